What follows belongs to an exercise in optimizing a design on an open flow for small area, a short achievable clock period and few clock cycles per item; a production flow would make more cautious choices. Where RTL was checked, it was by simulation tests only, not by an equivalence proof against the original. Runs are listed by start time; runs that overlapped did not see each other's results, and the first one shown may already differ from the original design. The series may have gaps, and a smaller design here may also do less where the tests do not look. The RTL of runs 1 to 3 was laid out without a check of its function. Power is estimated from default activity; no workload was simulated.

**design/flow/run.sh**
```bash
#!/bin/bash
# synth_recipe.tcl (not shown) runs the flow's synth.tcl, then flattens the netlist and writes it again
# the make line also repeats each setting of config.mk as NAME=value (left out here)
make -C /OpenROAD-flow-scripts/flow DESIGN_CONFIG=/design/flow/config.mk WORK_HOME=/design/flow/orfs CLKGATE_MAP_FILE= SYNTH_SCRIPT=/design/flow/synth_recipe.tcl finish
```
**design/flow/config.mk**
```make
export PLATFORM = sky130hd
export DESIGN_NAME = lfgm_top
export DESIGN_NICKNAME = lfgm_top
export VERILOG_FILES = /design/flow/design.v
export SDC_FILE = /design/flow/constraint.sdc
export NUM_CORES = 4
export LEC_CHECK = 0
export CAP_MARGIN = 20
export CORE_MARGIN = 2
export CORE_UTILIZATION = 25
export PLACE_DENSITY = 0.35
export SLEW_MARGIN = 20
```
**design/flow/constraint.sdc**
```tcl
create_clock -name core_clock -period 10.0 [get_ports {clk}]
set_input_delay 2.0000 -clock core_clock [delete_from_list [all_inputs] [get_ports {clk}]]
set_output_delay 2.0000 -clock core_clock [all_outputs]
set_load 0.01 [all_outputs]
```
**design/flow/design.v**
```verilog
module lfgm_jdg (
  input wire    [2:0]         up,
  input wire    [2:0]         mid,
  input wire    [2:0]         dn,
  output wire                 nxt_gen_cell
);
  logic         [3:0]         alive_cnt;
  assign alive_cnt    = up[0] + up[1] + up[2] + mid[0] + mid[2] + dn[0] + dn[1] + dn[2];
  assign nxt_gen_cell = (alive_cnt == 4'd3) || (mid[1] && (alive_cnt == 4'd2));
endmodule
module lfgm_gen_ln #(
  parameter                   GP_COLS                       = 40
)(
  input wire    [GP_COLS-1:0] up,
  input wire    [GP_COLS-1:0] mid,
  input wire    [GP_COLS-1:0] dn,
  output wire   [GP_COLS-1:0] nxt
);
  logic         [GP_COLS+1:0] w_up, w_mid, w_dn;
  assign w_up  = {1'b0, up,  1'b0};
  assign w_mid = {1'b0, mid, 1'b0};
  assign w_dn  = {1'b0, dn,  1'b0};
  genvar i;
  generate
    for(i = 0; i < GP_COLS; i = i + 1) begin: jdg_block
      lfgm_jdg lfgm_jdg_inst (
        .up           ( w_up [i+2:i] ),
        .mid          ( w_mid[i+2:i] ),
        .dn           ( w_dn [i+2:i] ),
        .nxt_gen_cell ( nxt[i] )
      );
    end
  endgenerate
endmodule
module lfgm_ctrl (
  input wire                  clk,
  input wire                  rst_n,
  input wire                  start_trg,
  output wire                 step,                                                        
  output wire                 phase,                                                       
  output wire                 busy
);
  logic                       busy_q;
  always_ff @( posedge clk, negedge rst_n ) begin
    if(~rst_n)
                              busy_q                        <= 1'b0;
    else
                              busy_q                        <= ~busy_q & start_trg;
  end
  assign                      step                          = busy_q | start_trg;
  assign                      phase                         = busy_q;
  assign                      busy                          = busy_q;
endmodule
module lfgm_cram #(
  parameter                   GP_COLS                       = 40,
  parameter                   GP_ROWS                       = 30
)(
  input wire                  clock,
  input wire                  rst_n,
  input wire                  step,
  input wire    [GP_COLS*GP_ROWS/2-1:0] new_rows,                                       
  output wire   [GP_COLS*GP_ROWS-1:0] slots,                                            
  input wire                  ld_we,
  input wire    [4:0]         ld_row,
  input wire    [GP_COLS-1:0] ld_data,
  input wire    [4:0]         rd_row,
  output reg    [GP_COLS-1:0] rd_data
);
  localparam                  LP_HALF                       = GP_ROWS / 2;
  logic         [GP_COLS-1:0] mem [0:GP_ROWS-1];
  genvar i;
  generate
    for(i = 0; i < GP_ROWS; i = i + 1) begin: word
      always_ff @( posedge clock, negedge rst_n ) begin
        if(~rst_n)
                              mem[i]                        <= '0;
        else if(ld_we && (ld_row == i + 1))
                              mem[i]                        <= ld_data;
        else if(step)
                              mem[i]                        <= (i < LP_HALF) ? mem[(i + LP_HALF) % GP_ROWS] : new_rows[((i + LP_HALF) % LP_HALF)*GP_COLS +: GP_COLS];
        else
                              mem[i]                        <= mem[i];
      end
      assign                  slots[i*GP_COLS +: GP_COLS]   = mem[i];
    end
  endgenerate
  always_ff @( posedge clock ) begin
    if((rd_row >= 5'd1) && (rd_row <= GP_ROWS))
                              rd_data                       <= mem[rd_row - 5'd1];
    else
                              rd_data                       <= '0;
  end
endmodule
module lfgm_top (
  input wire                  clk,
  input wire                  rst_n,
  input wire                  start,                                                       
  output wire                 busy,
  input wire                  ld_we,
  input wire    [4:0]         ld_row,
  input wire    [39:0]        ld_data,
  input wire    [4:0]         rd_row,
  output wire   [39:0]        rd_data
);
  localparam                  LP_COLS                       = 40;
  localparam                  LP_ROWS                       = 30;
  localparam                  LP_HALF                       = LP_ROWS / 2;
  logic                       step;
  logic                       phase;
  logic         [LP_COLS*LP_ROWS-1:0] slots;
  logic         [LP_COLS*LP_HALF-1:0] new_rows;
  logic         [LP_COLS-1:0] bnd;                                                         
  lfgm_ctrl lfgm_ctrl_inst (
    .clk        ( clk ),
    .rst_n      ( rst_n ),
    .start_trg  ( start ),
    .step       ( step ),
    .phase      ( phase ),
    .busy       ( busy )
  );
  lfgm_cram #(.GP_COLS(LP_COLS), .GP_ROWS(LP_ROWS))
    cell_ram (
    .clock      ( clk ),
    .rst_n      ( rst_n ),
    .step       ( step ),
    .new_rows   ( new_rows ),
    .slots      ( slots ),
    .ld_we      ( ld_we ),
    .ld_row     ( ld_row ),
    .ld_data    ( ld_data ),
    .rd_row     ( rd_row ),
    .rd_data    ( rd_data )
  );
  always_ff @( posedge clk ) begin
    bnd <= slots[(LP_HALF-1)*LP_COLS +: LP_COLS];
  end
  genvar j;
  generate
    for(j = 0; j < LP_HALF; j = j + 1) begin: row
      logic [LP_COLS-1:0] up, dn;
      if(j == 0)
        assign up = phase ? bnd : '0;
      else
        assign up = slots[(j-1)*LP_COLS +: LP_COLS];
      if(j == LP_HALF-1)
        assign dn = phase ? '0 : slots[LP_HALF*LP_COLS +: LP_COLS];
      else
        assign dn = slots[(j+1)*LP_COLS +: LP_COLS];
      lfgm_gen_ln #(.GP_COLS(LP_COLS))
        lfgm_gen_ln_inst (
        .up   ( up ),
        .mid  ( slots[j*LP_COLS +: LP_COLS] ),
        .dn   ( dn ),
        .nxt  ( new_rows[j*LP_COLS +: LP_COLS] )
      );
    end
  endgenerate
endmodule
```
==> results of run 1 <==
## tightest hold or removal path, stage by stage, from the launching register on
cell	delay [ns]
dfrtp_1	0.41
nand2_1	0.07
a31oi_1	0.07
## logic make-up after synthesis
logic type,after synthesis,synth area share [%]
compound gates,3373,12.6
xor+xnor,71,0.381
fa+ha+maj,4060,41.8
buf+inv,5166,12.1
flops,1281,19.4
mux,366,2.26
simple gates,4126,11.4
## path summary, 6_finish.rpt
| path | from | end | cells past startpoint |
|---|---|---|---|
| worst max register to register | lfgm_ctrl_inst.busy_q | cell_ram.mem[29][35] | 13 |
| worst min register to register | cell_ram.mem[27][3] | cell_ram.mem[12][3] | 2 |
| worst max-delay path | lfgm_ctrl_inst.busy_q | busy | 3 |
| min in group asynchronous | rst_n | cell_ram.mem[22][33] | 1 |
| worst min-delay path | cell_ram.mem[27][3] | cell_ram.mem[12][3] | 2 |
| max in group asynchronous | rst_n | lfgm_ctrl_inst.busy_q | 3 |
## layer usage
metal	vias up	share of wire (%)	GRT usage (%)
met5	-	0.0072	0
met3	770	4.8	2.63
met1	67300	47	31.3
li1	59400	-	-
met2	3414	45	35.7
met4	8	3.3	6.14
## placed cells by master (no fill, tap or decap), types with 200 or more instances in the layout
cell type,count
inv_1,4414
fa_1,2304
ha_1,1756
nor2_1,1730
a21oi_1,1581
nand2_1,1201
dfrtp_1,1200
nor4_1,581
a31oi_1,467
mux2i_1,364
a2111oi_0,349
o21ai_0,332
a22oi_1,311
nor2b_1,233
clkbuf_16,205
buf_4,200
## layout make-up
class	count	area (um^2)	area share (%)
Timing Repair Buffer	319	2920	1.61
Clock buffer	305	6050	3.34
Clock inverter	68	908	0.502
Tap cell	8642	10800	5.98
Antenna cell	29	72.6	0.0401
Multi-Input combinational cell	12000	112000	61.9
Sequential cell	1281	31700	17.5
Inverter	4414	16600	9.16
## flip-flops by register name, summed over array words and instances (netlist names)
| signal | count |
|---|---|
| lfgm_ctrl_inst.busy_q | 1 |
| cell_ram.rd_data | 40 |
| bnd | 40 |
| cell_ram.mem | 1200 |
## power by group
| part | switching (W) | internal (W) | leakage, nW |
|---|---|---|---|
| clock | 0.00329 | 0.00460 | 3.44 |
| sequential | 0.00577 | 0.00718 | 16.4 |
| combinational | 0.0277 | 0.0208 | 68.3 |
## metrics by stage
step	setup WS [ns]	area (um^2)	utilization, %
2_1_floorplan	6.11	163000	-
3_3_place_gp	4.21	174000	26.8
3_5_place_dp	4.14	174000	26.8
4_1_cts	4.47	181000	27.8
5_1_grt	4.51	181000	27.8
6_report	4.66	181000	27.9
==> results by group, run 1 <==
Worst setup path
  • Setup crit end kind: output pin
  • R2r setup slk: 5.13 ns
  • Crit path DAT: 3.34 ns
  • CP required: 8.00 ns
  • CP top delay family: buffers and inverters
  • Critical Path Slowest Stage Cell: dfrtp_4
  • Buf+Inv Stages, Crit Path: 3
  • CP dominant cell by count: buf_4
  • CP startpoint kind: register
  • CP max FO: 25
  • Worst Setup Path Type: reg2out
  • CP max stage delay: 0.82 ns
  • Crit path cell chain: buf_4 -> buf_4 -> clkdlybuf4s50_1

Clock network
  • CTS Buf Count: 201
  • Clock Sinks: 1281
  • H-tree depth: 4
  • CTS tree: done
  • # hold bufs at CTS: 0
  • Post-cts sizing count: 0
  • Maximum buffer depth of the clock tree: 4
  • Post-CTS Setup Inserts: 0
  • Worst skew pair latency: 0.98 ns
  • Clock root buffer: clkbuf_16
  • CTS clk-pin slew, worst paths: 0.07 ns

Timing
  • Max Slew Vio Count: 0
  • Clock skew: 0.0649 ns
  • Final setup TNS: 0 ns
  • Max_slew headroom: 13.0%
  • FMAX: 187 MHz
  • Hold Fails Final Rpt: 0
  • RSZ-0062 raised after global routing: no
  • Hold_ws: 0.554 ns
  • Worst slew pin tran: 1.31 ns
  • Tmin final: 5.34 ns
  • Fin crit share: 53.4%
  • Endpoints failing setup: 0

Placement
  • Gpl congestion: 0.850
  • I/O Buffers: 94
  • Placed Cells: 26700
  • DP Wirelength: 548000 um

Hold path
  • Hold Crit Class: reg2reg

Power and ir drop
  • Pwr/cell area: 383 nW/um^2
  • Maximum vdd ir drop: 159 uV
  • P_leak: 88.1 nW
  • Tot Pwr: 0.0694 W

Global routing
  • First-pass GRT wire length: 1050000 um
  • Largest net degree at the start of global routing: 143
  • GRT Overall Usage: 22.2%
  • Grt total ovfl: 0
  • Antenna violations before repair: 56
  • Number of global-route vias before repair: 132000

Yosys
  • Post-synthesis average cell area: 8.84 um^2
  • Most frequent cells after synthesis: inv_1, fa_1, ha_1, nor2_1, a21oi_1
  • Sequential share of the synthesized area: 19.4%
  • Most common cell in the synthesized netlist: inv_1
  • Synth Warn #: 4
  • Post-synthesis instance total: 18400
  • Cell Area, Synth: 163000 um^2
  • Synth top area cells: fa_1, dfrtp_1, ha_1, inv_1, a21oi_1
  • Flip-flop and latch count after synthesis: 1281
  • Post-synth EDFFs: 0
  • Post-synth top area share: 28.3%
  • Leading area contributor after synthesis: fa_1
  • Netlist cell types: 70
  • Top FF cell, synth: dfrtp_1
  • Asr flop ratio synth: 93.8%

Floorplan
  • # rows: 296
  • Die X: 811 um
  • Top Ports: 95
  • Starting Density: 25.1%
  • Core area: 650000 um^2
  • Die area: 659000 um^2
  • Die height: 811 um

Routing
  • Count of antenna-violating nets left after detailed routing: 0
  • DR pass1 iterations: 6
  • Via/cell ratio: 4.84
  • Wire per inst: 27.2 um
  • Total Routed Length: 735000 um
  • Number of DRC markers in iteration 0: 10500
  • Vias: 131000
  • Drt drc: 0

Finish
  • Layout area overhead: 11.0%
  • Post-Layout Cell Count: 27100
  • Layout cells sized above 1: 3.80%
  • NumNets Final: 22300
  • Fill cells: 69400

Status
  • Status: finished clean

Run
  • Max capacitance violation total: 0
==> inputs of run 2 (changes only) <==
--- a/design/flow/design.v
+++ b/design/flow/design.v
@@ -1,10 +1,12 @@
 module lfgm_jdg (
-  input wire    [2:0]         up,
-  input wire    [2:0]         mid,
-  input wire    [2:0]         dn,
+  input wire    [2:0]         lo,
+  input wire    [2:0]         hi,
+  input wire                  mid,
   output wire                 nxt_gen_cell
 );
-  logic         [3:0]         alive_cnt;
-  assign alive_cnt    = up[0] + up[1] + up[2] + mid[0] + mid[2] + dn[0] + dn[1] + dn[2];
-  assign nxt_gen_cell = (alive_cnt == 4'd3) || (mid[1] && (alive_cnt == 4'd2));
+  logic         [1:0]         lo_sum;
+  logic         [1:0]         hi_sum;
+  assign lo_sum       = lo[0] + lo[1] + lo[2];
+  assign hi_sum       = hi[0] + hi[1] + hi[2];
+  assign nxt_gen_cell = ~hi_sum[1] & (hi_sum[0] ^ lo_sum[1]) & (lo_sum[0] | mid);
 endmodule
@@ -22,9 +24,15 @@
   assign w_dn  = {1'b0, dn,  1'b0};
+  logic         [1:0]         v [0:GP_COLS+1];
+  logic         [1:0]         h [0:GP_COLS+1];
   genvar i;
   generate
+    for(i = 0; i < GP_COLS + 2; i = i + 1) begin: col
+      assign v[i] = w_up[i] + w_mid[i] + w_dn[i];
+      assign h[i] = w_up[i] + w_dn[i];
+    end
     for(i = 0; i < GP_COLS; i = i + 1) begin: jdg_block
       lfgm_jdg lfgm_jdg_inst (
-        .up           ( w_up [i+2:i] ),
-        .mid          ( w_mid[i+2:i] ),
-        .dn           ( w_dn [i+2:i] ),
+        .lo           ( {v[i][0], h[i+1][0], v[i+2][0]} ),
+        .hi           ( {v[i][1], h[i+1][1], v[i+2][1]} ),
+        .mid          ( mid[i] ),
         .nxt_gen_cell ( nxt[i] )
@@ -40,5 +48,7 @@
   output wire                 phase,                                                       
+  output reg                  parity,                                                      
   output wire                 busy
 );
-  logic                       busy_q;
+  logic                       busy_q;                                                      
+  logic                       busy_nq;                                                     
   always_ff @( posedge clk, negedge rst_n ) begin
@@ -49,4 +59,16 @@
   end
-  assign                      step                          = busy_q | start_trg;
-  assign                      phase                         = busy_q;
+  always_ff @( posedge clk, negedge rst_n ) begin
+    if(~rst_n)
+                              busy_nq                       <= 1'b1;
+    else
+                              busy_nq                       <= ~(busy_nq & start_trg);
+  end
+  always_ff @( posedge clk, negedge rst_n ) begin
+    if(~rst_n)
+                              parity                        <= 1'b0;
+    else
+                              parity                        <= ~parity;
+  end
+  assign                      step                          = ~busy_nq | start_trg;
+  assign                      phase                         = ~busy_nq;
   assign                      busy                          = busy_q;
@@ -60,2 +82,3 @@
   input wire                  step,
+  input wire                  parity,
   input wire    [GP_COLS*GP_ROWS/2-1:0] new_rows,                                       
@@ -70,16 +93,43 @@
   logic         [GP_COLS-1:0] mem [0:GP_ROWS-1];
+  logic         [GP_COLS-1:0] rd_mux [0:GP_ROWS];
+  logic         [GP_ROWS:1]   ld_dec;
+  logic         [GP_ROWS:1]   rd_dec;
   genvar i;
   generate
+    for(i = 1; i <= GP_ROWS; i = i + 1) begin: dec
+      assign                  ld_dec[i]                     = ld_we && (ld_row == i);
+      assign                  rd_dec[i]                     = (rd_row == i);
+    end
+  endgenerate
+  assign                      rd_mux[0]                     = '0;
+  generate
     for(i = 0; i < GP_ROWS; i = i + 1) begin: word
-      always_ff @( posedge clock, negedge rst_n ) begin
-        if(~rst_n)
+      localparam              LP_ROW_P0                     = i + 1;                       
+      localparam              LP_ROW_P1                     = (i + LP_HALF) % GP_ROWS + 1;  
+      logic                   ld_sel;
+      logic                   rd_sel;
+      assign                  ld_sel                        = parity ? ld_dec[LP_ROW_P0] : ld_dec[LP_ROW_P1];
+      assign                  rd_sel                        = parity ? rd_dec[LP_ROW_P1] : rd_dec[LP_ROW_P0];
+      if(i < LP_HALF) begin: upper
+        always_ff @( posedge clock, negedge rst_n ) begin
+          if(~rst_n)
                               mem[i]                        <= '0;
-        else if(ld_we && (ld_row == i + 1))
+          else if(ld_sel)
                               mem[i]                        <= ld_data;
-        else if(step)
-                              mem[i]                        <= (i < LP_HALF) ? mem[(i + LP_HALF) % GP_ROWS] : new_rows[((i + LP_HALF) % LP_HALF)*GP_COLS +: GP_COLS];
-        else
-                              mem[i]                        <= mem[i];
+          else
+                              mem[i]                        <= mem[i + LP_HALF];
+        end
+      end
+      else begin: lower
+        always_ff @( posedge clock, negedge rst_n ) begin
+          if(~rst_n)
+                              mem[i]                        <= '0;
+          else
+                              mem[i]                        <= ({GP_COLS{ld_sel}}           & ld_data) |
+                                                               ({GP_COLS{step}}             & new_rows[(i - LP_HALF)*GP_COLS +: GP_COLS]) |
+                                                               ({GP_COLS{~(ld_sel | step)}} & mem[i - LP_HALF]);
+        end
       end
       assign                  slots[i*GP_COLS +: GP_COLS]   = mem[i];
+      assign                  rd_mux[i+1]                   = rd_mux[i] | ({GP_COLS{rd_sel}} & mem[i]);
     end
@@ -87,6 +137,3 @@
   always_ff @( posedge clock ) begin
-    if((rd_row >= 5'd1) && (rd_row <= GP_ROWS))
-                              rd_data                       <= mem[rd_row - 5'd1];
-    else
-                              rd_data                       <= '0;
+                              rd_data                       <= rd_mux[GP_ROWS];
   end
@@ -109,2 +156,3 @@
   logic                       phase;
+  logic                       parity;
   logic         [LP_COLS*LP_ROWS-1:0] slots;
@@ -118,2 +166,3 @@
     .phase      ( phase ),
+    .parity     ( parity ),
     .busy       ( busy )
@@ -125,2 +174,3 @@
     .step       ( step ),
+    .parity     ( parity ),
     .new_rows   ( new_rows ),
@@ -134,3 +184,3 @@
   always_ff @( posedge clk ) begin
-    bnd <= slots[(LP_HALF-1)*LP_COLS +: LP_COLS];
+    bnd <= parity ? slots[0 +: LP_COLS] : slots[(LP_HALF-1)*LP_COLS +: LP_COLS];
   end
@@ -141,3 +191,3 @@
       if(j == 0)
-        assign up = phase ? bnd : '0;
+        assign up = ~parity ? '0 : (phase ? bnd : slots[(LP_ROWS-1)*LP_COLS +: LP_COLS]);
       else
@@ -145,3 +195,3 @@
       if(j == LP_HALF-1)
-        assign dn = phase ? '0 : slots[LP_HALF*LP_COLS +: LP_COLS];
+        assign dn = parity ? '0 : (phase ? bnd : slots[LP_HALF*LP_COLS +: LP_COLS]);
       else
--- a/design/flow/config.mk
+++ b/design/flow/config.mk
@@ -7,6 +7,8 @@
 export LEC_CHECK = 0
+export ABC_CLOCK_PERIOD_IN_PS = 3500
 export CAP_MARGIN = 20
 export CORE_MARGIN = 2
-export CORE_UTILIZATION = 25
-export PLACE_DENSITY = 0.35
+export CORE_UTILIZATION = 55
+export PLACE_DENSITY = 0.65
+export SETUP_SLACK_MARGIN = 5
 export SLEW_MARGIN = 20
==> results by group, run 2 <==
Yosys
  • Synth Warn #: 8
  • Post-synthesis average cell area: 11.1 um^2
  • Cell Area, Synth: 121000 um^2
  • Sequential share of the synthesized area: 26.2%
  • Flip-flop and latch count after synthesis: 1283
  • Top FF cell, synth: dfrtp_1
  • Asr flop ratio synth: 93.8%
  • Post-synthesis instance total: 11000
  • Most frequent cells after synthesis: fa_1, inv_1, dfrtp_1, a21oi_1, ha_1
  • Most common cell in the synthesized netlist: fa_1
  • Synth top area cells: fa_1, dfrtp_1, ha_1, mux2_2, inv_1
  • Post-synth top area share: 28.8%
  • Post-synth EDFFs: 0
  • Leading area contributor after synthesis: fa_1
  • Netlist cell types: 94

Timing
  • Tmin final: 5.16 ns
  • Post-route setup slack: 4.84 ns
  • Fin crit share: 51.6%
  • Max_slew headroom: 8.80%
  • Clock skew: 0.0372 ns
  • Max Slew Vio Count: 0
  • Hold Fails Final Rpt: 0
  • FMAX: 194 MHz
  • RSZ-0062 raised after global routing: no
  • Final setup TNS: 0 ns
  • Endpoints failing setup: 0
  • Worst slew pin tran: 1.35 ns

Power and ir drop
  • Switching power share of the total: 50.9%
  • Clock Power Share: 11.4%
  • Seq pwr share: 21.1%
  • Internal: 0.0271 W
  • Pwr/cell area: 423 nW/um^2
  • P_leak: 62.3 nW
  • Gate power share: 67.4%
  • Maximum vdd ir drop: 236 uV
  • Sw Pwr: 0.0282 W

Clock network
  • CTS clk-pin slew, worst paths: 0.06 ns
  • # hold bufs at CTS: 0
  • Clock Sinks: 1283
  • CTS tree: done
  • Maximum buffer depth of the clock tree: 3
  • Clock root buffer: clkbuf_16
  • H-tree depth: 4
  • CTS Buf Count: 165
  • Worst skew pair latency: 0.87 ns

Worst setup path
  • Crit path DAT: 5.95 ns
  • Worst Setup Path Type: in2reg
  • Crit path cell chain: buf_4 -> buf_4 -> and3b_1 -> a21boi_4 -> buf_4 -> a22oi_1 -> and4_1 -> nand4_1
  • CP max stage delay: 1.00 ns
  • CP top delay family: buffers and inverters
  • Setup crit end kind: register
  • CP dominant cell by count: buf_4
  • Buf+Inv Stages, Crit Path: 3
  • CP startpoint kind: input port
  • Critical Path Slowest Stage Cell: a21boi_4
  • CP max FO: 33
  • CP required: 10.79 ns

Global routing
  • Number of global-route vias before repair: 97300
  • Largest net degree at the start of global routing: 213
  • First-pass GRT wire length: 745000 um
  • Grt total ovfl: 0
  • Antenna violations before repair: 45
  • GRT Overall Usage: 47.5%

Finish
  • Commonest non-fill, non-tap cell in the layout: fa_1
  • Highest-count cells in the layout ignoring fill and taps: fa_1, inv_1, dfrtp_1
  • NumNets Final: 13200
  • Largest Register: cell_ram.mem
  • Layout cells sized above 1: 11.5%
  • Layout area overhead: 8.02%
  • Max FFs per register: 1200
  • Fill cells: 18100
  • Top flop regs: cell_ram.mem x1200, bnd x40, cell_ram.rd_data x40

Floorplan
  • Die area: 224000 um^2
  • Top Ports: 95
  • Starting Density: 55.2%
  • Die height: 473 um
  • Core area: 219000 um^2
  • # rows: 172
  • Die X: 473 um

Routing
  • DR pass1 iterations: 11
  • Via/cell ratio: 6.98
  • Total Routed Length: 527000 um
  • Number of DRC markers in iteration 0: 13900
  • Drt drc: 0
  • Wire per inst: 38.1 um
  • Count of antenna-violating nets left after detailed routing: 0
  • Vias: 96500

Status
  • Status: finished clean

Placement
  • Pre-CTS setup slack: 4.01 ns
  • Gpl congestion: 1.06
  • I/O Buffers: 94
  • DP Wirelength: 391000 um

Hold path
  • Hold Crit Class: reg2reg

Run
  • Max capacitance violation total: 0
[run 2: cell count changes after synthesis, moves of 382 or more]
cell	before	now
a21oi_1	1582	844
a31oi_1	467	0
fa_1	2304	1740
ha_1	1756	660
inv_1	4414	1398
mux2_2	1	631
nand2_1	1219	321
nor2_1	1752	320
nor4_1	581	29
o41ai_1	0	382
[run 2: worst reg2reg max path, stage by stage, from the launching register on]
cell	delay [ns]
dfrtp_4	0.96
clkinv_2	0.79
buf_4	0.65
a21oi_1	0.37
fa_1	0.46
inv_1	0.30
fa_1	0.45
nor2b_1	0.14
o41ai_1	0.34
[run 2: area by class of cell]
class / instances / area (um^2) / area share (%)
antenna: 28 / 70.1 / 0.0536
clock buffer: 256 / 4900 / 3.75
clock inverter: 54 / 624 / 0.477
inverter: 1398 / 5250 / 4.01
multi-input combinational: 7649 / 82000 / 62.7
sequential: 1283 / 31700 / 24.3
tap: 2871 / 3590 / 2.75
timing repair buffer: 298 / 2630 / 2.01
[run 2: what timing repair did]
action,4_1_cts,5_1_grt
setup endpoints to repair,9,26
gates resized for setup,1,2
buffers inserted,0,9
cloned,0,0
pin swaps,0,1
[run 2: metrics by stage]
stage	utilization, %	instances	hold slack [ns]	total power (W)	area [um^2]
after floorplan	-	11000	0.457	0.0365	121000
after global placement	57.0	13500	0.420	0.0458	125000
final	59.6	13800	0.460	0.0553	131000
after global routing	59.6	13800	0.484	0.0602	131000
after CTS	59.5	13800	0.461	0.0547	131000
after detailed placement	57.0	13500	0.447	0.0480	125000
[run 2: cell families after synthesis]
family,share of synthesized area (%)
and+or+nand+nor,7.93
buffers and inverters,6.61
adders and majority gates,35.6
muxes,7.40
DFF,26.2
xor gates and xnor gates,4.34
AOI/OAI and AO/OA,11.9
[run 2: worst paths after layout]
path                                        from                     to  slack [ns]  cells past startpoint
setup reg to reg           lfgm_ctrl_inst.parity    cell_ram.mem[15][8]        5.40                      8
hold reg to reg            lfgm_ctrl_inst.busy_q  lfgm_ctrl_inst.busy_q        0.46                      1
hold / removal             lfgm_ctrl_inst.busy_q  lfgm_ctrl_inst.busy_q        0.46                      1
max in group asynchronous                  rst_n   cell_ram.mem[20][35]        6.56                      3
min in group asynchronous                  rst_n   cell_ram.mem[27][25]        1.10                      1
setup / recovery                       rd_row[1]   cell_ram.rd_data[10]        4.84                      8
[run 2: power groups by stage]
| stage | clock [W] | combinational [W] | sequential (W) |
|---|---|---|---|
| floorplan | 0 | 0.0271 | 0.00941 |
| global placement | 0 | 0.0343 | 0.0115 |
| detailed placement | 0 | 0.0365 | 0.0115 |
| CTS | 0.00633 | 0.0369 | 0.0114 |
| global route | 0.00653 | 0.0420 | 0.0118 |
| finish | 0.00633 | 0.0373 | 0.0117 |
[run 2: metal layers]
layer  GRT usage (%)  up-vias  part of all wire, %
li1                -    37300                    -
met3            17.1     1986                   14
met1            61.6    49800                   36
met5               0        -                0.067
met4            32.2       50                  8.5
met2            66.6     7407                   42
==> inputs of run 3 (changes only) <==
==> design/flow/flow/run.sh (new file) <==
#!/bin/bash
set -euo pipefail
SETUP_MARGIN=${SETUP_MARGIN:-6.4}
bash standard.sh SETUP_SLACK_MARGIN=$SETUP_MARGIN finish > standard_flow.log 2>&1
==> design/flow/standard.sh (new file) <==
#!/bin/bash
# synth_recipe.tcl (not shown) runs the flow's synth.tcl, then flattens the netlist and writes it again
# the make line also repeats each setting of config.mk as NAME=value (left out here)
make -C /OpenROAD-flow-scripts/flow DESIGN_CONFIG=/design/flow/config.mk WORK_HOME=/design/flow/orfs CLKGATE_MAP_FILE= SYNTH_SCRIPT=/design/flow/synth_recipe.tcl "${@:-finish}"
--- a/design/flow/config.mk
+++ b/design/flow/config.mk
@@ -7,3 +7,2 @@
 export LEC_CHECK = 0
-export ABC_CLOCK_PERIOD_IN_PS = 3500
 export CAP_MARGIN = 20
@@ -12,3 +11,2 @@
 export PLACE_DENSITY = 0.65
-export SETUP_SLACK_MARGIN = 5
 export SLEW_MARGIN = 20
removed: design/flow/run.sh
==> results by group, run 3 <==
Routing
  • Drt drc: 0
  • Via/cell ratio: 7.07
  • Total Routed Length: 544000 um
  • Number of DRC markers in iteration 0: 14400
  • Count of antenna-violating nets left after detailed routing: 0
  • DR pass1 iterations: 6
  • Wire per inst: 39.1 um
  • Vias: 98500

Clock network
  • CTS tree: done
  • CTS clk-pin slew, worst paths: 0.06 ns
  • Clock root buffer: clkbuf_16
  • CTS Buf Count: 163
  • # hold bufs at CTS: 0
  • Maximum buffer depth of the clock tree: 3
  • H-tree depth: 4
  • Clock Sinks: 1283
  • Worst skew pair latency: 0.88 ns

Placement
  • Placed Cells: 13500
  • Pre-CTS setup slack: 3.71 ns
  • I/O Buffers: 94
  • DP Wirelength: 380000 um
  • Gpl congestion: 1.03
  • DP Area: 125000 um^2

Yosys
  • Post-synthesis instance total: 11000
  • Synth Warn #: 8
  • Most common cell in the synthesized netlist: fa_1
  • Flip-flop and latch count after synthesis: 1283
  • Sequential share of the synthesized area: 26.2%
  • Synth top area cells: fa_1, dfrtp_1, ha_1, mux2_2, inv_1
  • Leading area contributor after synthesis: fa_1
  • Top FF cell, synth: dfrtp_1
  • Area share of and/or/nand/nor cells after synthesis: 7.93%
  • Post-synth top area share: 28.8%
  • Post-synthesis average cell area: 11.1 um^2
  • Most frequent cells after synthesis: fa_1, inv_1, dfrtp_1, a21oi_1, ha_1
  • Cell Area, Synth: 121000 um^2
  • Mux cell area share after synthesis: 7.40%
  • Synth Area in Compound Gates: 11.9%
  • Largest family of logic cells by synthesized area: adder cells
  • Post-synth EDFFs: 0
  • Synth Area in Adders: 35.6%
  • Asr flop ratio synth: 93.8%
  • Netlist cell types: 94
  • Post-synthesis xor/xnor area fraction: 4.34%

Global routing
  • GR Layer Usage met3: 17.0%
  • GR Layer Usage met1: 62.3%
  • Top Usage Layer GRT: met2
  • Largest net degree at the start of global routing: 166
  • Antenna violations before repair: 51
  • Grt met2 use: 67.4%
  • First-pass GRT wire length: 762000 um
  • Grt total ovfl: 0
  • GRT Overall Usage: 48.8%
  • Number of global-route vias before repair: 98900

Hold path
  • Hold Crit Class: reg2reg
  • Hold Path Origin: lfgm_ctrl_inst.busy_q
  • Worst hold stages: 1
  • Hold endpoint: lfgm_ctrl_inst.busy_q

Floorplan
  • Die area: 224000 um^2
  • Starting Density: 55.2%
  • Top Ports: 95
  • Die X: 473 um
  • Die height: 473 um
  • # rows: 172
  • Core area: 219000 um^2

Timing
  • FMAX: 268 MHz
  • Endpoints failing setup: 0
  • Tmin final: 3.73 ns
  • Worst slew pin tran: 1.30 ns
  • Hold Fails Final Rpt: 0
  • Post-route setup slack: 6.27 ns
  • Fin crit share: 37.3%
  • RSZ-0062 raised after global routing: no
  • Max_slew headroom: 13.4%
  • Max Slew Vio Count: 0
  • Clock skew: 0.0302 ns
  • Final setup TNS: 0 ns

Finish
  • NumNets Final: 13300
  • Top flop regs: cell_ram.mem x1200, bnd x40, cell_ram.rd_data x40
  • Layout area overhead: 9.68%
  • Fill cells: 17800
  • Fin util: 60.5%
  • Highest-count cells in the layout ignoring fill and taps: fa_1, inv_1, dfrtp_1
  • Final Cell Area: 133000 um^2
  • Max FFs per register: 1200
  • Layout cells sized above 1: 12.8%
  • Post-Layout Cell Count: 13900
  • Commonest non-fill, non-tap cell in the layout: fa_1
  • Largest Register: cell_ram.mem

Worst setup path
  • CP startpoint kind: input port
  • R2r setup slk: 6.38 ns
  • Reg2Reg Depth: 9
  • Crit path DAT: 4.47 ns
  • CP max stage delay: 0.94 ns
  • Critical Path Slowest Stage Cell: mux2i_1
  • Crit path cell chain: clkbuf_16 -> mux2i_1 -> a2111oi_0 -> a2111o_1 -> nor4_1 -> nand4_1
  • CP top delay family: multiplexers
  • CP required: 10.75 ns
  • CP max FO: 39
  • Reg2reg end: cell_ram.rd_data[38]
  • Worst Setup Path Type: in2reg
  • Buf+Inv Stages, Crit Path: 1
  • Setup crit end kind: register
  • RR Startpoint: lfgm_ctrl_inst.parity

Power and ir drop
  • P_leak: 63.4 nW
  • Maximum vdd ir drop: 219 uV
  • Pwr/cell area: 417 nW/um^2

Status
  • Status: finished clean

Run
  • Max capacitance violation total: 0
run 3: cell count changes in the layout (fill, tap and decap cells not counted), sizes merged:
| cell | before | now |
|---|---|---|
| clkdlybuf4s50 | 75 | 28 |
| clkdlybuf4s15 | 0 | 4 |
| nand3 | 97 | 98 |
| clkinvlp | 3 | 1 |
| clkbuf | 257 | 274 |
| and3b | 9 | 10 |
| bufbuf | 0 | 13 |
| diode | 28 | 39 |
| buf | 222 | 292 |
| bufinv | 11 | 6 |
| clkinv | 34 | 25 |
| dlygate4sd2 | 0 | 39 |
run 3: final cells by class:
cell class / count / area (um^2) / area share (%)
Timing Repair Buffer: 384 / 4290 / 3.23
Tap cell: 2871 / 3590 / 2.71
Antenna cell: 39 / 97.6 / 0.0735
Clock inverter: 38 / 414 / 0.312
Clock buffer: 266 / 4960 / 3.74
Sequential cell: 1283 / 31800 / 23.9
Multi-Input combinational cell: 7651 / 82400 / 62.1
Inverter: 1398 / 5260 / 3.96
run 3: worst max path at each step:
| stage | from | to | slack [ns] | cells past startpoint |
|---|---|---|---|---|
| after global placement | rd_row[1] | cell_ram.rd_data[15] | 3.86 | 8 |
| after global routing | rd_row[3] | cell_ram.rd_data[15] | 6.39 | 9 |
| after floorplan | rd_row[1] | cell_ram.rd_data[32] | 6.31 | 7 |
| after detailed placement | rd_row[2] | cell_ram.rd_data[5] | 3.71 | 8 |
| final | rd_row[3] | cell_ram.rd_data[34] | 6.27 | 6 |
| after CTS | ld_row[2] | cell_ram.mem[7][8] | 6.30 | 7 |
run 3: worst reg2reg max path, stage by stage (launching register included):
cell	delay [ns]
dfrtp_4	0.51
buf_12	0.15
buf_4	0.15
buf_8	0.41
nand2b_1	0.60
a2bb2o_4	0.40
buf_4	0.36
a22o_1	0.41
nor4_2	0.38
nand4_1	0.14
run 3: power by group:
group	leakage (nW)	switching [W]	internal [W]	total (W)
Sequential	16.6	0.00453	0.00702	0.0115
Clock	2.65	0.00266	0.00354	0.00620
Combinational	44.2	0.0210	0.0165	0.0376
run 3: through the flow:
stage,power [W],hold slack (ns)
5_1_grt,0.0601,0.448
4_1_cts,0.0545,0.422
2_1_floorplan,0.0365,0.457
6_report,0.0553,0.421
3_3_place_gp,0.0456,0.412
3_5_place_dp,0.0480,0.418
run 3: per-layer routing:
layer,routed length (um),up-vias
met5,460,-
met3,74200,2339
met2,222000,8055
met1,193000,50500
li1,-,37600
met4,55000,36
run 3: kinds of logic after synthesis:
family | Yosys count
AO/OA/AOI/OAI | 2106
buffers and inverters | 2021
flip-flops | 1283
XOR/XNOR | 600
AND/OR/NAND/NOR | 1759
adder cells (fa/ha/maj) | 2400
multiplexers | 784
run 3: repair_timing:
item / in CTS / in global routing
gates cloned: 14 / 3
setup endpoints to repair: 1223 / 583
setup buffers: 74 / 23
pin swaps: 27 / 5
resized for setup: 261 / 38
==> inputs of run 4 (changes only) <==
--- a/design/flow/design.v
+++ b/design/flow/design.v
@@ -4,3 +4,7 @@
   input wire                  mid,
-  output wire                 nxt_gen_cell
+  input wire                  ld_sel,
+  input wire                  ld_bit,
+  input wire                  step,
+  input wire                  hold,                                                        
+  output wire                 d_n
 );
@@ -8,5 +12,45 @@
   logic         [1:0]         hi_sum;
-  assign lo_sum       = lo[0] + lo[1] + lo[2];
-  assign hi_sum       = hi[0] + hi[1] + hi[2];
+  logic                       nxt_gen_cell;
+  lfgm_add3 lo_add ( .a ( lo[0] ), .b ( lo[1] ), .c ( lo[2] ), .sum ( lo_sum ) );
+  lfgm_add3 hi_add ( .a ( hi[0] ), .b ( hi[1] ), .c ( hi[2] ), .sum ( hi_sum ) );
   assign nxt_gen_cell = ~hi_sum[1] & (hi_sum[0] ^ lo_sum[1]) & (lo_sum[0] | mid);
+  lfgm_sel3n d_sel (
+    .s0   ( ld_sel ), .d0 ( ld_bit ),
+    .s1   ( step ),   .d1 ( nxt_gen_cell ),
+    .s2   ( hold ),   .d2 ( mid ),
+    .q_n  ( d_n )
+  );
+endmodule
+module lfgm_add3 (
+  input wire                  a,
+  input wire                  b,
+  input wire                  c,
+  output wire   [1:0]         sum
+);
+  assign sum = a + b + c;
+endmodule
+module lfgm_add2 (
+  input wire                  a,
+  input wire                  b,
+  output wire   [1:0]         sum
+);
+  assign sum = a + b;
+endmodule
+module lfgm_sel3n (
+  input wire                  s0,
+  input wire                  d0,
+  input wire                  s1,
+  input wire                  d1,
+  input wire                  s2,
+  input wire                  d2,
+  output wire                 q_n
+);
+  assign q_n = ~((s0 & d0) | (s1 & d1) | (s2 & d2));
+endmodule
+module lfgm_add_h (
+  input wire    [1:0]         h,                                                           
+  input wire                  b,
+  output wire   [1:0]         sum
+);
+  assign sum = {h[1] | (h[0] & b), h[0] ^ b};
 endmodule
@@ -18,4 +62,9 @@
   input wire    [GP_COLS-1:0] dn,
-  output wire   [GP_COLS-1:0] nxt
-);
+  input wire                  ld_sel,
+  input wire    [GP_COLS-1:0] ld_data,
+  input wire                  step,
+  output wire   [GP_COLS-1:0] d_n
+);
+  logic                       hold;
+  assign hold  = ~(ld_sel | step);
   logic         [GP_COLS+1:0] w_up, w_mid, w_dn;
@@ -29,4 +78,4 @@
     for(i = 0; i < GP_COLS + 2; i = i + 1) begin: col
-      assign v[i] = w_up[i] + w_mid[i] + w_dn[i];
-      assign h[i] = w_up[i] + w_dn[i];
+      lfgm_add2 h_add ( .a ( w_up[i] ), .b ( w_dn[i] ), .sum ( h[i] ) );
+      lfgm_add_h v_add ( .h ( h[i] ), .b ( w_mid[i] ), .sum ( v[i] ) );
     end
@@ -37,3 +86,7 @@
         .mid          ( mid[i] ),
-        .nxt_gen_cell ( nxt[i] )
+        .ld_sel       ( ld_sel ),
+        .ld_bit       ( ld_data[i] ),
+        .step         ( step ),
+        .hold         ( hold ),
+        .d_n          ( d_n[i] )
       );
@@ -81,6 +134,6 @@
   input wire                  rst_n,
-  input wire                  step,
   input wire                  parity,
-  input wire    [GP_COLS*GP_ROWS/2-1:0] new_rows,                                       
+  input wire    [GP_COLS*GP_ROWS/2-1:0] lower_d_n,                                      
   output wire   [GP_COLS*GP_ROWS-1:0] slots,                                            
+  output wire   [GP_ROWS/2-1:0] lower_ld_sel,                                           
   input wire                  ld_we,
@@ -92,6 +145,10 @@
   localparam                  LP_HALF                       = GP_ROWS / 2;
-  logic         [GP_COLS-1:0] mem [0:GP_ROWS-1];
-  logic         [GP_COLS-1:0] rd_mux [0:GP_ROWS];
+  logic         [GP_COLS-1:0] mem_u [0:LP_HALF-1];                                         
+  logic         [GP_COLS-1:0] mem_ln [0:LP_HALF-1];                                        
+  logic         [GP_ROWS-1:0] rd_sel_v;
+  logic         [GP_COLS-1:0] rd_mux;
   logic         [GP_ROWS:1]   ld_dec;
   logic         [GP_ROWS:1]   rd_dec;
+  logic         [GP_COLS-1:0] ld_data_n;
+  assign                      ld_data_n                     = ~ld_data;
   genvar i;
@@ -103,3 +160,2 @@
   endgenerate
-  assign                      rd_mux[0]                     = '0;
   generate
@@ -110,2 +166,3 @@
       logic                   rd_sel;
+      logic   [GP_COLS-1:0]   cells;
       assign                  ld_sel                        = parity ? ld_dec[LP_ROW_P0] : ld_dec[LP_ROW_P1];
@@ -113,10 +170,14 @@
       if(i < LP_HALF) begin: upper
+        logic [GP_COLS-1:0]   d;
+        genvar                c;
+        for(c = 0; c < GP_COLS; c = c + 1) begin: bit_c
+          lfgm_mux2i d_mux ( .s ( ld_sel ), .a0 ( mem_ln[i][c] ), .a1 ( ld_data_n[c] ), .y ( d[c] ) );
+        end
         always_ff @( posedge clock, negedge rst_n ) begin
           if(~rst_n)
-                              mem[i]                        <= '0;
-          else if(ld_sel)
-                              mem[i]                        <= ld_data;
+                              mem_u[i]                      <= '0;
           else
-                              mem[i]                        <= mem[i + LP_HALF];
+                              mem_u[i]                      <= d;
         end
+        assign                cells                         = mem_u[i];
       end
@@ -125,11 +186,29 @@
           if(~rst_n)
-                              mem[i]                        <= '0;
+                              mem_ln[i - LP_HALF]           <= '1;
           else
-                              mem[i]                        <= ({GP_COLS{ld_sel}}           & ld_data) |
-                                                               ({GP_COLS{step}}             & new_rows[(i - LP_HALF)*GP_COLS +: GP_COLS]) |
-                                                               ({GP_COLS{~(ld_sel | step)}} & mem[i - LP_HALF]);
+                              mem_ln[i - LP_HALF]           <= lower_d_n[(i - LP_HALF)*GP_COLS +: GP_COLS];
         end
+        assign                cells                         = ~mem_ln[i - LP_HALF];
+        assign                lower_ld_sel[i - LP_HALF]     = ld_sel;
       end
-      assign                  slots[i*GP_COLS +: GP_COLS]   = mem[i];
-      assign                  rd_mux[i+1]                   = rd_mux[i] | ({GP_COLS{rd_sel}} & mem[i]);
+      assign                  slots[i*GP_COLS +: GP_COLS]   = cells;
+      assign                  rd_sel_v[i]                   = rd_sel;
+    end
+  endgenerate
+  generate
+    for(i = 0; i < GP_COLS; i = i + 1) begin: rd_col
+      logic   [LP_HALF-1:0]   col_u;
+      logic   [LP_HALF-1:0]   col_ln;
+      genvar                  r;
+      for(r = 0; r < LP_HALF; r = r + 1) begin: bit_r
+        assign                col_u[r]                      = mem_u[r][i];
+        assign                col_ln[r]                     = mem_ln[r][i];
+      end
+      lfgm_rdsel rdsel (
+        .sel_u  ( rd_sel_v[LP_HALF-1:0] ),
+        .d_u    ( col_u ),
+        .sel_ln ( ~rd_sel_v[GP_ROWS-1:LP_HALF] ),
+        .d_ln   ( col_ln ),
+        .q      ( rd_mux[i] )
+      );
     end
@@ -137,4 +216,56 @@
   always_ff @( posedge clock ) begin
-                              rd_data                       <= rd_mux[GP_ROWS];
-  end
+                              rd_data                       <= rd_mux;
+  end
+endmodule
+module lfgm_mux2i (
+  input wire                  s,
+  input wire                  a0,
+  input wire                  a1,
+  output wire                 y
+);
+  assign y = ~(s ? a1 : a0);
+endmodule
+module lfgm_rdsel (
+  input wire    [14:0]        sel_u,
+  input wire    [14:0]        d_u,
+  input wire    [14:0]        sel_ln,
+  input wire    [14:0]        d_ln,
+  output wire                 q
+);
+  logic         [4:0]         u_n;
+  logic         [7:0]         l;
+  genvar k;
+  generate
+    for(k = 0; k < 5; k = k + 1) begin: triple
+      lfgm_aoi222 u_tri ( .a0 ( sel_u[3*k] ),   .b0 ( d_u[3*k] ),
+                          .a1 ( sel_u[3*k+1] ), .b1 ( d_u[3*k+1] ),
+                          .a2 ( sel_u[3*k+2] ), .b2 ( d_u[3*k+2] ), .y ( u_n[k] ) );
+    end
+    for(k = 0; k < 7; k = k + 1) begin: pair
+      lfgm_oai22 l_pair ( .a0 ( sel_ln[2*k] ), .b0 ( d_ln[2*k] ), .a1 ( sel_ln[2*k+1] ), .b1 ( d_ln[2*k+1] ), .y ( l[k] ) );
+    end
+  endgenerate
+  lfgm_nor2  l_last ( .a ( sel_ln[14] ), .b ( d_ln[14] ), .y ( l[7] ) );
+  assign q = ~&u_n | |l;
+endmodule
+module lfgm_aoi222 ( input wire a0, input wire b0, input wire a1, input wire b1, input wire a2, input wire b2, output wire y );
+  assign y = ~((a0 & b0) | (a1 & b1) | (a2 & b2));
+endmodule
+module lfgm_aoi22 ( input wire a0, input wire b0, input wire a1, input wire b1, output wire y );
+  assign y = ~((a0 & b0) | (a1 & b1));
+endmodule
+module lfgm_oai22 ( input wire a0, input wire b0, input wire a1, input wire b1, output wire y );
+  assign y = ~((a0 | b0) & (a1 | b1));
+endmodule
+module lfgm_nand2 ( input wire a, input wire b, output wire y );
+  assign y = ~(a & b);
+endmodule
+module lfgm_nor2 ( input wire a, input wire b, output wire y );
+  assign y = ~(a | b);
+endmodule
+module lfgm_nand4 ( input wire a, input wire b, input wire c, input wire d, output wire y );
+  assign y = ~(a & b & c & d);
+endmodule
+module lfgm_nor4 ( input wire a, input wire b, input wire c, input wire d, output wire y );
+  assign y = ~(a | b | c | d);
 endmodule
@@ -158,3 +289,4 @@
   logic         [LP_COLS*LP_ROWS-1:0] slots;
-  logic         [LP_COLS*LP_HALF-1:0] new_rows;
+  logic         [LP_COLS*LP_HALF-1:0] lower_d_n;
+  logic         [LP_HALF-1:0] lower_ld_sel;
   logic         [LP_COLS-1:0] bnd;                                                         
@@ -171,13 +303,13 @@
     cell_ram (
-    .clock      ( clk ),
-    .rst_n      ( rst_n ),
-    .step       ( step ),
-    .parity     ( parity ),
-    .new_rows   ( new_rows ),
-    .slots      ( slots ),
-    .ld_we      ( ld_we ),
-    .ld_row     ( ld_row ),
-    .ld_data    ( ld_data ),
-    .rd_row     ( rd_row ),
-    .rd_data    ( rd_data )
+    .clock        ( clk ),
+    .rst_n        ( rst_n ),
+    .parity       ( parity ),
+    .lower_d_n    ( lower_d_n ),
+    .slots        ( slots ),
+    .lower_ld_sel ( lower_ld_sel ),
+    .ld_we        ( ld_we ),
+    .ld_row       ( ld_row ),
+    .ld_data      ( ld_data ),
+    .rd_row       ( rd_row ),
+    .rd_data      ( rd_data )
   );
@@ -200,6 +332,9 @@
         lfgm_gen_ln_inst (
-        .up   ( up ),
-        .mid  ( slots[j*LP_COLS +: LP_COLS] ),
-        .dn   ( dn ),
-        .nxt  ( new_rows[j*LP_COLS +: LP_COLS] )
+        .up       ( up ),
+        .mid      ( slots[j*LP_COLS +: LP_COLS] ),
+        .dn       ( dn ),
+        .ld_sel   ( lower_ld_sel[j] ),
+        .ld_data  ( ld_data ),
+        .step     ( step ),
+        .d_n      ( lower_d_n[j*LP_COLS +: LP_COLS] )
       );
--- a/design/flow/config.mk
+++ b/design/flow/config.mk
@@ -9,4 +9,6 @@
 export CORE_MARGIN = 2
-export CORE_UTILIZATION = 55
-export PLACE_DENSITY = 0.65
+export CORE_UTILIZATION = 45
+export PLACE_DENSITY = 0.55
 export SLEW_MARGIN = 20
+export SYNTH_HIERARCHICAL = 1
+export SYNTH_MINIMUM_KEEP_SIZE = 0
==> results by group, run 4 <==
Status
  • Status: finished clean

Finish
  • Fill cells: 20000
  • Multi-input logic area: 73600 um^2
  • Highest-count cells in the layout ignoring fill and taps: ha_1, fa_1, o22ai_1
  • Layout cells sized above 1: 14.7%
  • Final Cell Area: 119000 um^2
  • NumNets Final: 11000
  • Top flop regs: cell_ram.mem_ln x600, cell_ram.mem_u x600
  • Commonest non-fill, non-tap cell in the layout: ha_1
  • Register area: 32500 um^2
  • Layout area overhead: 12.9%

Timing
  • Hold Fails Final Rpt: 0
  • Endpoints failing setup: 0
  • RSZ-0062 raised after global routing: yes
  • Clock skew: 0.0260 ns
  • FMAX: 278 MHz
  • Max_slew headroom: 18.3%
  • Worst slew pin tran: 1.23 ns
  • Hold_ws: 0.502 ns
  • Fin crit share: 36.0%
  • Max Slew Vio Count: 0
  • Tmin final: 3.60 ns
  • Final setup TNS: 0 ns

Routing
  • DR pass1 iterations: 9
  • Total Routed Length: 407000 um
  • Via/cell ratio: 7.04
  • Wire per inst: 34.4 um
  • Number of DRC markers in iteration 0: 12000
  • Count of antenna-violating nets left after detailed routing: 0
  • Drt drc: 0
  • Vias: 83100

Hold path
  • Hold endpoint: cell_ram.mem_u[13][28]
  • Hold Path Origin: cell_ram.mem_ln[13][28]
  • Worst hold stages: 1
  • Hold Crit Class: reg2reg

Worst setup path
  • CP startpoint kind: input port
  • Setup crit end kind: register
  • Reg2reg end: cell_ram.mem_ln[14][24]
  • R2r setup slk: 6.48 ns
  • Crit path DAT: 4.33 ns
  • Reg2Reg Depth: 11
  • CP max FO: 40
  • CP required: 10.72 ns
  • Worst Setup Path Type: in2reg
  • RR Startpoint: lfgm_ctrl_inst.busy_nq

Power and ir drop
  • Switching power share of the total: 44.4%
  • Seq pwr share: 25.3%
  • Clock Power Share: 15.1%
  • Maximum vdd ir drop: 225 uV
  • P_leak: 54.8 nW
  • Internal: 0.0230 W
  • Sw Pwr: 0.0184 W
  • Gate power share: 59.6%
  • Pwr/cell area: 347 nW/um^2

Floorplan
  • Core area: 233000 um^2
  • # rows: 177
  • Starting Density: 45.3%
  • Die X: 488 um
  • Top Ports: 95
  • Die area: 238000 um^2
  • Die height: 488 um

Global routing
  • Largest net degree at the start of global routing: 150
  • First-pass GRT wire length: 595000 um
  • Number of global-route vias before repair: 85800
  • Grt total ovfl: 0
  • Antenna violations before repair: 3
  • GRT Overall Usage: 33.9%

Clock network
  • CTS Buf Count: 162
  • # hold bufs at CTS: 0
  • Worst skew pair latency: 0.85 ns
  • H-tree depth: 4
  • Maximum buffer depth of the clock tree: 3
  • CTS tree: done
  • Clock root buffer: clkbuf_16
  • CTS clk-pin slew, worst paths: 0.07 ns
  • Clock Sinks: 1283

Yosys
  • Synth Warn #: 16
  • Cell Area, Synth: 105000 um^2
  • Post-synthesis average cell area: 13.1 um^2
  • Post-synthesis instance total: 8061

Placement
  • DP Wirelength: 295000 um
  • Gpl congestion: 0.917
  • DP Area: 112000 um^2
  • I/O Buffers: 94

Run
  • Max capacitance violation total: 0
## run 4: per-stage QoR
stage,setup WS [ns],util [%],instances,total power [W]
after CTS,6.40,51.1,11800,0.0410
final,6.40,51.2,11800,0.0414
after detailed placement,3.72,48.2,11400,0.0345
after global placement,3.85,48.2,11400,0.0332
after floorplan,2.52,-,8136,0.0276
after global routing,6.40,51.2,11800,0.0448
## run 4: worst max-delay path: stages
cell      delay (ns)
buf_2           0.23
or4bb_4         0.64
a21oi_4         0.23
buf_6           0.29
nor2_4          0.07
buf_6           0.26
a222oi_1        0.42
## run 4: power by group through the flow
stage	logic, W	clock network, W	registers (W)
after floorplan	0.0181	0	0.00946
after global placement	0.0227	0	0.0105
after detailed placement	0.0241	0	0.0105
after CTS	0.0242	0.00631	0.0104
after global routing	0.0276	0.00652	0.0107
final	0.0247	0.00625	0.0105
## run 4: area by class of cell
| type | count | area share [%] |
|---|---|---|
| clock inverter | 61 | 0.616 |
| clock buffer | 243 | 4.06 |
| timing repair buffer | 282 | 2.58 |
| inverter | 123 | 0.394 |
| tap | 3132 | 3.29 |
| multi-input combinational | 6682 | 61.8 |
| antenna | 3 | 0.00630 |
| sequential | 1283 | 27.3 |
## run 4: how the worst max path moves through the flow
stage / start / to / slack [ns] / cells past startpoint
3_5_place_dp: ld_row[1] / cell_ram.mem_ln[12][2] / 3.72 / 7
4_1_cts: ld_row[4] / cell_ram.mem_ln[12][12] / 6.40 / 8
2_1_floorplan: start / cell_ram.mem_ln[0][0] / 2.52 / 3
6_report: ld_row[1] / cell_ram.mem_ln[0][38] / 6.40 / 7
5_1_grt: ld_row[1] / cell_ram.mem_ln[0][27] / 6.40 / 7
3_3_place_gp: ld_row[1] / cell_ram.mem_ln[12][1] / 3.85 / 7
## run 4: metal layers
| layer | part of all wire, % | track usage [%] |
|---|---|---|
| met3 | 9.1 | 6.60 |
| met1 | 42 | 47.1 |
| met2 | 45 | 52.1 |
| met5 | 0 | 0 |
| met4 | 4.1 | 13.3 |
## run 4: what timing repair did
| item | in CTS | in global routing |
|---|---|---|
| pin swaps | 22 | 4 |
| endpoints found under the setup margin | 1214 | 473 |
| gates resized for setup | 217 | 33 |
| setup buffers | 53 | 4 |
| gates cloned | 10 | 2 |
Testbench counts for the RTL of run 4, summed over its fixed seeds: cycles 512, gens 256.
==> inputs of run 5 (changes only) <==
==> design/flow/flow/run.sh (replaced) <==
#!/bin/bash
set -euo pipefail
SETUP_MARGIN=${SETUP_MARGIN:-6.7}
bash standard.sh SETUP_SLACK_MARGIN=$SETUP_MARGIN finish > standard_flow.log 2>&1
==> results by group, run 5 <==
Timing
  • Tmin final: 3.38 ns
  • Endpoints failing setup: 0
  • Max Slew Vio Count: 0
  • Max_slew headroom: 25.7%
  • Final setup TNS: 0 ns
  • Fin crit share: 33.8%
  • FMAX: 296 MHz
  • RSZ-0062 raised after global routing: yes
  • Hold Fails Final Rpt: 0
  • Worst slew pin tran: 1.11 ns
  • Clock skew: 0.0297 ns

Power and ir drop
  • Maximum vdd ir drop: 229 uV
  • Seq pwr share: 25.2%
  • Switching power share of the total: 44.4%
  • Pwr/cell area: 346 nW/um^2
  • Internal: 0.0231 W
  • Sw Pwr: 0.0185 W
  • Clock Power Share: 15.0%
  • P_leak: 55.2 nW
  • Gate power share: 59.8%

Routing
  • Drt drc: 0
  • Number of DRC markers in iteration 0: 12600
  • DR pass1 iterations: 11
  • Vias: 83800
  • Count of antenna-violating nets left after detailed routing: 0
  • Via/cell ratio: 7.08
  • Wire per inst: 35.0 um
  • Total Routed Length: 414000 um

Floorplan
  • # rows: 177
  • Die X: 488 um
  • Die height: 488 um
  • Core area: 233000 um^2
  • Die area: 238000 um^2
  • Starting Density: 45.3%
  • Top Ports: 95

Worst setup path
  • RR Startpoint: lfgm_ctrl_inst.busy_nq
  • CP dominant cell by count: buf_12
  • Worst Setup Path Type: in2reg
  • Reg2reg end: cell_ram.mem_ln[14][25]
  • CP startpoint kind: input port
  • CP top delay family: buffers and inverters
  • CP required: 10.72 ns
  • Crit path cell chain: clkdlybuf4s15_2 -> or3b_4 -> buf_4 -> a21oi_4 -> buf_12 -> nor2_4 -> buf_12 -> a222oi_1
  • Critical Path Slowest Stage Cell: or3b_4
  • R2r setup slk: 6.68 ns
  • Buf+Inv Stages, Crit Path: 4
  • CP max FO: 40
  • Setup crit end kind: register
  • CP max stage delay: 0.50 ns
  • Reg2Reg Depth: 11
  • Crit path DAT: 4.10 ns

Global routing
  • Number of global-route vias before repair: 86000
  • Grt total ovfl: 0
  • Antenna violations before repair: 6
  • Largest net degree at the start of global routing: 150
  • First-pass GRT wire length: 599000 um
  • GRT Overall Usage: 34.3%

Hold path
  • Hold Path Origin: cell_ram.mem_ln[12][30]
  • Worst hold stages: 1
  • Hold endpoint: cell_ram.mem_u[12][30]
  • Hold Crit Class: reg2reg

Yosys
  • Synth Warn #: 16
  • Cell Area, Synth: 105000 um^2
  • Post-synthesis average cell area: 13.1 um^2
  • Post-synthesis instance total: 8061

Run
  • Max capacitance violation total: 0

Finish
  • Commonest non-fill, non-tap cell in the layout: ha_1
  • Top flop regs: cell_ram.mem_ln x600, cell_ram.mem_u x600
  • Highest-count cells in the layout ignoring fill and taps: ha_1, fa_1, o22ai_1
  • Register area: 32600 um^2
  • NumNets Final: 11100
  • Layout cells sized above 1: 16.3%
  • Multi-input logic area: 73800 um^2
  • Fill cells: 19900
  • Layout area overhead: 14.0%
  • Fin util: 51.6%

Placement
  • DP Wirelength: 295000 um
  • I/O Buffers: 94
  • Gpl congestion: 0.917

Clock network
  • H-tree depth: 4
  • CTS clk-pin slew, worst paths: 0.06 ns
  • Clock root buffer: clkbuf_16
  • Worst skew pair latency: 0.86 ns
  • CTS Buf Count: 162
  • CTS tree: done
  • Maximum buffer depth of the clock tree: 3
  • Clock Sinks: 1283
  • # hold bufs at CTS: 0

Status
  • Status: finished clean
## run 5: changes by cell type in the layout (fill, tap and decap cells not counted), sizes merged
cell / before / now
buf: 190 / 257
dlygate4sd2: 39 / 6
clkbuf: 248 / 254
clkdlybuf4s15: 6 / 1
clkdlybuf4s50: 37 / 32
bufbuf: 3 / 6
diode: 3 / 6
dlymetal6s2s: 2 / 0
clkinvlp: 8 / 9
inv: 129 / 128
## run 5: per-layer routing
layer  global-route usage [%]  vias to the layer above  share of wire, %
met4                     14.6                        0               4.6
met1                     47.8                    43900                41
li1                         -                    34300                 -
met5                        0                        -                 0
met3                     6.50                      763               9.8
met2                     52.2                     4776                44
## run 5: worst max path at each step
stage	start	to	cells past startpoint
5_1_grt	lfgm_ctrl_inst.busy_nq	cell_ram.mem_ln[0][0]	11
6_report	ld_we	cell_ram.mem_ln[0][38]	8
3_3_place_gp	ld_row[1]	cell_ram.mem_ln[12][1]	7
4_1_cts	cell_ram.rd_data[32]	rd_data[32]	1
3_5_place_dp	ld_row[1]	cell_ram.mem_ln[12][2]	7
2_1_floorplan	start	cell_ram.mem_ln[0][0]	3
## run 5: area by class of cell
type	instances	area share, %
inverter	123	0.398
multi-input combinational	6682	61.4
antenna	6	0.0125
clock buffer	243	4.02
timing repair buffer	313	3.24
clock inverter	61	0.610
sequential	1283	27.1
tap	3132	3.26
## run 5: metrics by stage
step | instance area [um^2] | hold WS (ns) | total power (W) | std cells | setup slack [ns]
after detailed placement | 112000 | 0.476 | 0.0345 | 11400 | 3.72
after global placement | 112000 | 0.456 | 0.0332 | 11400 | 3.85
after global routing | 120000 | 0.519 | 0.0450 | 11800 | 6.58
final | 120000 | 0.504 | 0.0416 | 11800 | 6.62
after CTS | 120000 | 0.503 | 0.0411 | 11800 | 6.57
after floorplan | 106000 | 0.448 | 0.0276 | 8136 | 2.52
## run 5: power groups by stage
stage | registers, W | logic (W) | clock network (W)
final | 0.0105 | 0.0249 | 0.00625
after global placement | 0.0105 | 0.0227 | 0
after floorplan | 0.00946 | 0.0181 | 0
after detailed placement | 0.0105 | 0.0241 | 0
after CTS | 0.0105 | 0.0243 | 0.00631
after global routing | 0.0107 | 0.0278 | 0.00652
## run 5: timing repair
item	in CTS	in global routing
endpoints found under the setup margin	1281	703
gates resized for setup	523	82
cloned	15	6
pin swaps	41	23
buffers inserted	62	17
==> inputs of run 6 (changes only) <==
--- a/design/flow/design.v
+++ b/design/flow/design.v
@@ -1,2 +1,4 @@
-module lfgm_jdg (
+module lfgm_jdg #(
+  parameter                   GP_EDGE                       = 0                            
+)(
   input wire    [2:0]         lo,
@@ -13,4 +15,16 @@
   logic                       nxt_gen_cell;
-  lfgm_add3 lo_add ( .a ( lo[0] ), .b ( lo[1] ), .c ( lo[2] ), .sum ( lo_sum ) );
-  lfgm_add3 hi_add ( .a ( hi[0] ), .b ( hi[1] ), .c ( hi[2] ), .sum ( hi_sum ) );
+  generate
+    if(GP_EDGE == 1) begin: right_edge
+      lfgm_add2 lo_add ( .a ( lo[1] ), .b ( lo[2] ), .sum ( lo_sum ) );
+      lfgm_add2 hi_add ( .a ( hi[1] ), .b ( hi[2] ), .sum ( hi_sum ) );
+    end
+    else if(GP_EDGE == 2) begin: left_edge
+      lfgm_add2 lo_add ( .a ( lo[0] ), .b ( lo[1] ), .sum ( lo_sum ) );
+      lfgm_add2 hi_add ( .a ( hi[0] ), .b ( hi[1] ), .sum ( hi_sum ) );
+    end
+    else begin: inner
+      lfgm_add3 lo_add ( .a ( lo[0] ), .b ( lo[1] ), .c ( lo[2] ), .sum ( lo_sum ) );
+      lfgm_add3 hi_add ( .a ( hi[0] ), .b ( hi[1] ), .c ( hi[2] ), .sum ( hi_sum ) );
+    end
+  endgenerate
   assign nxt_gen_cell = ~hi_sum[1] & (hi_sum[0] ^ lo_sum[1]) & (lo_sum[0] | mid);
@@ -54,3 +68,10 @@
 );
-  assign sum = {h[1] | (h[0] & b), h[0] ^ b};
+  lfgm_xor2 sum0 ( .a ( h[0] ), .b ( b ), .y ( sum[0] ) );
+  lfgm_ao21 sum1 ( .a0 ( h[0] ), .a1 ( b ), .b ( h[1] ), .y ( sum[1] ) );
+endmodule
+module lfgm_xor2 ( input wire a, input wire b, output wire y );
+  assign y = a ^ b;
+endmodule
+module lfgm_ao21 ( input wire a0, input wire a1, input wire b, output wire y );
+  assign y = (a0 & a1) | b;
 endmodule
@@ -77,3 +98,7 @@
   generate
-    for(i = 0; i < GP_COLS + 2; i = i + 1) begin: col
+    assign v[0] = 2'd0;
+    assign h[0] = 2'd0;
+    assign v[GP_COLS+1] = 2'd0;
+    assign h[GP_COLS+1] = 2'd0;
+    for(i = 1; i <= GP_COLS; i = i + 1) begin: col
       lfgm_add2 h_add ( .a ( w_up[i] ), .b ( w_dn[i] ), .sum ( h[i] ) );
@@ -82,3 +107,3 @@
     for(i = 0; i < GP_COLS; i = i + 1) begin: jdg_block
-      lfgm_jdg lfgm_jdg_inst (
+      lfgm_jdg #(.GP_EDGE((i == 0) ? 2 : (i == GP_COLS-1) ? 1 : 0)) lfgm_jdg_inst (
         .lo           ( {v[i][0], h[i+1][0], v[i+2][0]} ),
@@ -136,3 +161,5 @@
   input wire    [GP_COLS*GP_ROWS/2-1:0] lower_d_n,                                      
-  output wire   [GP_COLS*GP_ROWS-1:0] slots,                                            
+  output wire   [GP_COLS*GP_ROWS/2-1:0] upper_q,                                       
+  output wire   [GP_COLS-1:0] slot15_n,                                                   
+  output wire   [GP_COLS-1:0] slot29_n,                                                   
   output wire   [GP_ROWS/2-1:0] lower_ld_sel,                                           
@@ -166,3 +193,2 @@
       logic                   rd_sel;
-      logic   [GP_COLS-1:0]   cells;
       assign                  ld_sel                        = parity ? ld_dec[LP_ROW_P0] : ld_dec[LP_ROW_P1];
@@ -181,3 +207,3 @@
         end
-        assign                cells                         = mem_u[i];
+        assign                upper_q[i*GP_COLS +: GP_COLS] = mem_u[i];
       end
@@ -190,6 +216,10 @@
         end
-        assign                cells                         = ~mem_ln[i - LP_HALF];
         assign                lower_ld_sel[i - LP_HALF]     = ld_sel;
+        if(i == LP_HALF) begin: first
+          assign              slot15_n                      = mem_ln[i - LP_HALF];
+        end
+        if(i == GP_ROWS - 1) begin: last
+          assign              slot29_n                      = mem_ln[i - LP_HALF];
+        end
       end
-      assign                  slots[i*GP_COLS +: GP_COLS]   = cells;
       assign                  rd_sel_v[i]                   = rd_sel;
@@ -288,3 +318,5 @@
   logic                       parity;
-  logic         [LP_COLS*LP_ROWS-1:0] slots;
+  logic         [LP_COLS*LP_HALF-1:0] slots;                                               
+  logic         [LP_COLS-1:0] slot15_n;
+  logic         [LP_COLS-1:0] slot29_n;
   logic         [LP_COLS*LP_HALF-1:0] lower_d_n;
@@ -307,3 +339,5 @@
     .lower_d_n    ( lower_d_n ),
-    .slots        ( slots ),
+    .upper_q      ( slots ),
+    .slot15_n     ( slot15_n ),
+    .slot29_n     ( slot29_n ),
     .lower_ld_sel ( lower_ld_sel ),
@@ -323,3 +357,3 @@
       if(j == 0)
-        assign up = ~parity ? '0 : (phase ? bnd : slots[(LP_ROWS-1)*LP_COLS +: LP_COLS]);
+        assign up = ~parity ? '0 : (phase ? bnd : ~slot29_n);
       else
@@ -327,3 +361,3 @@
       if(j == LP_HALF-1)
-        assign dn = parity ? '0 : (phase ? bnd : slots[LP_HALF*LP_COLS +: LP_COLS]);
+        assign dn = parity ? '0 : (phase ? bnd : ~slot15_n);
       else
==> design/flow/flow/run.sh (replaced) <==
#!/bin/bash
set -euo pipefail
SETUP_MARGIN=${SETUP_MARGIN:-6.6}
bash standard.sh SETUP_SLACK_MARGIN=$SETUP_MARGIN finish > standard_flow.log 2>&1
==> results by group, run 6 <==
Routing
  • DR top layer: met5
  • Met2 routed WL: 185000 um
  • DR pass1 iterations: 12
  • Via/cell ratio: 7.31
  • Met1 WL: 173000 um
  • Total Routed Length: 427000 um
  • Met3 WL: 45600 um
  • Number of DRC markers in iteration 0: 14100
  • Drt drc: 0
  • Wire per inst: 37.1 um
  • Count of antenna-violating nets left after detailed routing: 0
  • Vias: 84200

Finish
  • Highest-count cells in the layout ignoring fill and taps: fa_1, o22ai_1, a222oi_1
  • NumNets Final: 10200
  • Top flop regs: cell_ram.mem_ln x600, cell_ram.mem_u x600
  • Layout area overhead: 14.6%
  • Final Cell Area: 117000 um^2
  • Post-Layout Cell Count: 11500
  • Commonest non-fill, non-tap cell in the layout: fa_1
  • Layout cells sized above 1: 17.5%

Timing
  • Max_slew headroom: 20.5%
  • Fin crit share: 34.8%
  • Tmin final: 3.48 ns
  • Final setup TNS: 0 ns
  • FMAX: 287 MHz
  • RSZ-0062 raised after global routing: yes
  • Endpoints failing setup: 0
  • Hold Fails Final Rpt: 0
  • Clock skew: 0.0323 ns
  • Hold_ws: 0.506 ns
  • Worst slew pin tran: 1.19 ns
  • Max Slew Vio Count: 0

Worst setup path
  • Buf+Inv Stages, Crit Path: 6
  • CP max FO: 8
  • CP max stage delay: 0.46 ns
  • CP startpoint kind: input port
  • Setup crit end kind: register
  • RR Startpoint: lfgm_ctrl_inst.busy_nq
  • CP required: 10.75 ns
  • Worst Setup Path Type: in2reg
  • R2r setup slk: 6.66 ns
  • Crit path DAT: 4.23 ns
  • Critical Path Slowest Stage Cell: or3b_4
  • Reg2Reg Depth: 10
  • Reg2reg end: cell_ram.mem_ln[0][11]
  • Crit path cell chain: buf_16 -> or3b_4 -> buf_6 -> o32ai_4 -> buf_12 -> buf_16 -> nor2_4 -> buf_12 -> clkbuf_16 -> a222oi_1
  • CP top delay family: buffers and inverters

Global routing
  • GRT Overall Usage: 36.2%
  • First-pass GRT wire length: 612000 um
  • Largest net degree at the start of global routing: 156
  • Antenna violations before repair: 12
  • Number of global-route vias before repair: 85500
  • Grt total ovfl: 0

Yosys
  • Post-synthesis instance total: 7876
  • Cell Area, Synth: 102000 um^2
  • Post-synthesis average cell area: 13.0 um^2
  • Synth Warn #: 18

Clock network
  • CTS tree: done
  • Clock root buffer: clkbuf_16
  • Clock Sinks: 1283
  • Worst skew pair latency: 0.86 ns
  • H-tree depth: 4
  • CTS Buf Count: 159
  • CTS clk-pin slew, worst paths: 0.06 ns
  • Maximum buffer depth of the clock tree: 3

Hold path
  • Worst hold stages: 1
  • Hold Path Origin: cell_ram.mem_ln[11][28]
  • Hold endpoint: cell_ram.mem_u[11][28]
  • Hold Crit Class: reg2reg

Placement
  • Gpl congestion: 0.939
  • Placed Cells: 11100
  • I/O Buffers: 94
  • DP Area: 109000 um^2
  • DP Wirelength: 303000 um

Floorplan
  • Core area: 227000 um^2
  • Top Ports: 95
  • Die height: 481 um
  • Die X: 481 um
  • # rows: 175
  • Die area: 231000 um^2
  • Starting Density: 45.2%

Power and ir drop
  • P_leak: 56.7 nW
  • Maximum vdd ir drop: 225 uV
  • Tot Pwr: 0.0344 W
  • Pwr/cell area: 293 nW/um^2

Run
  • Max capacitance violation total: 0

Status
  • Status: finished clean
-- run 6: metrics by stage --
step | util [%] | worst slack, ns
global placement | 48.0 | 4.16
floorplan | - | 2.52
finish | 51.8 | 6.52
CTS | 51.3 | 6.50
detailed placement | 48.0 | 4.07
global route | 51.7 | 6.46
-- run 6: worst max path at each step --
stage / end / slack, ns / depth (start not counted) / start
final: cell_ram.mem_ln[7][28] / 6.52 / 10 / ld_row[1]
after global routing: cell_ram.mem_ln[7][21] / 6.46 / 10 / ld_row[1]
after CTS: cell_ram.mem_ln[7][1] / 6.50 / 10 / ld_row[0]
after detailed placement: cell_ram.mem_ln[11][25] / 4.07 / 8 / ld_row[1]
after global placement: cell_ram.mem_ln[13][19] / 4.16 / 6 / ld_row[1]
after floorplan: cell_ram.mem_ln[0][0] / 2.52 / 3 / start
-- run 6: layout make-up --
class	instances	area (um^2)
clock buffer	229	4580
clock inverter	69	882
tap	3009	3760
inverter	43	174
antenna	9	22.5
multi-input combinational	6501	70900
timing repair buffer	372	4520
sequential	1283	32600
fill	19400	109000
timing repair inverter	2	17.5
-- run 6: per-layer routing --
layer  up-vias  global-route usage [%]
met1     44200                    50.5
met3       846                    7.84
met4         2                    17.4
li1      33900                       -
met5         -                       0
met2      5222                    53.3
-- run 6: power breakdown --
part / total, W / switching (W) / internal, W / leakage [nW]
logic: 0.0183 / 0.0103 / 0.00793 / 38.8
clock network: 0.00625 / 0.00261 / 0.00364 / 2.70
registers: 0.00989 / 0.00217 / 0.00772 / 15.2
-- run 6: repair_timing --
| action | 4_1_cts | 5_1_grt |
|---|---|---|
| buffers inserted | 75 | 31 |
| pin swaps | 48 | 28 |
| hold buffers | 0 | 0 |
| gates cloned | 19 | 9 |
| setup endpoints to repair | 1281 | 514 |
| resized for setup | 469 | 110 |
Testbench counts for the RTL of run 6, summed over its fixed seeds: cycles 512, gens 256.
==> inputs of run 7 (changes only) <==
--- a/design/flow/design.v
+++ b/design/flow/design.v
@@ -176,4 +176,4 @@
   logic         [GP_COLS-1:0] rd_mux;
-  logic         [GP_ROWS:1]   ld_dec;
-  logic         [GP_ROWS:1]   rd_dec;
+  logic         [GP_ROWS-1:0] ld_sel_v;                                                    
+  logic         [GP_ROWS-1:0] rd_sel_q;                                                    
   logic         [GP_COLS-1:0] ld_data_n;
@@ -181,16 +181,10 @@
   genvar i;
-  generate
-    for(i = 1; i <= GP_ROWS; i = i + 1) begin: dec
-      assign                  ld_dec[i]                     = ld_we && (ld_row == i);
-      assign                  rd_dec[i]                     = (rd_row == i);
-    end
-  endgenerate
+  lfgm_dec #(.GP_ROWS(GP_ROWS)) ld_dec ( .en ( ld_we ), .row ( ld_row ), .flip ( ~parity ), .sel ( ld_sel_v ) );
+  lfgm_dec #(.GP_ROWS(GP_ROWS)) rd_dec ( .en ( 1'b1 ),  .row ( rd_row ), .flip ( parity ),  .sel ( rd_sel_q ) );
   generate
     for(i = 0; i < GP_ROWS; i = i + 1) begin: word
-      localparam              LP_ROW_P0                     = i + 1;                       
-      localparam              LP_ROW_P1                     = (i + LP_HALF) % GP_ROWS + 1;  
       logic                   ld_sel;
       logic                   rd_sel;
-      assign                  ld_sel                        = parity ? ld_dec[LP_ROW_P0] : ld_dec[LP_ROW_P1];
-      assign                  rd_sel                        = parity ? rd_dec[LP_ROW_P1] : rd_dec[LP_ROW_P0];
+      assign                  ld_sel                        = ld_sel_v[i];
+      assign                  rd_sel                        = rd_sel_q[i];
       if(i < LP_HALF) begin: upper
@@ -301,2 +295,36 @@
 endmodule
+module lfgm_dec #(
+  parameter                   GP_ROWS                       = 30
+)(
+  input wire                  en,
+  input wire    [4:0]         row,
+  input wire                  flip,
+  output wire   [GP_ROWS-1:0] sel
+);
+  localparam                  LP_HALF                       = GP_ROWS / 2;
+  logic         [3:0]         hi_f;                                                        
+  logic         [3:0]         hi_n;                                                        
+  logic         [7:0]         lo;                                                          
+  lfgm_pdec2 hi_f_dec ( .en ( flip ),  .a ( row[4:3] ), .y ( hi_f ) );
+  lfgm_pdec2 hi_n_dec ( .en ( ~flip ), .a ( row[4:3] ), .y ( hi_n ) );
+  lfgm_pdec3 lo_dec   ( .en ( en ),    .a ( row[2:0] ), .y ( lo ) );
+  genvar s;
+  generate
+    for(s = 0; s < GP_ROWS; s = s + 1) begin: slot
+      localparam              LP_ROW_N                      = s + 1;                       
+      localparam              LP_ROW_F                      = (s + LP_HALF) % GP_ROWS + 1;  
+      lfgm_ao22 sel_ao ( .a0 ( hi_n[LP_ROW_N / 8] ), .a1 ( lo[LP_ROW_N % 8] ),
+                         .b0 ( hi_f[LP_ROW_F / 8] ), .b1 ( lo[LP_ROW_F % 8] ), .y ( sel[s] ) );
+    end
+  endgenerate
+endmodule
+module lfgm_pdec2 ( input wire en, input wire [1:0] a, output wire [3:0] y );
+  assign y = {4{en}} & (4'd1 << a);
+endmodule
+module lfgm_pdec3 ( input wire en, input wire [2:0] a, output wire [7:0] y );
+  assign y = {8{en}} & (8'd1 << a);
+endmodule
+module lfgm_ao22 ( input wire a0, input wire a1, input wire b0, input wire b1, output wire y );
+  assign y = (a0 & a1) | (b0 & b1);
+endmodule
 module lfgm_top (
==> design/flow/flow/run.sh (replaced) <==
#!/bin/bash
set -euo pipefail
SETUP_MARGIN=${SETUP_MARGIN:-6.9}
bash standard.sh SETUP_SLACK_MARGIN=$SETUP_MARGIN finish > standard_flow.log 2>&1
==> results by group, run 7 <==
Status
  • Status: finished clean

Global routing
  • GRT Overall Usage: 39.7%
  • Grt total ovfl: 0
  • GR Layer Usage met1: 52.8%
  • Top Usage Layer GRT: met2
  • GR Layer Usage met3: 11.7%
  • Antenna violations before repair: 24
  • Number of global-route vias before repair: 87400
  • Grt met2 use: 56.5%
  • Largest net degree at the start of global routing: 152
  • First-pass GRT wire length: 657000 um

Routing
  • Count of antenna-violating nets left after detailed routing: 0
  • Number of DRC markers in iteration 0: 14100
  • Via/cell ratio: 7.49
  • Drt drc: 0
  • DR pass1 iterations: 14
  • Vias: 87900
  • Total Routed Length: 470000 um
  • Wire per inst: 40.0 um

Timing
  • Hold Fails Final Rpt: 0
  • Endpoints failing setup: 0
  • FMAX: 294 MHz
  • Clock skew: 0.0528 ns
  • Final setup TNS: 0 ns
  • Post-route setup slack: 6.60 ns
  • Fin crit share: 34.0%
  • Hold_ws: 0.490 ns
  • Max Slew Vio Count: 0
  • Tmin final: 3.40 ns
  • RSZ-0062 raised after global routing: yes
  • Max_slew headroom: 24.1%
  • Worst slew pin tran: 1.14 ns

Yosys
  • Synth Warn #: 18
  • Cell Area, Synth: 102000 um^2
  • Post-synthesis instance total: 7840
  • Post-synthesis average cell area: 13.1 um^2

Power and ir drop
  • Sw Pwr: 0.0158 W
  • Clock Power Share: 17.2%
  • P_leak: 59.4 nW
  • Pwr/cell area: 291 nW/um^2
  • Seq pwr share: 27.6%
  • Maximum vdd ir drop: 182 uV
  • Switching power share of the total: 44.0%
  • Internal: 0.0201 W
  • Gate power share: 55.1%
  • Tot Pwr: 0.0360 W

Finish
  • Layout cells sized above 1: 24.0%
  • Layout area overhead: 20.8%
  • NumNets Final: 10400
  • Final Cell Area: 124000 um^2
  • Commonest non-fill, non-tap cell in the layout: fa_1
  • Fill cells: 18700
  • Top flop regs: cell_ram.mem_ln x600, cell_ram.mem_u x600
  • Highest-count cells in the layout ignoring fill and taps: fa_1, o22ai_1, a222oi_1

Worst setup path
  • CP required: 10.74 ns
  • CP max FO: 8
  • CP startpoint kind: input port
  • Worst Setup Path Type: in2reg
  • R2r setup slk: 6.72 ns
  • Reg2Reg Depth: 12
  • Setup crit end kind: register
  • Reg2reg end: cell_ram.mem_ln[0][21]
  • Critical Path Slowest Stage Cell: a222oi_1
  • Crit path DAT: 4.14 ns
  • Crit path cell chain: buf_8 -> buf_6 -> and4bb_4 -> a22o_4 -> buf_12 -> buf_16 -> a222oi_1 -> and4b_1 -> nand4_1
  • RR Startpoint: lfgm_ctrl_inst.busy_nq
  • CP max stage delay: 0.69 ns
  • Worst setup path start: rd_row[2]

Hold path
  • Worst hold stages: 1
  • Hold Crit Class: reg2reg
  • Hold Path Origin: cell_ram.mem_ln[7][22]
  • Hold endpoint: cell_ram.mem_u[7][22]

Clock network
  • Worst skew pair latency: 0.87 ns
  • H-tree depth: 4
  • Clock Sinks: 1283
  • CTS tree: done
  • Clock root buffer: clkbuf_16
  • # hold bufs at CTS: 0
  • CTS clk-pin slew, worst paths: 0.06 ns
  • Maximum buffer depth of the clock tree: 3
  • CTS Buf Count: 162

Placement
  • Gpl congestion: 0.925
  • I/O Buffers: 94
  • DP Wirelength: 291000 um
  • DP Area: 108000 um^2
  • Pre-CTS setup slack: 4.38 ns

Floorplan
  • Core area: 227000 um^2
  • Die height: 481 um
  • Die area: 231000 um^2
  • Top Ports: 95
  • Starting Density: 45.1%
  • # rows: 175
  • Die X: 481 um

Run
  • Max capacitance violation total: 0
==> run 7: cell types whose count changed in the layout (fill, tap and decap cells not counted), sizes merged, moves of 9 or more <==
cell / previous run / this run
buf: 309 / 495
a21oi: 35 / 1
diode: 9 / 33
dlymetal6s2s: 2 / 11
a22o: 0 / 70
clkdlybuf4s50: 37 / 15
clkbuf: 242 / 265
o21ai: 12 / 0
inv: 54 / 67
clkinv: 39 / 30
==> run 7: area by class of cell <==
| type | count | area (um^2) | share of cell area [%] |
|---|---|---|---|
| Antenna cell | 33 | 82.6 | 0.0668 |
| Inverter | 60 | 332 | 0.268 |
| Timing Repair inverter | 5 | 87.6 | 0.0709 |
| Tap cell | 3009 | 3760 | 3.05 |
| Timing Repair Buffer | 556 | 7510 | 6.07 |
| Clock buffer | 254 | 4880 | 3.94 |
| Clock inverter | 51 | 563 | 0.455 |
| Multi-Input combinational cell | 6491 | 73800 | 59.7 |
| Sequential cell | 1283 | 32600 | 26.3 |
==> run 7: what timing repair did <==
action | CTS | global route
gates cloned | 76 | 5
buffers inserted | 191 | 97
pin swaps | 361 | 398
gates resized for setup | 907 | 436
endpoints found under the setup margin | 1510 | 1403
endpoints found under the hold margin | 0 | 0
==> run 7: worst max-delay path by stage <==
stage / endpoint / cells after the start
2_1_floorplan: cell_ram.mem_ln[0][0] / 3
3_3_place_gp: cell_ram.mem_ln[8][16] / 7
3_5_place_dp: cell_ram.mem_ln[8][15] / 7
4_1_cts: rd_data[11] / 1
5_1_grt: rd_data[11] / 1
6_report: cell_ram.rd_data[9] / 9
==> run 7: metal layers <==
layer	vias to the layer above	wire length [um]
met1	45900	180000
met2	6356	197000
met3	1269	57400
met4	6	35100
li1	34300	-
met5	-	175
==> run 7: power groups by stage <==
stage / sequential (W) / combinational (W) / clock [W]
final: 0.00994 / 0.0198 / 0.00620
after floorplan: 0.00898 / 0.0132 / 0
after global placement: 0.00977 / 0.0164 / 0
after detailed placement: 0.00978 / 0.0174 / 0
after CTS: 0.00980 / 0.0182 / 0.00622
after global routing: 0.0101 / 0.0216 / 0.00643
==> run 7: worst max-delay path: cells and delay by family <==
family	cells	cell delay, ns
and+or+nand+nor	3	0.60
AOI/OAI and AO/OA	2	0.97
buffers and inverters	4	0.54
==> run 7: per-stage QoR <==
step / util, % / cells
after floorplan: - / 7847
after detailed placement: 47.7 / 11000
final: 54.5 / 11700
after global routing: 54.5 / 11700
after CTS: 53.1 / 11600
after global placement: 47.7 / 11000
Testbench counts for the RTL of run 7, summed over its fixed seeds: cycles 512, gens 256.

## afterwards: timing with drivers on the ports
No port has a modelled driver above. Below, the same layouts with a new extraction and two added sets of constraints. Step 1: set_driving_cell puts a clkbuf_16 on clk and a buf_2 on each other input, an assumption about the parent block. Step 2 moves the port delays by t, midway between the first and last clock arrival at a register: inputs arrive t later, outputs are due t later. That takes back most of the time a late clock gives input paths. a / b / c = ideal / step 1 / step 2; a / b = the first two.
run	t, ns	setup WS [ns]	worst hold slack (ns)	clock arrival spread, ns	slew at the worst register clock pin (ns)
run 1	1.064	4.661 / 4.538 / 3.697	0.554 / 0.554 / 0.554	0.080 / 0.080	0.07 / 0.07
run 2	0.950	4.844 / 4.917 / 3.968	0.460 / 0.460 / 0.460	0.045 / 0.045	0.07 / 0.07
run 3	0.980	6.273 / 6.095 / 5.115	0.421 / 0.421 / 0.421	0.036 / 0.037	0.07 / 0.07
run 4	0.935	6.398 / 6.362 / 5.546	0.502 / 0.502 / 0.502	0.032 / 0.032	0.07 / 0.07
run 5	0.940	6.625 / 6.523 / 5.753	0.504 / 0.504 / 0.504	0.034 / 0.034	0.06 / 0.06
run 6	0.945	6.516 / 6.506 / 5.609	0.506 / 0.506 / 0.506	0.039 / 0.040	0.07 / 0.07
run 7	0.947	6.601 / 6.500 / 5.704	0.490 / 0.490 / 0.490	0.054 / 0.053	0.07 / 0.07
After both steps setup and hold are still met in every run listed. The setup slack of run 3, which loses most, moves by -0.178 ns with the drivers and by -1.158 ns with both steps.
